This design comes from an exercise in tuning for small area on the open sky130 flow, not from production work.
Only simulation tests tie the RTL to the original design; equivalence was not proved.
Order is by start time. A run may have started before the one above it ended, and the first run may already hold edits.
The series may have gaps, and a smaller design here may also do less where the tests do not look.

<file path="flow/run.sh">
#!/bin/bash
# synth_recipe.tcl (not shown) runs the flow's synth.tcl, then flattens the netlist and writes it again
# the make line also repeats each setting of config.mk as NAME=value (left out here)
make -C /OpenROAD-flow-scripts/flow DESIGN_CONFIG=/design/flow/config.mk WORK_HOME=/design/flow/orfs CLKGATE_MAP_FILE= SYNTH_SCRIPT=/design/flow/synth_recipe.tcl finish
</file>
<file path="flow/config.mk">
export PLATFORM = sky130hd
export DESIGN_NAME = rbm_top
export DESIGN_NICKNAME = rbm_top
export VERILOG_FILES = /design/flow/design.v
export SDC_FILE = /design/flow/constraint.sdc
export NUM_CORES = 4
export LEC_CHECK = 0
export CAP_MARGIN = 20
export CORE_MARGIN = 2
export CORE_UTILIZATION = 40
export SLEW_MARGIN = 20
</file>
<file path="flow/constraint.sdc">
create_clock -name core_clock -period 11.0 [get_ports {clk}]
set_input_delay 2.2000 -clock core_clock [delete_from_list [all_inputs] [get_ports {clk}]]
set_output_delay 2.2000 -clock core_clock [all_outputs]
set_load 0.01 [all_outputs]
</file>
<file path="flow/design.v">
module rbm_top (
    input clk,
    input reset,
    input stall,
    input [639:0] weights,
    input [79:0] visible_bias,
    input [79:0] hidden_bias,
    input [7:0] clamp0,
    input [7:0] clamp1,
    output [7:0] node_data,
    output [111:0] hidden_calc
);
    reg [31:0] lfsr_r, lfsr_u;
    reg [46:0] ext_r, ext_u;
    integer j;
    always @(*) begin
        ext_r = {lfsr_r, 15'd0};
        ext_u = {lfsr_u, 15'd0};
        for (j = 0; j < 15; j = j + 1) begin
            ext_r[14-j] = ~^(ext_r & ({32'h80200003, 15'd0} >> j));
            ext_u[14-j] = ^(ext_u & ({32'h80200003, 15'd0} >> j));
        end
    end
    always @(posedge clk) begin
        if (reset) begin
            lfsr_r <= 32'd1;
            lfsr_u <= 32'd1;
        end else begin
            lfsr_r <= ext_r[31:0];
            lfsr_u <= ext_u[31:0];
        end
    end
    wire [14:0] rnd1;
    wire [14:0] rnd2;
    wire [14:0] rnd3;
    wire [14:0] rnd4;
    wire [14:0] rnd5;
    wire [14:0] rnd6;
    wire [14:0] rnd7;
    wire [14:0] rnd8;
    wire [14:0] rnd9;
    wire [14:0] rnd10;
    wire [14:0] rnd11;
    wire [14:0] rnd12;
    wire [14:0] rnd13;
    wire [14:0] rnd14;
    wire [14:0] rnd15;
    wire [14:0] rnd16;
    assign rnd1 = lfsr_r[31:17];
    assign rnd2 = rnd1 ^ lfsr_u[30:16];
    assign rnd3 = rnd2 ^ lfsr_u[31:17];
    assign rnd4 = rnd2 ^ lfsr_u[29:15];
    assign rnd5 = rnd3 ^ lfsr_u[29:15];
    assign rnd7 = rnd1 ^ lfsr_u[29:15];
    assign rnd6 = rnd7 ^ lfsr_u[31:17];
    assign rnd8 = rnd5 ^ lfsr_u[28:14];
    assign rnd9 = rnd4 ^ lfsr_u[28:14];
    assign rnd10 = rnd7 ^ lfsr_u[28:14];
    assign rnd11 = rnd6 ^ lfsr_u[28:14];
    assign rnd12 = rnd1 ^ lfsr_u[28:14];
    assign rnd13 = rnd12 ^ lfsr_u[31:17];
    assign rnd14 = rnd3 ^ lfsr_u[28:14];
    assign rnd15 = rnd2 ^ lfsr_u[28:14];
    assign rnd16 = rnd11 ^ lfsr_u[27:13];
    reg [7:0] vis, hid;
    wire [7:0] vis_out, hid_out;
    always @(posedge clk) begin
        if (reset) begin
            vis <= 8'd0;
            hid <= 8'd0;
        end else if (!stall) begin
            vis <= (vis_out | clamp1) & ~clamp0;
            hid <= hid_out;
        end
    end
    assign node_data = vis;
    rbm_node vn0 (.clk(clk), .nodes(hid), .w({weights[70 +: 10], weights[60 +: 10], weights[50 +: 10], weights[40 +: 10], weights[30 +: 10], weights[20 +: 10], weights[10 +: 10], weights[0 +: 10]}), .bias(visible_bias[0 +: 10]), .rnd(rnd1), .new_val(vis_out[0]), .x());
    rbm_node vn1 (.clk(clk), .nodes(hid), .w({weights[150 +: 10], weights[140 +: 10], weights[130 +: 10], weights[120 +: 10], weights[110 +: 10], weights[100 +: 10], weights[90 +: 10], weights[80 +: 10]}), .bias(visible_bias[10 +: 10]), .rnd(rnd2), .new_val(vis_out[1]), .x());
    rbm_node vn2 (.clk(clk), .nodes(hid), .w({weights[230 +: 10], weights[220 +: 10], weights[210 +: 10], weights[200 +: 10], weights[190 +: 10], weights[180 +: 10], weights[170 +: 10], weights[160 +: 10]}), .bias(visible_bias[20 +: 10]), .rnd(rnd3), .new_val(vis_out[2]), .x());
    rbm_node vn3 (.clk(clk), .nodes(hid), .w({weights[310 +: 10], weights[300 +: 10], weights[290 +: 10], weights[280 +: 10], weights[270 +: 10], weights[260 +: 10], weights[250 +: 10], weights[240 +: 10]}), .bias(visible_bias[30 +: 10]), .rnd(rnd4), .new_val(vis_out[3]), .x());
    rbm_node vn4 (.clk(clk), .nodes(hid), .w({weights[390 +: 10], weights[380 +: 10], weights[370 +: 10], weights[360 +: 10], weights[350 +: 10], weights[340 +: 10], weights[330 +: 10], weights[320 +: 10]}), .bias(visible_bias[40 +: 10]), .rnd(rnd5), .new_val(vis_out[4]), .x());
    rbm_node vn5 (.clk(clk), .nodes(hid), .w({weights[470 +: 10], weights[460 +: 10], weights[450 +: 10], weights[440 +: 10], weights[430 +: 10], weights[420 +: 10], weights[410 +: 10], weights[400 +: 10]}), .bias(visible_bias[50 +: 10]), .rnd(rnd6), .new_val(vis_out[5]), .x());
    rbm_node vn6 (.clk(clk), .nodes(hid), .w({weights[550 +: 10], weights[540 +: 10], weights[530 +: 10], weights[520 +: 10], weights[510 +: 10], weights[500 +: 10], weights[490 +: 10], weights[480 +: 10]}), .bias(visible_bias[60 +: 10]), .rnd(rnd7), .new_val(vis_out[6]), .x());
    rbm_node vn7 (.clk(clk), .nodes(hid), .w({weights[630 +: 10], weights[620 +: 10], weights[610 +: 10], weights[600 +: 10], weights[590 +: 10], weights[580 +: 10], weights[570 +: 10], weights[560 +: 10]}), .bias(visible_bias[70 +: 10]), .rnd(rnd8), .new_val(vis_out[7]), .x());
    rbm_node hn0 (.clk(clk), .nodes(vis), .w({weights[560 +: 10], weights[480 +: 10], weights[400 +: 10], weights[320 +: 10], weights[240 +: 10], weights[160 +: 10], weights[80 +: 10], weights[0 +: 10]}), .bias(hidden_bias[0 +: 10]), .rnd(rnd9), .new_val(hid_out[0]), .x(hidden_calc[0 +: 14]));
    rbm_node hn1 (.clk(clk), .nodes(vis), .w({weights[570 +: 10], weights[490 +: 10], weights[410 +: 10], weights[330 +: 10], weights[250 +: 10], weights[170 +: 10], weights[90 +: 10], weights[10 +: 10]}), .bias(hidden_bias[10 +: 10]), .rnd(rnd10), .new_val(hid_out[1]), .x(hidden_calc[14 +: 14]));
    rbm_node hn2 (.clk(clk), .nodes(vis), .w({weights[580 +: 10], weights[500 +: 10], weights[420 +: 10], weights[340 +: 10], weights[260 +: 10], weights[180 +: 10], weights[100 +: 10], weights[20 +: 10]}), .bias(hidden_bias[20 +: 10]), .rnd(rnd11), .new_val(hid_out[2]), .x(hidden_calc[28 +: 14]));
    rbm_node hn3 (.clk(clk), .nodes(vis), .w({weights[590 +: 10], weights[510 +: 10], weights[430 +: 10], weights[350 +: 10], weights[270 +: 10], weights[190 +: 10], weights[110 +: 10], weights[30 +: 10]}), .bias(hidden_bias[30 +: 10]), .rnd(rnd12), .new_val(hid_out[3]), .x(hidden_calc[42 +: 14]));
    rbm_node hn4 (.clk(clk), .nodes(vis), .w({weights[600 +: 10], weights[520 +: 10], weights[440 +: 10], weights[360 +: 10], weights[280 +: 10], weights[200 +: 10], weights[120 +: 10], weights[40 +: 10]}), .bias(hidden_bias[40 +: 10]), .rnd(rnd13), .new_val(hid_out[4]), .x(hidden_calc[56 +: 14]));
    rbm_node hn5 (.clk(clk), .nodes(vis), .w({weights[610 +: 10], weights[530 +: 10], weights[450 +: 10], weights[370 +: 10], weights[290 +: 10], weights[210 +: 10], weights[130 +: 10], weights[50 +: 10]}), .bias(hidden_bias[50 +: 10]), .rnd(rnd14), .new_val(hid_out[5]), .x(hidden_calc[70 +: 14]));
    rbm_node hn6 (.clk(clk), .nodes(vis), .w({weights[620 +: 10], weights[540 +: 10], weights[460 +: 10], weights[380 +: 10], weights[300 +: 10], weights[220 +: 10], weights[140 +: 10], weights[60 +: 10]}), .bias(hidden_bias[60 +: 10]), .rnd(rnd15), .new_val(hid_out[6]), .x(hidden_calc[84 +: 14]));
    rbm_node hn7 (.clk(clk), .nodes(vis), .w({weights[630 +: 10], weights[550 +: 10], weights[470 +: 10], weights[390 +: 10], weights[310 +: 10], weights[230 +: 10], weights[150 +: 10], weights[70 +: 10]}), .bias(hidden_bias[70 +: 10]), .rnd(rnd16), .new_val(hid_out[7]), .x(hidden_calc[98 +: 14]));
endmodule
module rbm_node (
    input clk,
    input [7:0] nodes,
    input [79:0] w,
    input [9:0] bias,
    input [14:0] rnd,
    output new_val,
    output [13:0] x
);
    wire pp0_0 = nodes[0] & w[0];
    wire pp0_1 = nodes[0] & w[1];
    wire pp0_2 = nodes[0] & w[2];
    wire pp0_3 = nodes[0] & w[3];
    wire pp0_4 = nodes[0] & w[4];
    wire pp0_5 = nodes[0] & w[5];
    wire pp0_6 = nodes[0] & w[6];
    wire pp0_7 = nodes[0] & w[7];
    wire pp0_8 = nodes[0] & w[8];
    wire pp0_9 = ~(nodes[0] & w[9]);
    wire pp1_0 = nodes[1] & w[10];
    wire pp1_1 = nodes[1] & w[11];
    wire pp1_2 = nodes[1] & w[12];
    wire pp1_3 = nodes[1] & w[13];
    wire pp1_4 = nodes[1] & w[14];
    wire pp1_5 = nodes[1] & w[15];
    wire pp1_6 = nodes[1] & w[16];
    wire pp1_7 = nodes[1] & w[17];
    wire pp1_8 = nodes[1] & w[18];
    wire pp1_9 = ~(nodes[1] & w[19]);
    wire pp2_0 = nodes[2] & w[20];
    wire pp2_1 = nodes[2] & w[21];
    wire pp2_2 = nodes[2] & w[22];
    wire pp2_3 = nodes[2] & w[23];
    wire pp2_4 = nodes[2] & w[24];
    wire pp2_5 = nodes[2] & w[25];
    wire pp2_6 = nodes[2] & w[26];
    wire pp2_7 = nodes[2] & w[27];
    wire pp2_8 = nodes[2] & w[28];
    wire pp2_9 = ~(nodes[2] & w[29]);
    wire pp3_0 = nodes[3] & w[30];
    wire pp3_1 = nodes[3] & w[31];
    wire pp3_2 = nodes[3] & w[32];
    wire pp3_3 = nodes[3] & w[33];
    wire pp3_4 = nodes[3] & w[34];
    wire pp3_5 = nodes[3] & w[35];
    wire pp3_6 = nodes[3] & w[36];
    wire pp3_7 = nodes[3] & w[37];
    wire pp3_8 = nodes[3] & w[38];
    wire pp3_9 = ~(nodes[3] & w[39]);
    wire pp4_0 = nodes[4] & w[40];
    wire pp4_1 = nodes[4] & w[41];
    wire pp4_2 = nodes[4] & w[42];
    wire pp4_3 = nodes[4] & w[43];
    wire pp4_4 = nodes[4] & w[44];
    wire pp4_5 = nodes[4] & w[45];
    wire pp4_6 = nodes[4] & w[46];
    wire pp4_7 = nodes[4] & w[47];
    wire pp4_8 = nodes[4] & w[48];
    wire pp4_9 = ~(nodes[4] & w[49]);
    wire pp5_0 = nodes[5] & w[50];
    wire pp5_1 = nodes[5] & w[51];
    wire pp5_2 = nodes[5] & w[52];
    wire pp5_3 = nodes[5] & w[53];
    wire pp5_4 = nodes[5] & w[54];
    wire pp5_5 = nodes[5] & w[55];
    wire pp5_6 = nodes[5] & w[56];
    wire pp5_7 = nodes[5] & w[57];
    wire pp5_8 = nodes[5] & w[58];
    wire pp5_9 = ~(nodes[5] & w[59]);
    wire pp6_0 = nodes[6] & w[60];
    wire pp6_1 = nodes[6] & w[61];
    wire pp6_2 = nodes[6] & w[62];
    wire pp6_3 = nodes[6] & w[63];
    wire pp6_4 = nodes[6] & w[64];
    wire pp6_5 = nodes[6] & w[65];
    wire pp6_6 = nodes[6] & w[66];
    wire pp6_7 = nodes[6] & w[67];
    wire pp6_8 = nodes[6] & w[68];
    wire pp6_9 = ~(nodes[6] & w[69]);
    wire pp7_0 = nodes[7] & w[70];
    wire pp7_1 = nodes[7] & w[71];
    wire pp7_2 = nodes[7] & w[72];
    wire pp7_3 = nodes[7] & w[73];
    wire pp7_4 = nodes[7] & w[74];
    wire pp7_5 = nodes[7] & w[75];
    wire pp7_6 = nodes[7] & w[76];
    wire pp7_7 = nodes[7] & w[77];
    wire pp7_8 = nodes[7] & w[78];
    wire pp7_9 = ~(nodes[7] & w[79]);
    wire s0 = pp0_0 ^ pp1_0 ^ pp2_0;
    wire c0 = (pp0_0 & pp1_0) | (pp0_0 & pp2_0) | (pp1_0 & pp2_0);
    wire s1 = pp3_0 ^ pp4_0 ^ pp5_0;
    wire c1 = (pp3_0 & pp4_0) | (pp3_0 & pp5_0) | (pp4_0 & pp5_0);
    wire s2 = pp6_0 ^ pp7_0 ^ s0;
    wire c2 = (pp6_0 & pp7_0) | (pp6_0 & s0) | (pp7_0 & s0);
    wire s3 = s1 ^ s2;
    wire c3 = s1 & s2;
    wire s4 = pp0_1 ^ pp1_1 ^ pp2_1;
    wire c4 = (pp0_1 & pp1_1) | (pp0_1 & pp2_1) | (pp1_1 & pp2_1);
    wire s5 = pp3_1 ^ pp4_1 ^ pp5_1;
    wire c5 = (pp3_1 & pp4_1) | (pp3_1 & pp5_1) | (pp4_1 & pp5_1);
    wire s6 = pp6_1 ^ pp7_1 ^ c0;
    wire c6 = (pp6_1 & pp7_1) | (pp6_1 & c0) | (pp7_1 & c0);
    wire s7 = c1 ^ c2 ^ c3;
    wire c7 = (c1 & c2) | (c1 & c3) | (c2 & c3);
    wire s8 = s4 ^ s5 ^ s6;
    wire c8 = (s4 & s5) | (s4 & s6) | (s5 & s6);
    wire s9 = s7 ^ s8;
    wire c9 = s7 & s8;
    wire s10 = pp0_2 ^ pp1_2 ^ pp2_2;
    wire c10 = (pp0_2 & pp1_2) | (pp0_2 & pp2_2) | (pp1_2 & pp2_2);
    wire s11 = pp3_2 ^ pp4_2 ^ pp5_2;
    wire c11 = (pp3_2 & pp4_2) | (pp3_2 & pp5_2) | (pp4_2 & pp5_2);
    wire s12 = pp6_2 ^ pp7_2 ^ c4;
    wire c12 = (pp6_2 & pp7_2) | (pp6_2 & c4) | (pp7_2 & c4);
    wire s13 = c5 ^ c6 ^ c7;
    wire c13 = (c5 & c6) | (c5 & c7) | (c6 & c7);
    wire s14 = c8 ^ c9 ^ s10;
    wire c14 = (c8 & c9) | (c8 & s10) | (c9 & s10);
    wire s15 = s11 ^ s12 ^ s13;
    wire c15 = (s11 & s12) | (s11 & s13) | (s12 & s13);
    wire s16 = s14 ^ s15;
    wire c16 = s14 & s15;
    wire s17 = pp0_3 ^ pp1_3 ^ pp2_3;
    wire c17 = (pp0_3 & pp1_3) | (pp0_3 & pp2_3) | (pp1_3 & pp2_3);
    wire s18 = pp3_3 ^ pp4_3 ^ pp5_3;
    wire c18 = (pp3_3 & pp4_3) | (pp3_3 & pp5_3) | (pp4_3 & pp5_3);
    wire s19 = pp6_3 ^ pp7_3 ^ c10;
    wire c19 = (pp6_3 & pp7_3) | (pp6_3 & c10) | (pp7_3 & c10);
    wire s20 = c11 ^ c12 ^ c13;
    wire c20 = (c11 & c12) | (c11 & c13) | (c12 & c13);
    wire s21 = c14 ^ c15 ^ c16;
    wire c21 = (c14 & c15) | (c14 & c16) | (c15 & c16);
    wire s22 = s17 ^ s18 ^ s19;
    wire c22 = (s17 & s18) | (s17 & s19) | (s18 & s19);
    wire s23 = s20 ^ s21 ^ s22;
    wire c23 = (s20 & s21) | (s20 & s22) | (s21 & s22);
    wire s24 = pp0_4 ^ pp1_4 ^ pp2_4;
    wire c24 = (pp0_4 & pp1_4) | (pp0_4 & pp2_4) | (pp1_4 & pp2_4);
    wire s25 = pp3_4 ^ pp4_4 ^ pp5_4;
    wire c25 = (pp3_4 & pp4_4) | (pp3_4 & pp5_4) | (pp4_4 & pp5_4);
    wire s26 = pp6_4 ^ pp7_4 ^ c17;
    wire c26 = (pp6_4 & pp7_4) | (pp6_4 & c17) | (pp7_4 & c17);
    wire s27 = c18 ^ c19 ^ c20;
    wire c27 = (c18 & c19) | (c18 & c20) | (c19 & c20);
    wire s28 = c21 ^ c22 ^ c23;
    wire c28 = (c21 & c22) | (c21 & c23) | (c22 & c23);
    wire s29 = s24 ^ s25 ^ s26;
    wire c29 = (s24 & s25) | (s24 & s26) | (s25 & s26);
    wire s30 = s27 ^ s28 ^ s29;
    wire c30 = (s27 & s28) | (s27 & s29) | (s28 & s29);
    wire s31 = pp0_5 ^ pp1_5 ^ pp2_5;
    wire c31 = (pp0_5 & pp1_5) | (pp0_5 & pp2_5) | (pp1_5 & pp2_5);
    wire s32 = pp3_5 ^ pp4_5 ^ pp5_5;
    wire c32 = (pp3_5 & pp4_5) | (pp3_5 & pp5_5) | (pp4_5 & pp5_5);
    wire s33 = pp6_5 ^ pp7_5 ^ c24;
    wire c33 = (pp6_5 & pp7_5) | (pp6_5 & c24) | (pp7_5 & c24);
    wire s34 = c25 ^ c26 ^ c27;
    wire c34 = (c25 & c26) | (c25 & c27) | (c26 & c27);
    wire s35 = c28 ^ c29 ^ c30;
    wire c35 = (c28 & c29) | (c28 & c30) | (c29 & c30);
    wire s36 = s31 ^ s32 ^ s33;
    wire c36 = (s31 & s32) | (s31 & s33) | (s32 & s33);
    wire s37 = s34 ^ s35 ^ s36;
    wire c37 = (s34 & s35) | (s34 & s36) | (s35 & s36);
    wire s38 = pp0_6 ^ pp1_6 ^ pp2_6;
    wire c38 = (pp0_6 & pp1_6) | (pp0_6 & pp2_6) | (pp1_6 & pp2_6);
    wire s39 = pp3_6 ^ pp4_6 ^ pp5_6;
    wire c39 = (pp3_6 & pp4_6) | (pp3_6 & pp5_6) | (pp4_6 & pp5_6);
    wire s40 = pp6_6 ^ pp7_6 ^ c31;
    wire c40 = (pp6_6 & pp7_6) | (pp6_6 & c31) | (pp7_6 & c31);
    wire s41 = c32 ^ c33 ^ c34;
    wire c41 = (c32 & c33) | (c32 & c34) | (c33 & c34);
    wire s42 = c35 ^ c36 ^ c37;
    wire c42 = (c35 & c36) | (c35 & c37) | (c36 & c37);
    wire s43 = s38 ^ s39 ^ s40;
    wire c43 = (s38 & s39) | (s38 & s40) | (s39 & s40);
    wire s44 = s41 ^ s42 ^ s43;
    wire c44 = (s41 & s42) | (s41 & s43) | (s42 & s43);
    wire s45 = pp0_7 ^ pp1_7 ^ pp2_7;
    wire c45 = (pp0_7 & pp1_7) | (pp0_7 & pp2_7) | (pp1_7 & pp2_7);
    wire s46 = pp3_7 ^ pp4_7 ^ pp5_7;
    wire c46 = (pp3_7 & pp4_7) | (pp3_7 & pp5_7) | (pp4_7 & pp5_7);
    wire s47 = pp6_7 ^ pp7_7 ^ c38;
    wire c47 = (pp6_7 & pp7_7) | (pp6_7 & c38) | (pp7_7 & c38);
    wire s48 = c39 ^ c40 ^ c41;
    wire c48 = (c39 & c40) | (c39 & c41) | (c40 & c41);
    wire s49 = c42 ^ c43 ^ c44;
    wire c49 = (c42 & c43) | (c42 & c44) | (c43 & c44);
    wire s50 = s45 ^ s46 ^ s47;
    wire c50 = (s45 & s46) | (s45 & s47) | (s46 & s47);
    wire s51 = s48 ^ s49 ^ s50;
    wire c51 = (s48 & s49) | (s48 & s50) | (s49 & s50);
    wire s52 = pp0_8 ^ pp1_8 ^ pp2_8;
    wire c52 = (pp0_8 & pp1_8) | (pp0_8 & pp2_8) | (pp1_8 & pp2_8);
    wire s53 = pp3_8 ^ pp4_8 ^ pp5_8;
    wire c53 = (pp3_8 & pp4_8) | (pp3_8 & pp5_8) | (pp4_8 & pp5_8);
    wire s54 = pp6_8 ^ pp7_8 ^ c45;
    wire c54 = (pp6_8 & pp7_8) | (pp6_8 & c45) | (pp7_8 & c45);
    wire s55 = c46 ^ c47 ^ c48;
    wire c55 = (c46 & c47) | (c46 & c48) | (c47 & c48);
    wire s56 = c49 ^ c50 ^ c51;
    wire c56 = (c49 & c50) | (c49 & c51) | (c50 & c51);
    wire s57 = s52 ^ s53 ^ s54;
    wire c57 = (s52 & s53) | (s52 & s54) | (s53 & s54);
    wire s58 = s55 ^ s56 ^ s57;
    wire c58 = (s55 & s56) | (s55 & s57) | (s56 & s57);
    wire s59 = pp0_9 ^ pp1_9 ^ pp2_9;
    wire c59 = (pp0_9 & pp1_9) | (pp0_9 & pp2_9) | (pp1_9 & pp2_9);
    wire s60 = pp3_9 ^ pp4_9 ^ pp5_9;
    wire c60 = (pp3_9 & pp4_9) | (pp3_9 & pp5_9) | (pp4_9 & pp5_9);
    wire s61 = pp6_9 ^ pp7_9 ^ c52;
    wire c61 = (pp6_9 & pp7_9) | (pp6_9 & c52) | (pp7_9 & c52);
    wire s62 = c53 ^ c54 ^ c55;
    wire c62 = (c53 & c54) | (c53 & c55) | (c54 & c55);
    wire s63 = c56 ^ c57 ^ c58;
    wire c63 = (c56 & c57) | (c56 & c58) | (c57 & c58);
    wire s64 = s59 ^ s60 ^ s61;
    wire c64 = (s59 & s60) | (s59 & s61) | (s60 & s61);
    wire s65 = s62 ^ s63 ^ s64;
    wire c65 = (s62 & s63) | (s62 & s64) | (s63 & s64);
    wire s66 = c59 ^ c60 ^ c61;
    wire c66 = (c59 & c60) | (c59 & c61) | (c60 & c61);
    wire s67 = c62 ^ c63 ^ c64;
    wire c67 = (c62 & c63) | (c62 & c64) | (c63 & c64);
    wire s68 = c65 ^ s66 ^ s67;
    wire c68 = (c65 & s66) | (c65 & s67) | (s66 & s67);
    wire s69 = c66 ^ c67 ^ c68;
    wire c69 = (c66 & c67) | (c66 & c68) | (c67 & c68);
    wire [12:0] tsum = {c69, s69, s68, s65, s58, s51, s44, s37, s30, s23, s16, s9, s3};
    reg [12:0] tacc;
    always @(posedge clk) tacc <= tsum;
    wire [13:0] ssum = {~tacc[12], ~tacc[12], tacc[11:0]};
    wire [13:0] sbias = {{4{bias[9]}}, bias};
    wire [14:0] bc;
    assign bc[0] = 1'b0;
    genvar g;
    for (g = 0; g < 14; g = g + 1) begin : badd
        assign x[g] = ssum[g] ^ sbias[g] ^ bc[g];
        assign bc[g+1] = (ssum[g] & sbias[g]) | (ssum[g] & bc[g]) | (sbias[g] & bc[g]);
    end
    wire neg = x[13];
    wire [12:0] m = x[12:0] ^ {13{neg}};
    wire [8:0] idx9 = {1'b0, m[8:1]} + {8'd0, neg & m[0]};
    wire sat = (|m[12:9]) | idx9[8];
    wire [7:0] idx = idx9[7:0];
    reg [14:0] lut;
    reg lut1;
    always @(*) begin
        lut1 = 1'b0;
        case (idx)
            8'd0: lut = 15'h4000;
            8'd1: lut = 15'h4200;
            8'd2: lut = 15'h43ff;
            8'd3: lut = 15'h45fc;
            8'd4: lut = 15'h47f5;
            8'd5: lut = 15'h49eb;
            8'd6: lut = 15'h4bdc;
            8'd7: lut = 15'h4dc8;
            8'd8: lut = 15'h4fad;
            8'd9: lut = 15'h518a;
            8'd10: lut = 15'h5360;
            8'd11: lut = 15'h552c;
            8'd12: lut = 15'h56ef;
            8'd13: lut = 15'h58a8;
            8'd14: lut = 15'h5a57;
            8'd15: lut = 15'h5bfb;
            8'd16: lut = 15'h5d93;
            8'd17: lut = 15'h5f20;
            8'd18: lut = 15'h60a1;
            8'd19: lut = 15'h6216;
            8'd20: lut = 15'h637f;
            8'd21: lut = 15'h64db;
            8'd22: lut = 15'h662b;
            8'd23: lut = 15'h676f;
            8'd24: lut = 15'h68a6;
            8'd25: lut = 15'h69d2;
            8'd26: lut = 15'h6af1;
            8'd27: lut = 15'h6c05;
            8'd28: lut = 15'h6d0d;
            8'd29: lut = 15'h6e09;
            8'd30: lut = 15'h6efb;
            8'd31: lut = 15'h6fe2;
            8'd32: lut = 15'h70be;
            8'd33: lut = 15'h7190;
            8'd34: lut = 15'h7258;
            8'd35: lut = 15'h7316;
            8'd36: lut = 15'h73cc;
            8'd37: lut = 15'h7478;
            8'd38: lut = 15'h751b;
            8'd39: lut = 15'h75b7;
            8'd40: lut = 15'h764a;
            8'd41: lut = 15'h76d6;
            8'd42: lut = 15'h775b;
            8'd43: lut = 15'h77d8;
            8'd44: lut = 15'h784f;
            8'd45: lut = 15'h78c0;
            8'd46: lut = 15'h792a;
            8'd47: lut = 15'h798f;
            8'd48: lut = 15'h79ee;
            8'd49: lut = 15'h7a48;
            8'd50: lut = 15'h7a9d;
            8'd51: lut = 15'h7aed;
            8'd52: lut = 15'h7b39;
            8'd53: lut = 15'h7b80;
            8'd54: lut = 15'h7bc4;
            8'd55: lut = 15'h7c03;
            8'd56: lut = 15'h7c3f;
            8'd57: lut = 15'h7c78;
            8'd58: lut = 15'h7cad;
            8'd59: lut = 15'h7ce0;
            8'd60: lut = 15'h7d0f;
            8'd61: lut = 15'h7d3c;
            8'd62: lut = 15'h7d66;
            8'd63: lut = 15'h7d8d;
            8'd64: lut = 15'h7db3;
            8'd65: lut = 15'h7dd6;
            8'd66: lut = 15'h7df7;
            8'd67: lut = 15'h7e16;
            8'd68: lut = 15'h7e33;
            8'd69: lut = 15'h7e4f;
            8'd70: lut = 15'h7e69;
            8'd71: lut = 15'h7e81;
            8'd72: lut = 15'h7e98;
            8'd73: lut = 15'h7eae;
            8'd74: lut = 15'h7ec2;
            8'd75: lut = 15'h7ed5;
            8'd76: lut = 15'h7ee7;
            8'd77: lut = 15'h7ef8;
            8'd78: lut = 15'h7f08;
            8'd79: lut = 15'h7f17;
            8'd80: lut = 15'h7f25;
            8'd81: lut = 15'h7f32;
            8'd82: lut = 15'h7f3e;
            8'd83: lut = 15'h7f4a;
            8'd84: lut = 15'h7f55;
            8'd85: lut = 15'h7f5f;
            8'd86: lut = 15'h7f69;
            8'd87: lut = 15'h7f72;
            8'd88: lut = 15'h7f7b;
            8'd89: lut = 15'h7f83;
            8'd90: lut = 15'h7f8a;
            8'd91: lut = 15'h7f91;
            8'd92: lut = 15'h7f98;
            8'd93: lut = 15'h7f9e;
            8'd94: lut = 15'h7fa4;
            8'd95: lut = 15'h7faa;
            8'd96: lut = 15'h7faf;
            8'd97: lut = 15'h7fb4;
            8'd98: lut = 15'h7fb8;
            8'd99: lut = 15'h7fbd;
            8'd100: lut = 15'h7fc1;
            8'd101: lut = 15'h7fc5;
            8'd102: lut = 15'h7fc8;
            8'd103: lut = 15'h7fcc;
            8'd104: lut = 15'h7fcf;
            8'd105: lut = 15'h7fd2;
            8'd106: lut = 15'h7fd5;
            8'd107: lut = 15'h7fd7;
            8'd108: lut = 15'h7fda;
            8'd109: lut = 15'h7fdc;
            8'd110: lut = 15'h7fde;
            8'd111: lut = 15'h7fe0;
            8'd112: lut = 15'h7fe2;
            8'd113: lut = 15'h7fe4;
            8'd114: lut = 15'h7fe6;
            8'd115: lut = 15'h7fe7;
            8'd116: lut = 15'h7fe9;
            8'd117: lut = 15'h7fea;
            8'd118: lut = 15'h7feb;
            8'd119: lut = 15'h7fed;
            8'd120: lut = 15'h7fee;
            8'd121: lut = 15'h7fef;
            8'd122: lut = 15'h7ff0;
            8'd123: lut = 15'h7ff1;
            8'd124: lut = 15'h7ff2;
            8'd125: lut = 15'h7ff3;
            8'd126: lut = 15'h7ff4;
            8'd127: lut = 15'h7ff4;
            8'd128: lut = 15'h7ff5;
            8'd129: lut = 15'h7ff6;
            8'd130: lut = 15'h7ff6;
            8'd131: lut = 15'h7ff7;
            8'd132: lut = 15'h7ff7;
            8'd133: lut = 15'h7ff8;
            8'd134: lut = 15'h7ff8;
            8'd135: lut = 15'h7ff9;
            8'd136: lut = 15'h7ff9;
            8'd137: lut = 15'h7ffa;
            8'd138: lut = 15'h7ffa;
            8'd139: lut = 15'h7ffa;
            8'd140: lut = 15'h7ffb;
            8'd141: lut = 15'h7ffb;
            8'd142: lut = 15'h7ffb;
            8'd143: lut = 15'h7ffc;
            8'd144: lut = 15'h7ffc;
            8'd145: lut = 15'h7ffc;
            8'd146: lut = 15'h7ffc;
            8'd147: lut = 15'h7ffd;
            8'd148: lut = 15'h7ffd;
            8'd149: lut = 15'h7ffd;
            8'd150: lut = 15'h7ffd;
            8'd151: lut = 15'h7ffd;
            8'd152: lut = 15'h7ffe;
            8'd153: lut = 15'h7ffe;
            8'd154: lut = 15'h7ffe;
            8'd155: lut = 15'h7ffe;
            8'd156: lut = 15'h7ffe;
            8'd157: lut = 15'h7ffe;
            8'd158: lut = 15'h7ffe;
            8'd159: lut = 15'h7ffe;
            8'd160: lut = 15'h7fff;
            8'd161: lut = 15'h7fff;
            8'd162: lut = 15'h7fff;
            8'd163: lut = 15'h7fff;
            8'd164: lut = 15'h7fff;
            8'd165: lut = 15'h7fff;
            8'd166: lut = 15'h7fff;
            8'd167: lut = 15'h7fff;
            8'd168: lut = 15'h7fff;
            8'd169: lut = 15'h7fff;
            8'd170: lut = 15'h7fff;
            8'd171: lut = 15'h7fff;
            8'd172: lut = 15'h7fff;
            8'd173: lut = 15'h7fff;
            8'd174: lut = 15'h7fff;
            8'd175: lut = 15'h7fff;
            8'd176: lut = 15'h7fff;
            8'd177: lut = 15'h7fff;
            default: begin lut = 15'h7fff; lut1 = 1'b1; end
        endcase
    end
    wire [14:0] rc = rnd ^ {15{neg}};
    wire gt = sat | lut1 | (lut > rc);
    assign new_val = gt ^ neg;
endmodule
</file>
==> qor.csv, run 1 <==
stage,metric,value,unit
global_route,GRT Total Usage,49.9,%
logic_synthesis,#FFs+latches synth,288,
sta,unrepaired setup endpoints after global routing,true,
sta,Hold Slack,0.453,ns
sta,Final Cycle Share,107,%
worst_setup_path,slowest cell on the critical path,fa_2,
clock_tree,CTS Hold Bufs,0,
worst_setup_path,Worst path max stage delay,0.66,ns
outcome,run status,"complete, but fails checks",
sta,fin. max-slew vios,0,
clock_tree,clock sinks,288,
logic_synthesis,main flop type after synthesis,dfxtp_1,
drt,drt drc,0,
logic_synthesis,synth warn,2,
worst_setup_path,Critical Path AT,12.35,ns
global_route,first-pass GRT wire length,836,mm
worst_setup_path,most frequent CP cell,fa_2,
final_layout,post-route insts no fill,18100,
placement,Placed Cells,17800,
global_route,largest net degree at the start of global routing,67,
worst_setup_path,top cell family by delay on the critical path,adder cells,
drt,via count,111000,
placement,HPWL reported at the end of detailed placement,511,mm
global_route,total grt overflow,0,
drt,DRT Pass-1 Iters,10,
logic_synthesis,Synth Net Count,14700,
logic_synthesis,Synth area leaders,"fa_1 28%, ha_1 8.5%, dfxtp_1 6.2%",
drt,Total Wirelength,608,mm
clock_tree,CTS max path bufs,3,
drt,WL met1,210,mm
drt,routed vias/inst,6.16,
sta,fmax,85.2,MHz
sta,endpoints failing hold,0,
sta,min cycle time layout,11.74,ns
global_route,number of global-route vias before repair,111000,
worst_setup_path,CP endpoint kind,flop,
worst_setup_path,Buf/Inv on CP,11,
final_layout,share of cells above drive strength 1,29.1,%
logic_synthesis,"Cell Area, Synth",0.0928,mm2
drt,DR iter-0 viols,14500,
drt,top routing layer in use,met5,
logic_synthesis,"count leader, synth",nand2_1,
floorplan,I/O pins,939,
worst_setup_path,CP max FO,2,
sta,Worst Tran Pin Value,1.32,ns
drt,WL met2,249,mm
sta,Slew headroom,11.5,%
sta,final setup fails,56,
logic_synthesis,top cell type by total area after synthesis,fa_1,
logic_synthesis,register area share after synthesis,6.22,%
clock_tree,H-tree levels,2,
drt,antenna-violating nets left,0,
flow_run,max-cap viol count,0,
worst_setup_path,Worst setup SP type,input port,
placement,IO buf count,938,
clock_tree,clk slew on worst S/H paths,0.06,ns
worst_setup_path,Critical Path RT,11.61,ns
outcome,layout violations,setup timing,
min_path,Hold Path Class,flop to flop,
logic_synthesis,Syn Inst Count,12000,
clock_tree,Clock Latency Late Sink,0.69,ns
clock_tree,cts bufs inserted,42,
floorplan,full die area,0.236,mm2
worst_setup_path,kind of critical path,input port to flop,
final_layout,Layout Nets,17700,
floorplan,Die W,486,um
floorplan,area of the core,0.230,mm2
clock_tree,CTS tree,built,
floorplan,Die Ht,486,um
logic_synthesis,"top cells by count, synth","1518 x nand2_1, 1439 x inv_1, 1288 x fa_1, 719 x clkbuf_1, 707 x nor2_1",
logic_synthesis,Yosys cell types,88,
logic_synthesis,Post-synth EDFFs,0,
sta,clk_skew,0.0636,ns
drt,Routed wire per std cell,33.6,um
global_route,initial antenna violation count,90,
logic_synthesis,ys async rst share,0,%
drt,met3 WL,72.6,mm
floorplan,Initial Utilization,40.3,%
logic_synthesis,Yosys top cell area share,27.8,%
sta,final setup margin,-0.736,ns
final_layout,area delta synth->final,44.6,%
floorplan,# rows,176,
clock_tree,Root Buffer,clkbuf_16,
placement,GP Congestion,1.13,
logic_synthesis,synthesized area per cell,7.76,um2
-- cells by family (layout without fill, tap and decap cells) --
| logic type | after synthesis | in the layout | share of synthesized area (%) |
|---|---|---|---|
| simple gates | 3742 | 3742 | 18.7 |
| compound gates | 2771 | 2771 | 19.9 |
| buf+inv | 2329 | 5357 | 9.58 |
| fa+ha+maj | 1920 | 1920 | 36.3 |
| xor+xnor | 839 | 839 | 8.06 |
| flops | 288 | 288 | 6.22 |
| mux | 66 | 66 | 1.18 |
| other cells | 0 | 63 | 0 |
-- registers in the layout, indices dropped and copies added (netlist names) --
register / count
hid: 8
hn0.tacc: 13
hn1.tacc: 13
hn2.tacc: 13
hn3.tacc: 13
hn4.tacc: 13
hn5.tacc: 13
hn6.tacc: 13
hn7.tacc: 13
lfsr_r: 32
lfsr_u: 32
vis: 8
vn0.tacc: 13
vn1.tacc: 13
vn2.tacc: 13
vn3.tacc: 13
vn4.tacc: 13
vn5.tacc: 13
vn6.tacc: 13
vn7.tacc: 13
-- timing repair --
item	4_1_cts	5_1_grt
gates resized for setup	717	643
buffers inserted	56	91
pin swaps	267	435
endpoints found under the setup margin	80	81
cloned	8	9
-- area by class of cell --
cell class | instances | area (um2)
clock inverters | 17 | 178
well taps | 3026 | 3790
multi-input cells | 9338 | 83900
fillers | 20600 | 96200
clock buffers | 59 | 1240
inverters | 1454 | 5530
repair buffers | 3826 | 33500
repair inverters | 1 | 7.51
diodes | 63 | 158
flip-flops and latches | 288 | 5820
-- worst register-to-register path, delay by kind of cell (launching register included) --
family                     cells  cell delay, ns
adders and majority gates     23            9.08
buffers and inverters         11            0.93
DFF                            1            0.52
and+or+nand+nor                1            0.16
-- placed cells by master, fill, tap and decap left out, types with 467 or more instances in the layout --
| cell | netlist | final |
|---|---|---|
| buf_4 | 8 | 2633 |
| nand2_1 | 1518 | 1489 |
| inv_1 | 1439 | 1283 |
| fa_1 | 1288 | 925 |
| clkdlybuf4s50_1 | 0 | 873 |
| nor2_1 | 707 | 656 |
| a21oi_1 | 617 | 562 |
| and2_1 | 585 | 539 |
| xnor2_1 | 644 | 528 |
| ha_1 | 632 | 505 |
| o21ai_0 | 570 | 467 |
-- path summary, 6_finish.rpt --
kind                              startpoint            to  slack [ns]  cells past startpoint
worst max-delay path            weights[420]  vn5.tacc[11]       -0.74                     35
worst min-delay path               lfsr_r[4]    lfsr_r[19]        0.45                      1
worst max register to register        hid[0]  vn0.tacc[11]        0.23                     35
worst min register to register     lfsr_r[4]    lfsr_r[19]        0.45                      1
-- through the flow --
stage          setup TNS [ns]  util [%]  setup slack (ns)  cell area (um2)
2_1_floorplan          -28.94         -            -0.874            94800
3_3_place_gp           -98.08      55.0             -1.75           127000
3_5_place_dp          -110.36      55.0             -1.88           127000
4_1_cts                -20.45      56.7             -1.06           131000
5_1_grt                -32.94      58.2            -0.948           134000
6_report               -19.62      58.2            -0.736           134000
-- routing by layer --
metal | GRT usage [%] | vias to the layer above
met5 | 0.939 | -
met4 | 48.9 | 48
met3 | 14.9 | 2259
met2 | 72.1 | 8342
met1 | 58.1 | 54400
li1 | - | 46300
Power of run 1 is left out: the tool's default activity adds up to more than one toggle a clock period on the data nets, which glitch-free logic cannot reach.
==> run 2: changes to the inputs <==
==> flow/design.v (replaced) <==
module rbm_top (
    input clk,
    input reset,
    input stall,
    input [639:0] weights,
    input [79:0] visible_bias,
    input [79:0] hidden_bias,
    input [7:0] clamp0,
    input [7:0] clamp1,
    output [7:0] node_data,
    output [111:0] hidden_calc
);
    reg [31:0] lfsr_r, lfsr_u;
    reg [46:0] ext_r, ext_u;
    integer j;
    always @(*) begin
        ext_r = {lfsr_r, 15'd0};
        ext_u = {lfsr_u, 15'd0};
        for (j = 0; j < 15; j = j + 1) begin
            ext_r[14-j] = ~^(ext_r & ({32'h80200003, 15'd0} >> j));
            ext_u[14-j] = ^(ext_u & ({32'h80200003, 15'd0} >> j));
        end
    end
    always @(posedge clk) begin
        if (reset) begin
            lfsr_r <= 32'd1;
            lfsr_u <= 32'd1;
        end else begin
            lfsr_r <= ext_r[31:0];
            lfsr_u <= ext_u[31:0];
        end
    end
    wire [14:0] rnd1;
    wire [14:0] rnd2;
    wire [14:0] rnd3;
    wire [14:0] rnd4;
    wire [14:0] rnd5;
    wire [14:0] rnd6;
    wire [14:0] rnd7;
    wire [14:0] rnd8;
    wire [14:0] rnd9;
    wire [14:0] rnd10;
    wire [14:0] rnd11;
    wire [14:0] rnd12;
    wire [14:0] rnd13;
    wire [14:0] rnd14;
    wire [14:0] rnd15;
    wire [14:0] rnd16;
    assign rnd1 = lfsr_r[31:17];
    assign rnd2 = rnd1 ^ lfsr_u[30:16];
    assign rnd3 = rnd2 ^ lfsr_u[31:17];
    assign rnd4 = rnd2 ^ lfsr_u[29:15];
    assign rnd5 = rnd3 ^ lfsr_u[29:15];
    assign rnd7 = rnd1 ^ lfsr_u[29:15];
    assign rnd6 = rnd7 ^ lfsr_u[31:17];
    assign rnd8 = rnd5 ^ lfsr_u[28:14];
    assign rnd9 = rnd4 ^ lfsr_u[28:14];
    assign rnd10 = rnd7 ^ lfsr_u[28:14];
    assign rnd11 = rnd6 ^ lfsr_u[28:14];
    assign rnd12 = rnd1 ^ lfsr_u[28:14];
    assign rnd13 = rnd12 ^ lfsr_u[31:17];
    assign rnd14 = rnd3 ^ lfsr_u[28:14];
    assign rnd15 = rnd2 ^ lfsr_u[28:14];
    assign rnd16 = rnd11 ^ lfsr_u[27:13];
    reg [7:0] vis, hid;
    wire [7:0] vis_out, hid_out;
    always @(posedge clk) begin
        if (reset) begin
            vis <= 8'd0;
            hid <= 8'd0;
        end else if (!stall) begin
            vis <= (vis_out | clamp1) & ~clamp0;
            hid <= hid_out;
        end
    end
    assign node_data = vis;
    rbm_node vn0 (.clk(clk), .nodes(hid), .w({weights[70 +: 10], weights[60 +: 10], weights[50 +: 10], weights[40 +: 10], weights[30 +: 10], weights[20 +: 10], weights[10 +: 10], weights[0 +: 10]}), .bias(visible_bias[0 +: 10]), .rnd(rnd1), .new_val(vis_out[0]), .x());
    rbm_node vn1 (.clk(clk), .nodes(hid), .w({weights[150 +: 10], weights[140 +: 10], weights[130 +: 10], weights[120 +: 10], weights[110 +: 10], weights[100 +: 10], weights[90 +: 10], weights[80 +: 10]}), .bias(visible_bias[10 +: 10]), .rnd(rnd2), .new_val(vis_out[1]), .x());
    rbm_node vn2 (.clk(clk), .nodes(hid), .w({weights[230 +: 10], weights[220 +: 10], weights[210 +: 10], weights[200 +: 10], weights[190 +: 10], weights[180 +: 10], weights[170 +: 10], weights[160 +: 10]}), .bias(visible_bias[20 +: 10]), .rnd(rnd3), .new_val(vis_out[2]), .x());
    rbm_node vn3 (.clk(clk), .nodes(hid), .w({weights[310 +: 10], weights[300 +: 10], weights[290 +: 10], weights[280 +: 10], weights[270 +: 10], weights[260 +: 10], weights[250 +: 10], weights[240 +: 10]}), .bias(visible_bias[30 +: 10]), .rnd(rnd4), .new_val(vis_out[3]), .x());
    rbm_node vn4 (.clk(clk), .nodes(hid), .w({weights[390 +: 10], weights[380 +: 10], weights[370 +: 10], weights[360 +: 10], weights[350 +: 10], weights[340 +: 10], weights[330 +: 10], weights[320 +: 10]}), .bias(visible_bias[40 +: 10]), .rnd(rnd5), .new_val(vis_out[4]), .x());
    rbm_node vn5 (.clk(clk), .nodes(hid), .w({weights[470 +: 10], weights[460 +: 10], weights[450 +: 10], weights[440 +: 10], weights[430 +: 10], weights[420 +: 10], weights[410 +: 10], weights[400 +: 10]}), .bias(visible_bias[50 +: 10]), .rnd(rnd6), .new_val(vis_out[5]), .x());
    rbm_node vn6 (.clk(clk), .nodes(hid), .w({weights[550 +: 10], weights[540 +: 10], weights[530 +: 10], weights[520 +: 10], weights[510 +: 10], weights[500 +: 10], weights[490 +: 10], weights[480 +: 10]}), .bias(visible_bias[60 +: 10]), .rnd(rnd7), .new_val(vis_out[6]), .x());
    rbm_node vn7 (.clk(clk), .nodes(hid), .w({weights[630 +: 10], weights[620 +: 10], weights[610 +: 10], weights[600 +: 10], weights[590 +: 10], weights[580 +: 10], weights[570 +: 10], weights[560 +: 10]}), .bias(visible_bias[70 +: 10]), .rnd(rnd8), .new_val(vis_out[7]), .x());
    rbm_node hn0 (.clk(clk), .nodes(vis), .w({weights[560 +: 10], weights[480 +: 10], weights[400 +: 10], weights[320 +: 10], weights[240 +: 10], weights[160 +: 10], weights[80 +: 10], weights[0 +: 10]}), .bias(hidden_bias[0 +: 10]), .rnd(rnd9), .new_val(hid_out[0]), .x(hidden_calc[0 +: 14]));
    rbm_node hn1 (.clk(clk), .nodes(vis), .w({weights[570 +: 10], weights[490 +: 10], weights[410 +: 10], weights[330 +: 10], weights[250 +: 10], weights[170 +: 10], weights[90 +: 10], weights[10 +: 10]}), .bias(hidden_bias[10 +: 10]), .rnd(rnd10), .new_val(hid_out[1]), .x(hidden_calc[14 +: 14]));
    rbm_node hn2 (.clk(clk), .nodes(vis), .w({weights[580 +: 10], weights[500 +: 10], weights[420 +: 10], weights[340 +: 10], weights[260 +: 10], weights[180 +: 10], weights[100 +: 10], weights[20 +: 10]}), .bias(hidden_bias[20 +: 10]), .rnd(rnd11), .new_val(hid_out[2]), .x(hidden_calc[28 +: 14]));
    rbm_node hn3 (.clk(clk), .nodes(vis), .w({weights[590 +: 10], weights[510 +: 10], weights[430 +: 10], weights[350 +: 10], weights[270 +: 10], weights[190 +: 10], weights[110 +: 10], weights[30 +: 10]}), .bias(hidden_bias[30 +: 10]), .rnd(rnd12), .new_val(hid_out[3]), .x(hidden_calc[42 +: 14]));
    rbm_node hn4 (.clk(clk), .nodes(vis), .w({weights[600 +: 10], weights[520 +: 10], weights[440 +: 10], weights[360 +: 10], weights[280 +: 10], weights[200 +: 10], weights[120 +: 10], weights[40 +: 10]}), .bias(hidden_bias[40 +: 10]), .rnd(rnd13), .new_val(hid_out[4]), .x(hidden_calc[56 +: 14]));
    rbm_node hn5 (.clk(clk), .nodes(vis), .w({weights[610 +: 10], weights[530 +: 10], weights[450 +: 10], weights[370 +: 10], weights[290 +: 10], weights[210 +: 10], weights[130 +: 10], weights[50 +: 10]}), .bias(hidden_bias[50 +: 10]), .rnd(rnd14), .new_val(hid_out[5]), .x(hidden_calc[70 +: 14]));
    rbm_node hn6 (.clk(clk), .nodes(vis), .w({weights[620 +: 10], weights[540 +: 10], weights[460 +: 10], weights[380 +: 10], weights[300 +: 10], weights[220 +: 10], weights[140 +: 10], weights[60 +: 10]}), .bias(hidden_bias[60 +: 10]), .rnd(rnd15), .new_val(hid_out[6]), .x(hidden_calc[84 +: 14]));
    rbm_node hn7 (.clk(clk), .nodes(vis), .w({weights[630 +: 10], weights[550 +: 10], weights[470 +: 10], weights[390 +: 10], weights[310 +: 10], weights[230 +: 10], weights[150 +: 10], weights[70 +: 10]}), .bias(hidden_bias[70 +: 10]), .rnd(rnd16), .new_val(hid_out[7]), .x(hidden_calc[98 +: 14]));
endmodule
module rbm_node (
    input clk,
    input [7:0] nodes,
    input [79:0] w,
    input [9:0] bias,
    input [14:0] rnd,
    output new_val,
    output [13:0] x
);
    wire pp0_0 = nodes[0] & w[0];
    wire pp0_1 = nodes[0] & w[1];
    wire pp0_2 = nodes[0] & w[2];
    wire pp0_3 = nodes[0] & w[3];
    wire pp0_4 = nodes[0] & w[4];
    wire pp0_5 = nodes[0] & w[5];
    wire pp0_6 = nodes[0] & w[6];
    wire pp0_7 = nodes[0] & w[7];
    wire pp0_8 = nodes[0] & w[8];
    wire pp0_9 = ~(nodes[0] & w[9]);
    wire pp1_0 = nodes[1] & w[10];
    wire pp1_1 = nodes[1] & w[11];
    wire pp1_2 = nodes[1] & w[12];
    wire pp1_3 = nodes[1] & w[13];
    wire pp1_4 = nodes[1] & w[14];
    wire pp1_5 = nodes[1] & w[15];
    wire pp1_6 = nodes[1] & w[16];
    wire pp1_7 = nodes[1] & w[17];
    wire pp1_8 = nodes[1] & w[18];
    wire pp1_9 = ~(nodes[1] & w[19]);
    wire pp2_0 = nodes[2] & w[20];
    wire pp2_1 = nodes[2] & w[21];
    wire pp2_2 = nodes[2] & w[22];
    wire pp2_3 = nodes[2] & w[23];
    wire pp2_4 = nodes[2] & w[24];
    wire pp2_5 = nodes[2] & w[25];
    wire pp2_6 = nodes[2] & w[26];
    wire pp2_7 = nodes[2] & w[27];
    wire pp2_8 = nodes[2] & w[28];
    wire pp2_9 = ~(nodes[2] & w[29]);
    wire pp3_0 = nodes[3] & w[30];
    wire pp3_1 = nodes[3] & w[31];
    wire pp3_2 = nodes[3] & w[32];
    wire pp3_3 = nodes[3] & w[33];
    wire pp3_4 = nodes[3] & w[34];
    wire pp3_5 = nodes[3] & w[35];
    wire pp3_6 = nodes[3] & w[36];
    wire pp3_7 = nodes[3] & w[37];
    wire pp3_8 = nodes[3] & w[38];
    wire pp3_9 = ~(nodes[3] & w[39]);
    wire pp4_0 = nodes[4] & w[40];
    wire pp4_1 = nodes[4] & w[41];
    wire pp4_2 = nodes[4] & w[42];
    wire pp4_3 = nodes[4] & w[43];
    wire pp4_4 = nodes[4] & w[44];
    wire pp4_5 = nodes[4] & w[45];
    wire pp4_6 = nodes[4] & w[46];
    wire pp4_7 = nodes[4] & w[47];
    wire pp4_8 = nodes[4] & w[48];
    wire pp4_9 = ~(nodes[4] & w[49]);
    wire pp5_0 = nodes[5] & w[50];
    wire pp5_1 = nodes[5] & w[51];
    wire pp5_2 = nodes[5] & w[52];
    wire pp5_3 = nodes[5] & w[53];
    wire pp5_4 = nodes[5] & w[54];
    wire pp5_5 = nodes[5] & w[55];
    wire pp5_6 = nodes[5] & w[56];
    wire pp5_7 = nodes[5] & w[57];
    wire pp5_8 = nodes[5] & w[58];
    wire pp5_9 = ~(nodes[5] & w[59]);
    wire pp6_0 = nodes[6] & w[60];
    wire pp6_1 = nodes[6] & w[61];
    wire pp6_2 = nodes[6] & w[62];
    wire pp6_3 = nodes[6] & w[63];
    wire pp6_4 = nodes[6] & w[64];
    wire pp6_5 = nodes[6] & w[65];
    wire pp6_6 = nodes[6] & w[66];
    wire pp6_7 = nodes[6] & w[67];
    wire pp6_8 = nodes[6] & w[68];
    wire pp6_9 = ~(nodes[6] & w[69]);
    wire pp7_0 = nodes[7] & w[70];
    wire pp7_1 = nodes[7] & w[71];
    wire pp7_2 = nodes[7] & w[72];
    wire pp7_3 = nodes[7] & w[73];
    wire pp7_4 = nodes[7] & w[74];
    wire pp7_5 = nodes[7] & w[75];
    wire pp7_6 = nodes[7] & w[76];
    wire pp7_7 = nodes[7] & w[77];
    wire pp7_8 = nodes[7] & w[78];
    wire pp7_9 = ~(nodes[7] & w[79]);
    wire xfs0 = pp0_0 ^ pp1_0;
    wire fs0 = xfs0 ^ pp2_0;
    wire fc0 = (pp0_0 & pp1_0) | (pp2_0 & xfs0);
    wire xfs1 = pp0_1 ^ pp1_1;
    wire fs1 = xfs1 ^ pp2_1;
    wire fc1 = (pp0_1 & pp1_1) | (pp2_1 & xfs1);
    wire fs2 = pp3_1 ^ pp4_1;
    wire fc2 = pp3_1 & pp4_1;
    wire xfs3 = pp0_2 ^ pp1_2;
    wire fs3 = xfs3 ^ pp2_2;
    wire fc3 = (pp0_2 & pp1_2) | (pp2_2 & xfs3);
    wire xfs4 = pp3_2 ^ pp4_2;
    wire fs4 = xfs4 ^ pp5_2;
    wire fc4 = (pp3_2 & pp4_2) | (pp5_2 & xfs4);
    wire xfs5 = pp0_3 ^ pp1_3;
    wire fs5 = xfs5 ^ pp2_3;
    wire fc5 = (pp0_3 & pp1_3) | (pp2_3 & xfs5);
    wire xfs6 = pp3_3 ^ pp4_3;
    wire fs6 = xfs6 ^ pp5_3;
    wire fc6 = (pp3_3 & pp4_3) | (pp5_3 & xfs6);
    wire xfs7 = pp0_4 ^ pp1_4;
    wire fs7 = xfs7 ^ pp2_4;
    wire fc7 = (pp0_4 & pp1_4) | (pp2_4 & xfs7);
    wire xfs8 = pp3_4 ^ pp4_4;
    wire fs8 = xfs8 ^ pp5_4;
    wire fc8 = (pp3_4 & pp4_4) | (pp5_4 & xfs8);
    wire xfs9 = pp0_5 ^ pp1_5;
    wire fs9 = xfs9 ^ pp2_5;
    wire fc9 = (pp0_5 & pp1_5) | (pp2_5 & xfs9);
    wire xfs10 = pp3_5 ^ pp4_5;
    wire fs10 = xfs10 ^ pp5_5;
    wire fc10 = (pp3_5 & pp4_5) | (pp5_5 & xfs10);
    wire xfs11 = pp0_6 ^ pp1_6;
    wire fs11 = xfs11 ^ pp2_6;
    wire fc11 = (pp0_6 & pp1_6) | (pp2_6 & xfs11);
    wire xfs12 = pp3_6 ^ pp4_6;
    wire fs12 = xfs12 ^ pp5_6;
    wire fc12 = (pp3_6 & pp4_6) | (pp5_6 & xfs12);
    wire xfs13 = pp0_7 ^ pp1_7;
    wire fs13 = xfs13 ^ pp2_7;
    wire fc13 = (pp0_7 & pp1_7) | (pp2_7 & xfs13);
    wire xfs14 = pp3_7 ^ pp4_7;
    wire fs14 = xfs14 ^ pp5_7;
    wire fc14 = (pp3_7 & pp4_7) | (pp5_7 & xfs14);
    wire xfs15 = pp0_8 ^ pp1_8;
    wire fs15 = xfs15 ^ pp2_8;
    wire fc15 = (pp0_8 & pp1_8) | (pp2_8 & xfs15);
    wire xfs16 = pp3_8 ^ pp4_8;
    wire fs16 = xfs16 ^ pp5_8;
    wire fc16 = (pp3_8 & pp4_8) | (pp5_8 & xfs16);
    wire xfs17 = pp0_9 ^ pp1_9;
    wire fs17 = xfs17 ^ pp2_9;
    wire fc17 = (pp0_9 & pp1_9) | (pp2_9 & xfs17);
    wire xfs18 = pp3_9 ^ pp4_9;
    wire fs18 = xfs18 ^ pp5_9;
    wire fc18 = (pp3_9 & pp4_9) | (pp5_9 & xfs18);
    wire xfs19 = pp3_0 ^ pp4_0;
    wire fs19 = xfs19 ^ pp5_0;
    wire fc19 = (pp3_0 & pp4_0) | (pp5_0 & xfs19);
    wire xfs20 = pp5_1 ^ pp6_1;
    wire fs20 = xfs20 ^ pp7_1;
    wire fc20 = (pp5_1 & pp6_1) | (pp7_1 & xfs20);
    wire fs21 = fc0 ^ fs1;
    wire fc21 = fc0 & fs1;
    wire xfs22 = pp6_2 ^ pp7_2;
    wire fs22 = xfs22 ^ fc1;
    wire fc22 = (pp6_2 & pp7_2) | (fc1 & xfs22);
    wire xfs23 = fc2 ^ fs3;
    wire fs23 = xfs23 ^ fs4;
    wire fc23 = (fc2 & fs3) | (fs4 & xfs23);
    wire xfs24 = pp6_3 ^ pp7_3;
    wire fs24 = xfs24 ^ fc3;
    wire fc24 = (pp6_3 & pp7_3) | (fc3 & xfs24);
    wire xfs25 = fc4 ^ fs5;
    wire fs25 = xfs25 ^ fs6;
    wire fc25 = (fc4 & fs5) | (fs6 & xfs25);
    wire xfs26 = pp6_4 ^ pp7_4;
    wire fs26 = xfs26 ^ fc5;
    wire fc26 = (pp6_4 & pp7_4) | (fc5 & xfs26);
    wire xfs27 = fc6 ^ fs7;
    wire fs27 = xfs27 ^ fs8;
    wire fc27 = (fc6 & fs7) | (fs8 & xfs27);
    wire xfs28 = pp6_5 ^ pp7_5;
    wire fs28 = xfs28 ^ fc7;
    wire fc28 = (pp6_5 & pp7_5) | (fc7 & xfs28);
    wire xfs29 = fc8 ^ fs9;
    wire fs29 = xfs29 ^ fs10;
    wire fc29 = (fc8 & fs9) | (fs10 & xfs29);
    wire xfs30 = pp6_6 ^ pp7_6;
    wire fs30 = xfs30 ^ fc9;
    wire fc30 = (pp6_6 & pp7_6) | (fc9 & xfs30);
    wire xfs31 = fc10 ^ fs11;
    wire fs31 = xfs31 ^ fs12;
    wire fc31 = (fc10 & fs11) | (fs12 & xfs31);
    wire xfs32 = pp6_7 ^ pp7_7;
    wire fs32 = xfs32 ^ fc11;
    wire fc32 = (pp6_7 & pp7_7) | (fc11 & xfs32);
    wire xfs33 = fc12 ^ fs13;
    wire fs33 = xfs33 ^ fs14;
    wire fc33 = (fc12 & fs13) | (fs14 & xfs33);
    wire xfs34 = pp6_8 ^ pp7_8;
    wire fs34 = xfs34 ^ fc13;
    wire fc34 = (pp6_8 & pp7_8) | (fc13 & xfs34);
    wire xfs35 = fc14 ^ fs15;
    wire fs35 = xfs35 ^ fs16;
    wire fc35 = (fc14 & fs15) | (fs16 & xfs35);
    wire xfs36 = pp6_9 ^ pp7_9;
    wire fs36 = xfs36 ^ fc15;
    wire fc36 = (pp6_9 & pp7_9) | (fc15 & xfs36);
    wire xfs37 = fc16 ^ fs17;
    wire fs37 = xfs37 ^ fs18;
    wire fc37 = (fc16 & fs17) | (fs18 & xfs37);
    wire fs38 = pp6_0 ^ pp7_0;
    wire fc38 = pp6_0 & pp7_0;
    wire xfs39 = fs2 ^ fc19;
    wire fs39 = xfs39 ^ fs20;
    wire fc39 = (fs2 & fc19) | (fs20 & xfs39);
    wire xfs40 = fc20 ^ fc21;
    wire fs40 = xfs40 ^ fs22;
    wire fc40 = (fc20 & fc21) | (fs22 & xfs40);
    wire xfs41 = fc22 ^ fc23;
    wire fs41 = xfs41 ^ fs24;
    wire fc41 = (fc22 & fc23) | (fs24 & xfs41);
    wire xfs42 = fc24 ^ fc25;
    wire fs42 = xfs42 ^ fs26;
    wire fc42 = (fc24 & fc25) | (fs26 & xfs42);
    wire xfs43 = fc26 ^ fc27;
    wire fs43 = xfs43 ^ fs28;
    wire fc43 = (fc26 & fc27) | (fs28 & xfs43);
    wire xfs44 = fc28 ^ fc29;
    wire fs44 = xfs44 ^ fs30;
    wire fc44 = (fc28 & fc29) | (fs30 & xfs44);
    wire xfs45 = fc30 ^ fc31;
    wire fs45 = xfs45 ^ fs32;
    wire fc45 = (fc30 & fc31) | (fs32 & xfs45);
    wire xfs46 = fc32 ^ fc33;
    wire fs46 = xfs46 ^ fs34;
    wire fc46 = (fc32 & fc33) | (fs34 & xfs46);
    wire xfs47 = fc34 ^ fc35;
    wire fs47 = xfs47 ^ fs36;
    wire fc47 = (fc34 & fc35) | (fs36 & xfs47);
    wire xfs48 = fc17 ^ fc18;
    wire fs48 = xfs48 ^ fc36;
    wire fc48 = (fc17 & fc18) | (fc36 & xfs48);
    wire fs49 = fs0 ^ fs19;
    wire fc49 = fs0 & fs19;
    wire xfs50 = fs21 ^ fc38;
    wire fs50 = xfs50 ^ fs39;
    wire fc50 = (fs21 & fc38) | (fs39 & xfs50);
    wire xfs51 = fs23 ^ fc39;
    wire fs51 = xfs51 ^ fs40;
    wire fc51 = (fs23 & fc39) | (fs40 & xfs51);
    wire xfs52 = fs25 ^ fc40;
    wire fs52 = xfs52 ^ fs41;
    wire fc52 = (fs25 & fc40) | (fs41 & xfs52);
    wire xfs53 = fs27 ^ fc41;
    wire fs53 = xfs53 ^ fs42;
    wire fc53 = (fs27 & fc41) | (fs42 & xfs53);
    wire xfs54 = fs29 ^ fc42;
    wire fs54 = xfs54 ^ fs43;
    wire fc54 = (fs29 & fc42) | (fs43 & xfs54);
    wire xfs55 = fs31 ^ fc43;
    wire fs55 = xfs55 ^ fs44;
    wire fc55 = (fs31 & fc43) | (fs44 & xfs55);
    wire xfs56 = fs33 ^ fc44;
    wire fs56 = xfs56 ^ fs45;
    wire fc56 = (fs33 & fc44) | (fs45 & xfs56);
    wire xfs57 = fs35 ^ fc45;
    wire fs57 = xfs57 ^ fs46;
    wire fc57 = (fs35 & fc45) | (fs46 & xfs57);
    wire xfs58 = fs37 ^ fc46;
    wire fs58 = xfs58 ^ fs47;
    wire fc58 = (fs37 & fc46) | (fs47 & xfs58);
    wire xfs59 = fc37 ^ fc47;
    wire fs59 = xfs59 ^ fs48;
    wire fc59 = (fc37 & fc47) | (fs48 & xfs59);
    wire fs60 = fs38 ^ fs49;
    wire fc60 = fs38 & fs49;
    wire xfs61 = fc49 ^ fs50;
    wire fs61 = xfs61 ^ fc60;
    wire fc61 = (fc49 & fs50) | (fc60 & xfs61);
    wire xfs62 = fc50 ^ fs51;
    wire fs62 = xfs62 ^ fc61;
    wire fc62 = (fc50 & fs51) | (fc61 & xfs62);
    wire xfs63 = fc51 ^ fs52;
    wire fs63 = xfs63 ^ fc62;
    wire fc63 = (fc51 & fs52) | (fc62 & xfs63);
    wire xfs64 = fc52 ^ fs53;
    wire fs64 = xfs64 ^ fc63;
    wire fc64 = (fc52 & fs53) | (fc63 & xfs64);
    wire xfs65 = fc53 ^ fs54;
    wire fs65 = xfs65 ^ fc64;
    wire fc65 = (fc53 & fs54) | (fc64 & xfs65);
    wire xfs66 = fc54 ^ fs55;
    wire fs66 = xfs66 ^ fc65;
    wire fc66 = (fc54 & fs55) | (fc65 & xfs66);
    wire xfs67 = fc55 ^ fs56;
    wire fs67 = xfs67 ^ fc66;
    wire fc67 = (fc55 & fs56) | (fc66 & xfs67);
    wire xfs68 = fc56 ^ fs57;
    wire fs68 = xfs68 ^ fc67;
    wire fc68 = (fc56 & fs57) | (fc67 & xfs68);
    wire xfs69 = fc57 ^ fs58;
    wire fs69 = xfs69 ^ fc68;
    wire fc69 = (fc57 & fs58) | (fc68 & xfs69);
    wire xfs70 = fc58 ^ fs59;
    wire fs70 = xfs70 ^ fc69;
    wire fc70 = (fc58 & fs59) | (fc69 & xfs70);
    wire xfs71 = fc48 ^ fc59;
    wire fs71 = xfs71 ^ fc70;
    wire fc71 = (fc48 & fc59) | (fc70 & xfs71);
    wire [12:0] tsum = {fc71, fs71, fs70, fs69, fs68, fs67, fs66, fs65, fs64, fs63, fs62, fs61, fs60};
    reg [12:0] tacc;
    always @(posedge clk) tacc <= tsum;
    wire [12:0] s = {~tacc[12], tacc[11:0]};
    wire [9:0] bc;
    assign bc[0] = 1'b0;
    genvar g;
    for (g = 0; g < 9; g = g + 1) begin : badd
        wire hx = s[g] ^ bias[g];
        assign x[g] = hx ^ bc[g];
        assign bc[g+1] = (s[g] & bias[g]) | (bc[g] & hx);
    end
    wire [4:0] shi = {s[12], s[12:9]};
    wire [4:0] shi_p = shi + 5'd1;
    wire [4:0] shi_m = shi - 5'd1;
    wire c9 = bc[9];
    assign x[13:9] = (c9 == bias[9]) ? shi : (c9 ? shi_p : shi_m);
    wire neg = x[13];
    wire [9:0] pre;
    assign pre[0] = 1'b0;
    for (g = 0; g < 9; g = g + 1) begin : por
        assign pre[g+1] = pre[g] | x[g];
    end
    wire [8:0] mag = x[8:0] ^ ({9{neg}} & pre[8:0]);
    wire sat = neg ? (~&x[12:9] | ~pre[9]) : (|x[12:9]);
    wire [7:0] idx = mag[8:1];
    wire [14:0] lut;
    wire lut1;
    sig_lut tab (.idx(idx), .lut(lut), .lut1(lut1));
    wire [14:0] rc = rnd ^ {15{neg}};
    wire gt = sat | lut1 | (lut > rc);
    assign new_val = gt ^ neg;
endmodule
module sig_lut (
    input [7:0] idx,
    output [14:0] lut,
    output lut1
);
    wire new_n26;
    wire new_n27;
    wire new_n28;
    wire new_n29;
    wire new_n30;
    wire new_n31;
    wire new_n32;
    wire new_n33;
    wire new_n34;
    wire new_n35;
    wire new_n36;
    wire new_n37;
    wire new_n38;
    wire new_n39;
    wire new_n40;
    wire new_n41;
    wire new_n42;
    wire new_n43;
    wire new_n44;
    wire new_n45;
    wire new_n46;
    wire new_n47;
    wire new_n48;
    wire new_n49;
    wire new_n50;
    wire new_n51;
    wire new_n52;
    wire new_n53;
    wire new_n54;
    wire new_n55;
    wire new_n56;
    wire new_n57;
    wire new_n58;
    wire new_n59;
    wire new_n60;
    wire new_n61;
    wire new_n62;
    wire new_n63;
    wire new_n64;
    wire new_n65;
    wire new_n66;
    wire new_n67;
    wire new_n68;
    wire new_n69;
    wire new_n70;
    wire new_n71;
    wire new_n72;
    wire new_n73;
    wire new_n74;
    wire new_n75;
    wire new_n76;
    wire new_n77;
    wire new_n78;
    wire new_n79;
    wire new_n80;
    wire new_n81;
    wire new_n82;
    wire new_n83;
    wire new_n84;
    wire new_n85;
    wire new_n86;
    wire new_n87;
    wire new_n88;
    wire new_n89;
    wire new_n90;
    wire new_n91;
    wire new_n92;
    wire new_n93;
    wire new_n94;
    wire new_n95;
    wire new_n96;
    wire new_n97;
    wire new_n98;
    wire new_n99;
    wire new_n100;
    wire new_n101;
    wire new_n102;
    wire new_n103;
    wire new_n104;
    wire new_n105;
    wire new_n106;
    wire new_n107;
    wire new_n108;
    wire new_n109;
    wire new_n110;
    wire new_n111;
    wire new_n112;
    wire new_n113;
    wire new_n114;
    wire new_n115;
    wire new_n116;
    wire new_n117;
    wire new_n118;
    wire new_n119;
    wire new_n120;
    wire new_n121;
    wire new_n123;
    wire new_n124;
    wire new_n125;
    wire new_n126;
    wire new_n127;
    wire new_n128;
    wire new_n129;
    wire new_n130;
    wire new_n131;
    wire new_n132;
    wire new_n133;
    wire new_n134;
    wire new_n135;
    wire new_n136;
    wire new_n137;
    wire new_n138;
    wire new_n139;
    wire new_n140;
    wire new_n141;
    wire new_n142;
    wire new_n143;
    wire new_n144;
    wire new_n145;
    wire new_n146;
    wire new_n147;
    wire new_n148;
    wire new_n149;
    wire new_n150;
    wire new_n151;
    wire new_n152;
    wire new_n153;
    wire new_n154;
    wire new_n155;
    wire new_n156;
    wire new_n157;
    wire new_n158;
    wire new_n159;
    wire new_n160;
    wire new_n161;
    wire new_n162;
    wire new_n163;
    wire new_n164;
    wire new_n165;
    wire new_n166;
    wire new_n167;
    wire new_n168;
    wire new_n169;
    wire new_n170;
    wire new_n171;
    wire new_n172;
    wire new_n173;
    wire new_n174;
    wire new_n175;
    wire new_n176;
    wire new_n177;
    wire new_n178;
    wire new_n179;
    wire new_n180;
    wire new_n181;
    wire new_n182;
    wire new_n183;
    wire new_n184;
    wire new_n185;
    wire new_n186;
    wire new_n187;
    wire new_n188;
    wire new_n189;
    wire new_n191;
    wire new_n192;
    wire new_n193;
    wire new_n194;
    wire new_n195;
    wire new_n196;
    wire new_n197;
    wire new_n198;
    wire new_n199;
    wire new_n200;
    wire new_n201;
    wire new_n202;
    wire new_n203;
    wire new_n204;
    wire new_n205;
    wire new_n206;
    wire new_n207;
    wire new_n208;
    wire new_n209;
    wire new_n210;
    wire new_n211;
    wire new_n212;
    wire new_n213;
    wire new_n214;
    wire new_n215;
    wire new_n216;
    wire new_n217;
    wire new_n218;
    wire new_n219;
    wire new_n220;
    wire new_n221;
    wire new_n222;
    wire new_n223;
    wire new_n224;
    wire new_n225;
    wire new_n226;
    wire new_n227;
    wire new_n228;
    wire new_n229;
    wire new_n231;
    wire new_n232;
    wire new_n233;
    wire new_n234;
    wire new_n235;
    wire new_n236;
    wire new_n237;
    wire new_n238;
    wire new_n239;
    wire new_n240;
    wire new_n241;
    wire new_n242;
    wire new_n243;
    wire new_n244;
    wire new_n245;
    wire new_n246;
    wire new_n247;
    wire new_n248;
    wire new_n249;
    wire new_n250;
    wire new_n251;
    wire new_n252;
    wire new_n253;
    wire new_n254;
    wire new_n255;
    wire new_n256;
    wire new_n257;
    wire new_n258;
    wire new_n259;
    wire new_n260;
    wire new_n261;
    wire new_n262;
    wire new_n263;
    wire new_n264;
    wire new_n265;
    wire new_n266;
    wire new_n268;
    wire new_n269;
    wire new_n270;
    wire new_n271;
    wire new_n272;
    wire new_n273;
    wire new_n274;
    wire new_n275;
    wire new_n276;
    wire new_n277;
    wire new_n278;
    wire new_n279;
    wire new_n280;
    wire new_n281;
    wire new_n282;
    wire new_n283;
    wire new_n284;
    wire new_n285;
    wire new_n286;
    wire new_n287;
    wire new_n288;
    wire new_n289;
    wire new_n290;
    wire new_n291;
    wire new_n292;
    wire new_n293;
    wire new_n295;
    wire new_n296;
    wire new_n297;
    wire new_n298;
    wire new_n299;
    wire new_n300;
    wire new_n301;
    wire new_n302;
    wire new_n303;
    wire new_n304;
    wire new_n305;
    wire new_n306;
    wire new_n307;
    wire new_n308;
    wire new_n309;
    wire new_n310;
    wire new_n311;
    wire new_n312;
    wire new_n313;
    wire new_n314;
    wire new_n315;
    wire new_n316;
    wire new_n317;
    wire new_n318;
    wire new_n319;
    wire new_n320;
    wire new_n321;
    wire new_n322;
    wire new_n323;
    wire new_n325;
    wire new_n326;
    wire new_n327;
    wire new_n328;
    wire new_n329;
    wire new_n330;
    wire new_n331;
    wire new_n332;
    wire new_n333;
    wire new_n334;
    wire new_n335;
    wire new_n336;
    wire new_n337;
    wire new_n338;
    wire new_n339;
    wire new_n340;
    wire new_n341;
    wire new_n342;
    wire new_n343;
    wire new_n344;
    wire new_n345;
    wire new_n346;
    wire new_n347;
    wire new_n349;
    wire new_n350;
    wire new_n351;
    wire new_n352;
    wire new_n353;
    wire new_n354;
    wire new_n355;
    wire new_n356;
    wire new_n357;
    wire new_n358;
    wire new_n359;
    wire new_n360;
    wire new_n361;
    wire new_n362;
    wire new_n363;
    wire new_n364;
    wire new_n365;
    wire new_n366;
    wire new_n368;
    wire new_n369;
    wire new_n370;
    wire new_n371;
    wire new_n372;
    wire new_n373;
    wire new_n374;
    wire new_n375;
    wire new_n376;
    wire new_n377;
    wire new_n378;
    wire new_n380;
    wire new_n381;
    wire new_n382;
    wire new_n383;
    wire new_n384;
    wire new_n385;
    wire new_n386;
    wire new_n387;
    wire new_n388;
    wire new_n389;
    wire new_n390;
    wire new_n391;
    wire new_n392;
    wire new_n393;
    wire new_n394;
    wire new_n395;
    wire new_n397;
    wire new_n398;
    wire new_n399;
    wire new_n400;
    wire new_n401;
    wire new_n402;
    wire new_n403;
    wire new_n404;
    wire new_n405;
    wire new_n406;
    wire new_n408;
    wire new_n409;
    wire new_n410;
    wire new_n411;
    wire new_n412;
    wire new_n414;
    wire new_n415;
    wire new_n416;
    wire new_n419;
    wire new_n420;
    assign new_n26 = ~idx[0] & idx[1];
    assign new_n27 = ~idx[1] & idx[2];
    assign new_n28 = idx[1] & ~idx[2];
    assign new_n29 = ~new_n27 & ~new_n28;
    assign new_n30 = idx[0] & new_n29;
    assign new_n31 = ~new_n26 & ~new_n30;
    assign new_n32 = ~idx[3] & new_n31;
    assign new_n33 = ~idx[2] & idx[3];
    assign new_n34 = ~idx[4] & ~new_n33;
    assign new_n35 = idx[1] & idx[3];
    assign new_n36 = idx[0] & ~idx[4];
    assign new_n37 = ~new_n35 & new_n36;
    assign new_n38 = ~new_n34 & ~new_n37;
    assign new_n39 = ~new_n32 & ~new_n38;
    assign new_n40 = idx[0] & idx[1];
    assign new_n41 = ~idx[0] & ~idx[1];
    assign new_n42 = ~new_n40 & ~new_n41;
    assign new_n43 = ~new_n26 & new_n33;
    assign new_n44 = idx[2] & new_n42;
    assign new_n45 = ~idx[0] & ~idx[3];
    assign new_n46 = ~new_n44 & ~new_n45;
    assign new_n47 = idx[1] & idx[2];
    assign new_n48 = new_n45 & new_n47;
    assign new_n49 = ~new_n46 & ~new_n48;
    assign new_n50 = ~new_n43 & ~new_n49;
    assign new_n51 = ~idx[1] & idx[3];
    assign new_n52 = idx[0] & idx[2];
    assign new_n53 = ~idx[3] & ~new_n52;
    assign new_n54 = ~new_n47 & new_n53;
    assign new_n55 = ~new_n51 & ~new_n54;
    assign new_n56 = ~idx[2] & ~idx[3];
    assign new_n57 = ~idx[1] & new_n56;
    assign new_n58 = ~new_n55 & ~new_n57;
    assign new_n59 = ~new_n50 & new_n58;
    assign new_n60 = ~new_n27 & ~new_n59;
    assign new_n61 = new_n42 & ~new_n60;
    assign new_n62 = ~idx[1] & ~idx[2];
    assign new_n63 = ~idx[3] & ~new_n62;
    assign new_n64 = ~new_n61 & new_n63;
    assign new_n65 = idx[0] & idx[3];
    assign new_n66 = ~new_n47 & new_n65;
    assign new_n67 = idx[4] & ~new_n66;
    assign new_n68 = ~new_n64 & new_n67;
    assign new_n69 = ~new_n39 & ~new_n68;
    assign new_n70 = idx[5] & ~new_n69;
    assign new_n71 = idx[2] & idx[3];
    assign new_n72 = idx[1] & new_n71;
    assign new_n73 = ~new_n56 & ~new_n72;
    assign new_n74 = ~new_n51 & new_n73;
    assign new_n75 = ~new_n62 & ~new_n74;
    assign new_n76 = ~new_n46 & ~new_n75;
    assign new_n77 = idx[4] & ~new_n76;
    assign new_n78 = ~new_n43 & new_n77;
    assign new_n79 = idx[3] & ~new_n62;
    assign new_n80 = new_n42 & new_n79;
    assign new_n81 = idx[0] & ~new_n73;
    assign new_n82 = ~idx[2] & new_n51;
    assign new_n83 = ~new_n81 & ~new_n82;
    assign new_n84 = ~new_n79 & ~new_n83;
    assign new_n85 = ~new_n80 & ~new_n84;
    assign new_n86 = ~idx[4] & ~new_n85;
    assign new_n87 = ~new_n78 & ~new_n86;
    assign new_n88 = ~idx[5] & ~new_n87;
    assign new_n89 = idx[6] & ~new_n88;
    assign new_n90 = ~new_n70 & new_n89;
    assign new_n91 = new_n60 & ~new_n71;
    assign new_n92 = ~new_n66 & ~new_n91;
    assign new_n93 = ~idx[5] & ~idx[6];
    assign new_n94 = ~idx[4] & new_n93;
    assign new_n95 = new_n92 & new_n94;
    assign new_n96 = idx[5] & ~idx[6];
    assign new_n97 = idx[4] & ~new_n57;
    assign new_n98 = ~idx[2] & new_n65;
    assign new_n99 = ~new_n44 & ~new_n98;
    assign new_n100 = new_n97 & new_n99;
    assign new_n101 = ~idx[4] & ~new_n56;
    assign new_n102 = new_n50 & new_n101;
    assign new_n103 = ~new_n100 & ~new_n102;
    assign new_n104 = new_n96 & ~new_n103;
    assign new_n105 = idx[4] & ~idx[5];
    assign new_n106 = ~idx[6] & new_n105;
    assign new_n107 = new_n83 & new_n106;
    assign new_n108 = ~idx[7] & ~new_n107;
    assign new_n109 = ~new_n104 & new_n108;
    assign new_n110 = ~new_n95 & new_n109;
    assign new_n111 = ~new_n90 & new_n110;
    assign new_n112 = ~idx[2] & ~new_n40;
    assign new_n113 = ~idx[3] & ~new_n112;
    assign new_n114 = idx[4] & ~new_n113;
    assign new_n115 = ~new_n40 & new_n71;
    assign new_n116 = ~idx[4] & ~new_n115;
    assign new_n117 = ~new_n42 & ~new_n65;
    assign new_n118 = new_n116 & ~new_n117;
    assign new_n119 = ~new_n114 & ~new_n118;
    assign new_n120 = idx[7] & new_n93;
    assign new_n121 = ~new_n119 & new_n120;
    assign lut[0] = ~new_n111 & ~new_n121;
    assign new_n123 = ~idx[0] & new_n62;
    assign new_n124 = ~new_n56 & ~new_n76;
    assign new_n125 = ~new_n123 & ~new_n124;
    assign new_n126 = ~idx[0] & ~new_n28;
    assign new_n127 = idx[3] & ~new_n126;
    assign new_n128 = ~new_n125 & ~new_n127;
    assign new_n129 = idx[1] & ~idx[3];
    assign new_n130 = ~new_n51 & ~new_n129;
    assign new_n131 = new_n92 & ~new_n130;
    assign new_n132 = idx[0] & new_n74;
    assign new_n133 = ~idx[3] & new_n112;
    assign new_n134 = ~new_n41 & new_n133;
    assign new_n135 = ~new_n27 & ~new_n134;
    assign new_n136 = ~new_n132 & new_n135;
    assign new_n137 = ~new_n131 & new_n136;
    assign new_n138 = ~idx[4] & new_n137;
    assign new_n139 = ~new_n128 & ~new_n138;
    assign new_n140 = idx[5] & ~new_n139;
    assign new_n141 = ~new_n61 & ~new_n71;
    assign new_n142 = ~new_n29 & new_n127;
    assign new_n143 = ~idx[4] & ~idx[5];
    assign new_n144 = ~new_n142 & new_n143;
    assign new_n145 = ~new_n141 & new_n144;
    assign new_n146 = ~new_n47 & new_n79;
    assign new_n147 = new_n105 & ~new_n146;
    assign new_n148 = ~new_n134 & new_n147;
    assign new_n149 = ~idx[6] & ~new_n148;
    assign new_n150 = ~new_n145 & new_n149;
    assign new_n151 = ~new_n140 & new_n150;
    assign new_n152 = ~new_n57 & new_n116;
    assign new_n153 = ~new_n37 & ~new_n152;
    assign new_n154 = ~new_n43 & ~new_n153;
    assign new_n155 = idx[2] & new_n41;
    assign new_n156 = ~new_n30 & ~new_n155;
    assign new_n157 = ~idx[3] & new_n156;
    assign new_n158 = idx[4] & ~new_n51;
    assign new_n159 = ~new_n157 & new_n158;
    assign new_n160 = idx[5] & ~new_n159;
    assign new_n161 = ~new_n154 & new_n160;
    assign new_n162 = idx[3] & new_n112;
    assign new_n163 = idx[4] & ~new_n162;
    assign new_n164 = idx[0] & new_n71;
    assign new_n165 = new_n163 & ~new_n164;
    assign new_n166 = ~idx[3] & ~new_n126;
    assign new_n167 = new_n165 & ~new_n166;
    assign new_n168 = ~idx[5] & ~idx[7];
    assign new_n169 = new_n35 & new_n52;
    assign new_n170 = new_n101 & ~new_n169;
    assign new_n171 = idx[0] & ~new_n62;
    assign new_n172 = ~new_n123 & ~new_n171;
    assign new_n173 = idx[3] & ~new_n172;
    assign new_n174 = ~new_n47 & ~new_n173;
    assign new_n175 = new_n170 & ~new_n174;
    assign new_n176 = new_n168 & ~new_n175;
    assign new_n177 = ~new_n167 & new_n176;
    assign new_n178 = ~idx[6] & ~idx[7];
    assign new_n179 = ~new_n177 & ~new_n178;
    assign new_n180 = ~new_n161 & new_n179;
    assign new_n181 = ~new_n151 & ~new_n180;
    assign new_n182 = ~idx[2] & ~new_n41;
    assign new_n183 = new_n116 & ~new_n182;
    assign new_n184 = idx[3] & ~new_n183;
    assign new_n185 = ~new_n155 & ~new_n182;
    assign new_n186 = ~idx[4] & ~new_n185;
    assign new_n187 = new_n93 & ~new_n186;
    assign new_n188 = ~new_n184 & new_n187;
    assign new_n189 = idx[7] & ~new_n188;
    assign lut[1] = new_n181 | new_n189;
    assign new_n191 = ~new_n92 & new_n112;
    assign new_n192 = ~new_n52 & new_n143;
    assign new_n193 = ~new_n191 & new_n192;
    assign new_n194 = ~new_n42 & ~new_n72;
    assign new_n195 = ~new_n133 & new_n194;
    assign new_n196 = new_n105 & new_n195;
    assign new_n197 = ~idx[0] & ~new_n27;
    assign new_n198 = ~new_n75 & ~new_n197;
    assign new_n199 = idx[4] & ~new_n198;
    assign new_n200 = ~new_n33 & new_n42;
    assign new_n201 = ~new_n38 & ~new_n200;
    assign new_n202 = ~new_n199 & ~new_n201;
    assign new_n203 = idx[5] & ~new_n202;
    assign new_n204 = ~new_n196 & ~new_n203;
    assign new_n205 = ~new_n193 & new_n204;
    assign new_n206 = new_n178 & ~new_n205;
    assign new_n207 = idx[6] & ~idx[7];
    assign new_n208 = ~idx[0] & new_n63;
    assign new_n209 = ~idx[4] & ~new_n208;
    assign new_n210 = ~new_n127 & new_n209;
    assign new_n211 = ~new_n77 & ~new_n210;
    assign new_n212 = ~new_n146 & ~new_n211;
    assign new_n213 = new_n142 & new_n209;
    assign new_n214 = ~new_n212 & ~new_n213;
    assign new_n215 = idx[5] & ~new_n214;
    assign new_n216 = new_n49 & new_n105;
    assign new_n217 = ~new_n45 & ~new_n129;
    assign new_n218 = ~new_n175 & new_n217;
    assign new_n219 = ~new_n28 & ~new_n218;
    assign new_n220 = new_n28 & new_n218;
    assign new_n221 = new_n143 & ~new_n220;
    assign new_n222 = ~new_n219 & new_n221;
    assign new_n223 = ~new_n216 & ~new_n222;
    assign new_n224 = ~new_n215 & new_n223;
    assign new_n225 = new_n207 & ~new_n224;
    assign new_n226 = new_n94 & ~new_n169;
    assign new_n227 = ~new_n54 & new_n226;
    assign new_n228 = idx[7] & ~new_n227;
    assign new_n229 = ~new_n225 & ~new_n228;
    assign lut[2] = new_n206 | ~new_n229;
    assign new_n231 = new_n55 & new_n165;
    assign new_n232 = ~new_n64 & new_n157;
    assign new_n233 = new_n37 & ~new_n232;
    assign new_n234 = ~new_n231 & ~new_n233;
    assign new_n235 = idx[5] & ~new_n234;
    assign new_n236 = new_n130 & new_n143;
    assign new_n237 = ~new_n171 & new_n236;
    assign new_n238 = idx[2] & ~new_n169;
    assign new_n239 = new_n105 & ~new_n238;
    assign new_n240 = ~new_n237 & ~new_n239;
    assign new_n241 = ~new_n235 & new_n240;
    assign new_n242 = new_n178 & ~new_n241;
    assign new_n243 = idx[3] & ~new_n27;
    assign new_n244 = ~new_n99 & new_n243;
    assign new_n245 = idx[4] & ~new_n244;
    assign new_n246 = ~new_n57 & new_n156;
    assign new_n247 = idx[3] & ~new_n57;
    assign new_n248 = ~new_n246 & ~new_n247;
    assign new_n249 = new_n245 & ~new_n248;
    assign new_n250 = ~idx[5] & ~new_n249;
    assign new_n251 = ~idx[1] & new_n198;
    assign new_n252 = new_n35 & ~new_n126;
    assign new_n253 = ~idx[4] & ~new_n252;
    assign new_n254 = ~new_n251 & new_n253;
    assign new_n255 = idx[4] & ~new_n79;
    assign new_n256 = ~new_n56 & new_n255;
    assign new_n257 = idx[5] & ~new_n256;
    assign new_n258 = ~new_n254 & new_n257;
    assign new_n259 = ~new_n250 & ~new_n258;
    assign new_n260 = ~new_n44 & ~new_n82;
    assign new_n261 = new_n143 & ~new_n260;
    assign new_n262 = new_n207 & ~new_n261;
    assign new_n263 = ~new_n259 & new_n262;
    assign new_n264 = idx[7] & new_n94;
    assign new_n265 = new_n54 & new_n264;
    assign new_n266 = ~new_n263 & ~new_n265;
    assign lut[3] = ~new_n242 & new_n266;
    assign new_n268 = new_n105 & ~new_n137;
    assign new_n269 = idx[5] & ~new_n255;
    assign new_n270 = ~new_n183 & new_n269;
    assign new_n271 = ~new_n54 & ~new_n173;
    assign new_n272 = new_n143 & ~new_n271;
    assign new_n273 = ~new_n270 & ~new_n272;
    assign new_n274 = ~new_n268 & new_n273;
    assign new_n275 = idx[6] & ~new_n274;
    assign new_n276 = ~idx[4] & ~new_n72;
    assign new_n277 = new_n168 & new_n276;
    assign new_n278 = new_n53 & ~new_n62;
    assign new_n279 = new_n277 & ~new_n278;
    assign new_n280 = idx[4] & new_n59;
    assign new_n281 = ~idx[4] & ~new_n71;
    assign new_n282 = ~new_n41 & new_n281;
    assign new_n283 = ~idx[4] & new_n56;
    assign new_n284 = idx[5] & ~new_n283;
    assign new_n285 = ~new_n282 & new_n284;
    assign new_n286 = ~new_n280 & new_n285;
    assign new_n287 = new_n42 & new_n243;
    assign new_n288 = new_n105 & ~new_n287;
    assign new_n289 = ~new_n32 & new_n288;
    assign new_n290 = ~idx[6] & ~new_n289;
    assign new_n291 = ~new_n286 & new_n290;
    assign new_n292 = ~idx[7] & ~new_n291;
    assign new_n293 = ~new_n279 & ~new_n292;
    assign lut[4] = new_n275 | new_n293;
    assign new_n295 = new_n31 & ~new_n59;
    assign new_n296 = ~new_n66 & ~new_n295;
    assign new_n297 = new_n105 & ~new_n296;
    assign new_n298 = ~new_n51 & ~new_n182;
    assign new_n299 = new_n210 & new_n298;
    assign new_n300 = idx[2] & new_n46;
    assign new_n301 = ~idx[3] & new_n42;
    assign new_n302 = idx[4] & ~new_n301;
    assign new_n303 = ~new_n300 & new_n302;
    assign new_n304 = idx[5] & ~new_n303;
    assign new_n305 = ~new_n299 & new_n304;
    assign new_n306 = new_n29 & new_n143;
    assign new_n307 = ~new_n173 & new_n306;
    assign new_n308 = ~new_n305 & ~new_n307;
    assign new_n309 = ~new_n297 & new_n308;
    assign new_n310 = ~idx[6] & ~new_n309;
    assign new_n311 = idx[0] & ~new_n86;
    assign new_n312 = ~new_n65 & ~new_n85;
    assign new_n313 = new_n143 & ~new_n312;
    assign new_n314 = ~new_n311 & new_n313;
    assign new_n315 = idx[3] & ~new_n123;
    assign new_n316 = new_n112 & ~new_n315;
    assign new_n317 = ~new_n47 & ~new_n316;
    assign new_n318 = idx[4] & ~new_n317;
    assign new_n319 = idx[5] & ~new_n170;
    assign new_n320 = idx[6] & ~new_n319;
    assign new_n321 = ~new_n318 & new_n320;
    assign new_n322 = ~new_n314 & new_n321;
    assign new_n323 = ~new_n310 & ~new_n322;
    assign lut[5] = idx[7] | new_n323;
    assign new_n325 = new_n34 & new_n60;
    assign new_n326 = new_n53 & ~new_n59;
    assign new_n327 = new_n245 & ~new_n326;
    assign new_n328 = new_n96 & ~new_n327;
    assign new_n329 = ~new_n325 & new_n328;
    assign new_n330 = ~idx[4] & ~new_n66;
    assign new_n331 = ~new_n62 & new_n330;
    assign new_n332 = idx[3] & new_n31;
    assign new_n333 = idx[2] & ~new_n26;
    assign new_n334 = ~idx[3] & ~new_n333;
    assign new_n335 = idx[4] & ~new_n334;
    assign new_n336 = ~new_n332 & new_n335;
    assign new_n337 = ~new_n331 & ~new_n336;
    assign new_n338 = new_n93 & ~new_n337;
    assign new_n339 = idx[4] & ~new_n133;
    assign new_n340 = ~new_n315 & new_n339;
    assign new_n341 = ~new_n146 & ~new_n301;
    assign new_n342 = new_n143 & ~new_n341;
    assign new_n343 = ~new_n284 & ~new_n342;
    assign new_n344 = ~new_n340 & new_n343;
    assign new_n345 = idx[6] & ~new_n344;
    assign new_n346 = ~idx[7] & ~new_n345;
    assign new_n347 = ~new_n338 & new_n346;
    assign lut[6] = new_n329 | ~new_n347;
    assign new_n349 = ~new_n72 & new_n163;
    assign new_n350 = ~new_n232 & new_n349;
    assign new_n351 = new_n236 & ~new_n333;
    assign new_n352 = new_n93 & ~new_n351;
    assign new_n353 = ~new_n350 & new_n352;
    assign new_n354 = ~new_n112 & ~new_n124;
    assign new_n355 = new_n276 & ~new_n354;
    assign new_n356 = idx[4] & new_n315;
    assign new_n357 = new_n168 & ~new_n356;
    assign new_n358 = ~new_n355 & new_n357;
    assign new_n359 = ~new_n178 & ~new_n358;
    assign new_n360 = ~idx[4] & ~new_n65;
    assign new_n361 = ~new_n248 & new_n360;
    assign new_n362 = idx[4] & ~new_n252;
    assign new_n363 = ~new_n157 & new_n362;
    assign new_n364 = new_n96 & ~new_n363;
    assign new_n365 = ~new_n361 & new_n364;
    assign new_n366 = ~new_n359 & ~new_n365;
    assign lut[7] = new_n353 | ~new_n366;
    assign new_n368 = ~new_n51 & ~new_n232;
    assign new_n369 = ~idx[4] & ~new_n368;
    assign new_n370 = ~new_n71 & new_n77;
    assign new_n371 = new_n96 & ~new_n370;
    assign new_n372 = ~new_n369 & new_n371;
    assign new_n373 = new_n106 & ~new_n246;
    assign new_n374 = new_n93 & new_n152;
    assign new_n375 = ~new_n133 & new_n277;
    assign new_n376 = ~new_n178 & ~new_n375;
    assign new_n377 = ~new_n374 & ~new_n376;
    assign new_n378 = ~new_n373 & new_n377;
    assign lut[8] = new_n372 | ~new_n378;
    assign new_n380 = ~idx[3] & ~new_n172;
    assign new_n381 = new_n330 & ~new_n380;
    assign new_n382 = idx[3] & ~new_n47;
    assign new_n383 = ~new_n80 & new_n382;
    assign new_n384 = idx[4] & ~new_n383;
    assign new_n385 = ~new_n232 & new_n384;
    assign new_n386 = ~new_n381 & ~new_n385;
    assign new_n387 = new_n93 & ~new_n386;
    assign new_n388 = new_n133 & new_n277;
    assign new_n389 = ~new_n178 & ~new_n388;
    assign new_n390 = idx[4] & ~new_n125;
    assign new_n391 = ~new_n47 & new_n278;
    assign new_n392 = new_n34 & ~new_n391;
    assign new_n393 = new_n96 & ~new_n392;
    assign new_n394 = ~new_n390 & new_n393;
    assign new_n395 = ~new_n389 & ~new_n394;
    assign lut[9] = new_n387 | ~new_n395;
    assign new_n397 = idx[5] & ~new_n124;
    assign new_n398 = ~new_n162 & ~new_n391;
    assign new_n399 = ~idx[5] & ~new_n398;
    assign new_n400 = idx[4] & ~new_n399;
    assign new_n401 = ~new_n397 & new_n400;
    assign new_n402 = new_n143 & new_n195;
    assign new_n403 = idx[5] & new_n281;
    assign new_n404 = ~new_n54 & new_n403;
    assign new_n405 = new_n178 & ~new_n404;
    assign new_n406 = ~new_n402 & new_n405;
    assign lut[10] = new_n401 | ~new_n406;
    assign new_n408 = ~new_n56 & new_n185;
    assign new_n409 = new_n143 & ~new_n408;
    assign new_n410 = new_n63 & new_n105;
    assign new_n411 = ~new_n403 & ~new_n410;
    assign new_n412 = ~new_n409 & new_n411;
    assign lut[11] = ~new_n178 | new_n412;
    assign new_n414 = ~idx[4] & ~new_n315;
    assign new_n415 = ~new_n97 & ~new_n414;
    assign new_n416 = ~idx[6] & new_n168;
    assign lut[12] = new_n415 | ~new_n416;
    assign lut[13] = new_n97 | ~new_n416;
    assign new_n419 = idx[5] & new_n97;
    assign new_n420 = ~idx[6] & ~new_n419;
    assign lut1 = idx[7] & ~new_n420;
    assign lut[14] = 1'b1;
endmodule
--- a/flow/config.mk
+++ b/flow/config.mk
@@ -7,2 +7,3 @@
 export LEC_CHECK = 0
+export ABC_AREA = 1
 export CAP_MARGIN = 20
==> qor.csv, run 2 <==
stage,metric,value,unit
clock_tree,Clock Latency Late Sink,0.77,ns
sta,Final Cycle Share,96.2,%
drt,top routing layer in use,met5,
worst_setup_path,Critical Path RT,11.64,ns
drt,met3 WL,80.1,mm
logic_synthesis,Post-synth EDFFs,0,
worst_setup_path,CP Launch Point,hidden_bias[0],
final_layout,fillers,21400,
sta,final setup fails,0,
floorplan,full die area,0.219,mm2
clock_tree,H-tree levels,2,
drt,Routed wire per std cell,33.8,um
worst_setup_path,CP endpoint kind,flop,
global_route,number of global-route vias before repair,98500,
final_layout,area of the multi-input gates,0.0694,mm2
floorplan,I/O pins,939,
worst_setup_path,Worst setup SP type,input port,
logic_synthesis,main flop type after synthesis,dfxtp_1,
logic_synthesis,top cell type by total area after synthesis,fa_1,
worst_setup_path,Worst path max stage delay,0.45,ns
final_layout,Layout Nets,16300,
worst_setup_path,kind of critical path,input port to flop,
floorplan,Die W,468,um
placement,GP Congestion,1.22,
floorplan,# rows,170,
worst_setup_path,top cell family by delay on the critical path,adder cells,
global_route,initial antenna violation count,117,
logic_synthesis,Yosys top cell area share,28.3,%
logic_synthesis,"top cells by count, synth","3208 x nand2_1, 2319 x inv_1, 1216 x fa_1, 737 x nor2_1, 675 x nand3_1",
worst_setup_path,slowest cell on the critical path,o211ai_1,
sta,Worst Tran Pin Value,1.27,ns
drt,via count,99300,
logic_synthesis,ys async rst share,0,%
global_route,first-pass GRT wire length,767,mm
drt,WL met1,184,mm
final_layout,share of cells above drive strength 1,9.11,%
logic_synthesis,"Cell Area, Synth",0.0860,mm2
outcome,run status,finished clean,
logic_synthesis,Yosys cell types,76,
logic_synthesis,"count leader, synth",nand2_1,
worst_setup_path,most frequent CP cell,fa_1,
placement,Post-DP Area,0.103,mm2
worst_setup_path,Critical Path AT,11.22,ns
clock_tree,Root Buffer,clkbuf_16,
final_layout,"Design Area, Final",0.104,mm2
floorplan,area of the core,0.214,mm2
clock_tree,cts bufs inserted,46,
min_path,worst hold start,lfsr_u[2],
drt,DR iter-0 viols,14300,
final_layout,"commonest non-fill, non-tap cell in the layout",nand2_1,
sta,min cycle time layout,10.58,ns
final_layout,most frequent cells in the layout,"3208 x nand2_1, 2317 x inv_1, 1214 x fa_1",
logic_synthesis,synthesized area per cell,6.95,um2
placement,pre-CTS setup slack,-0.583,ns
drt,routed vias/inst,5.96,
drt,WL met2,224,mm
final_layout,area delta synth->final,21.4,%
sta,Slew headroom,15.3,%
sta,final setup margin,0.423,ns
placement,Placed Cells,16500,
logic_synthesis,synth warn,2,
drt,Total Wirelength,564,mm
logic_synthesis,#FFs+latches synth,288,
drt,antenna-violating nets left,0,
worst_setup_path,r2r startpoint,hn0.tacc[0],
logic_synthesis,register area share after synthesis,6.71,%
clock_tree,CTS tree,built,
logic_synthesis,Synth area leaders,"fa_1 28%, nand2_1 14%, inv_1 10%",
clock_tree,clock sinks,288,
sta,fin. max-slew vios,0,
placement,IO buf count,938,
sta,clk_skew,0.0846,ns
drt,DRT Pass-1 Iters,12,
floorplan,Initial Utilization,40.1,%
worst_setup_path,Buf/Inv on CP,5,
final_layout,post-route insts no fill,16700,
clock_tree,CTS max path bufs,3,
floorplan,Die Ht,468,um
logic_synthesis,Synth Net Count,15000,
placement,HPWL reported at the end of detailed placement,478,mm
global_route,total grt overflow,0,
sta,endpoints failing hold,0,
global_route,GRT Total Usage,50.6,%
logic_synthesis,Syn Inst Count,12400,
min_path,Hold Path Class,flop to flop,
global_route,largest net degree at the start of global routing,63,
final_layout,top flop regs,"lfsr_r: 32 flops, lfsr_u: 32 flops",
worst_setup_path,CP max FO,18,
drt,drt drc,0,
flow_run,max-cap viol count,0,
clock_tree,clk slew on worst S/H paths,0.08,ns
sta,fmax,94.5,MHz
final_layout,Storage cell area,0.00582,mm2
## run 2: cell types whose count changed after synthesis, moves of 124 or more
cell      before   now
nand2_2        0   124
xnor2_1      644   161
a21oi_1      617   478
nand3_1      292   675
o211ai_1     270   115
nand2_1     1518  3208
xor2_1       185   417
clkbuf_1     719   196
a211oi_1     211    23
nor3_1       252    66
inv_1       1439  2319
and2_1       585     0
## run 2: stage by stage
stage          setup TNS (ns)  util (%)  hold WS [ns]
2_1_floorplan               0         -         0.388
3_3_place_gp           -0.579      47.9         0.391
3_5_place_dp           -0.856      47.9         0.392
4_1_cts                     0      48.6         0.399
5_1_grt               -0.0321      48.7         0.426
6_report                    0      48.7         0.402
## run 2: path summary, 6_finish.rpt
check                                  end  slack (ns)  depth (start not counted)
worst max-delay path                hid[0]        0.42                         41
worst min-delay path            lfsr_u[17]        0.40                          2
worst max register to register      hid[0]        2.01                         40
worst min register to register  lfsr_u[17]        0.40                          2
## run 2: metal layers
layer | global-route usage (%) | vias up
met3 | 22.4 | 2500
met2 | 71.7 | 8286
met1 | 54.3 | 47300
met5 | 0.769 | -
li1 | - | 41100
met4 | 52.5 | 52
## run 2: cells by family after synthesis
group,after synthesis,share of synthesized area (%)
flip-flops,288,6.71
AND/OR/NAND/NOR,5175,25.6
adder cells (fa/ha/maj),1808,36.9
buffers and inverters,2805,12.7
AO/OA/AOI/OAI,1658,11.1
XOR/XNOR,633,7.02
## run 2: worst reg2reg max path, delay by kind of cell (launching register included)
kind / cells / cell delay, ns
adder cells (fa/ha/maj): 12 / 4.46
AND/OR/NAND/NOR: 14 / 1.66
buffers and inverters: 4 / 0.45
XOR/XNOR: 2 / 0.35
AO/OA/AOI/OAI: 8 / 1.67
flip-flops: 1 / 0.31
## run 2: layout make-up
| class | instances | share of cell area [%] |
|---|---|---|
| repair buffers | 1633 | 14.1 |
| clock inverters | 22 | 0.183 |
| multi-input cells | 9274 | 66.5 |
| diodes | 105 | 0.252 |
| well taps | 2838 | 3.40 |
| inverters | 2435 | 8.76 |
| flip-flops and latches | 288 | 5.58 |
| clock buffers | 62 | 1.28 |
## run 2: what timing repair did
item,4_1_cts,5_1_grt
endpoints found under the setup margin,0,4
setup buffers,0,0
resized for setup,0,13
hold buffers,0,0
hold endpoints to repair,0,0
Power of run 2 is left out for the same reason.

-- afterwards: timing with drivers on the ports --
Ports are ideal in the flow. The routed layouts listed here were re-timed in OpenROAD. Step 1 (the two cells are an assumption about what drives the block):
set clk [get_ports {clk}]
set_driving_cell -lib_cell sky130_fd_sc_hd__clkbuf_16 $clk
set_driving_cell -lib_cell sky130_fd_sc_hd__buf_2 [delete_from_list [all_inputs] $clk]
Step 2 times the ports against the registers' clock, not the clock port: input delays grow and output delays shrink by t, the midpoint of the rising clock arrivals with the driver on. Slacks: ideal / step 1 / step 2; pairs: ideal / step 1.
| run | t, ns | slack for setup (ns) | worst hold slack (ns) | worst register clock-pin slew, ns |
|---|---|---|---|---|
| run 1 | 0.761 | -0.736 / -0.761 / -1.522 | 0.453 / 0.453 / 0.453 | 0.08 / 0.08 |
| run 2 | 0.835 | 0.423 / 0.427 / -0.325 | 0.402 / 0.402 / 0.402 | 0.08 / 0.08 |
With both steps, setup timing fails in run 2, where it was met with ideal ports. The setup slack of run 1, which loses most, moves by -0.025 ns with the drivers and by -0.786 ns with both steps.
